Context: an optimization exercise on an open-source flow, tuned for small area. The choices shown serve that exercise and are no tape-out recipe. At most, simulation tests tie the RTL to the original design; equivalence was not proved. Runs are listed by start time; runs that overlapped did not see each other's results, and the first one shown may already differ from the original design. The series may have gaps, and a smaller design here may also do less where the tests do not look. The RTL of run 1 was laid out without a check of its function. Power and IR drop assume default switching activity.

==> flow/design.v <==
module alu(
	input      [31:0] A,
	input      [31:0] B,
	input      [ 3:0] ALUop,
	output            Overflow,
	output            CarryOut,
	output            Zero,
	output  reg   [31:0] Result
);
reg [32 :0] storage_B;
reg         symbol_A;
reg         symbol_B;
reg         symbol_result;
reg [31:0]  temp_result;
reg         is_sub;
reg [63:0]  sra48;
wire        A_and_SB;
wire        A_nor_SB;
wire        neg_R;
reg [32:0] result_33;
always@(*) begin
is_sub=0;
storage_B=0;
symbol_A=0;
symbol_B=0;
symbol_result=0;
temp_result=0;
Result=0;
sra48=0;
case(ALUop)
4'b0000: begin
        is_sub=0;
        storage_B = B;
        Result=A & storage_B;
        symbol_A=0;
        symbol_B=0;
        symbol_result=0;
        sra48=0;
        end
4'b0001: begin
        is_sub=0;
        storage_B = B;
        Result=A | storage_B;
        symbol_result=0;
        sra48=0;
        end
4'b0010: begin
        is_sub=0;
        symbol_A=A[31];
        symbol_B=B[31];
        storage_B = {symbol_B,B};
        {symbol_result,Result}={symbol_A,A} + storage_B;
        sra48=0;
        end
4'b0011: begin
        is_sub=1;
        symbol_A=A[31];
        symbol_B=B[31];
        storage_B = ~{symbol_B,B};
        {symbol_result,Result}={symbol_A,A} +storage_B + 1;
        sra48=0;
        end
4'b0100:begin
       is_sub=0;
       symbol_A=A[31];
       symbol_B=B[31];
       storage_B = ~{symbol_B,B};
       {symbol_result,temp_result}={symbol_A,A} + storage_B + 1;
       sra48=0;
       if(symbol_result==0)
       Result=0;
       else
       Result=1;
       end
4'b0101:begin
        is_sub=0;
		storage_B = B;
		Result=~A & ~B;
		symbol_result=0;
        symbol_A=0;
        symbol_B=0;
        symbol_result=0;
        sra48=0;
        end
4'b0110:begin
        is_sub=0;
		storage_B = B;
		Result=A^B;
		symbol_result=0;
        symbol_A=0;
        symbol_B=0;
        symbol_result=0;
        sra48=0;
        end		
4'b0111:begin
        is_sub=0;
		storage_B = B;
		Result=B<<A;
		symbol_result=0;
        symbol_A=0;
        symbol_B=0;
        symbol_result=0;
        sra48=0;
        end
4'b1000:begin
        is_sub=0;
		storage_B = B;
		Result=B>>A[4:0];
		symbol_result=0;
        symbol_A=0;
        symbol_B=0;
        symbol_result=0;
        sra48=0;
		end
4'b1001:begin
        is_sub=0;
		storage_B = B;
		sra48={{32{B[31]}},B}>>A[4:0];		
        Result=sra48[31:0];
		symbol_result=0;
        symbol_A=0;
        symbol_B=0;
        symbol_result=0;
        end	
default:begin
        is_sub=0;
        storage_B=0;
        symbol_result=0;
        Result=0;
        sra48=0;
        end
endcase
end
assign A_nor_SB = A[31] ^ storage_B[31];
assign A_and_SB = A[31] & storage_B[31];
assign neg_R    = ~Result[31];
assign CarryOut = is_sub^( (neg_R & A_nor_SB) | A_and_SB);
assign Overflow = (ALUop == 4'b0010 || ALUop == 4'b0011) & symbol_result^Result[31];
assign Zero     = ~(|Result);
endmodule
`timescale 10ns / 1ns
module regfile(
	input         clk,
	input         rst,
	input         wen,
	input  [ 4:0] waddr,
	input  [ 4:0] raddr1,
	input  [ 4:0] raddr2,
	input  [31:0] wdata,
	output [31:0] rdata1,
	output [31:0] rdata2
);
reg  [31:0] r [31:0];
integer i;
always@(posedge clk) begin
    if(wen==1 && waddr!=0)
      r[waddr]=wdata;
    end
assign rdata1 = (raddr1==5'b0) ? 32'b0 : r[raddr1];
assign rdata2 = (raddr2==5'b0) ? 32'b0 : r[raddr2];
endmodule
module mymul(
	input             CLK,
	input      [32:0] A,
	input      [32:0] B,
	output reg [65:0] P
);
reg [32:0] a_r;
reg [32:0] b_r;
always @(posedge CLK) begin
	a_r <= A;
	b_r <= B;
	P   <= $signed(a_r) * $signed(b_r);
end
endmodule
module mydiv(
	input             aclk,
	input             aresetn,
	input      [39:0] s_axis_divisor_tdata,
	output            s_axis_divisor_tready,
	input             s_axis_divisor_tvalid,
	input      [39:0] s_axis_dividend_tdata,
	output            s_axis_dividend_tready,
	input             s_axis_dividend_tvalid,
	output reg [79:0] m_axis_dout_tdata,
	output reg        m_axis_dout_tvalid
);
reg        busy;
reg [ 5:0] cnt;
reg [31:0] q;       
reg [32:0] r;       
reg [31:0] d;       
reg        q_neg;
reg        r_neg;
wire        start   = s_axis_divisor_tvalid & s_axis_dividend_tvalid & ~busy;
wire [31:0] a_mag   = s_axis_dividend_tdata[39] ? (~s_axis_dividend_tdata[31:0] + 32'd1) : s_axis_dividend_tdata[31:0];
wire [31:0] b_mag   = s_axis_divisor_tdata[39]  ? (~s_axis_divisor_tdata[31:0]  + 32'd1) : s_axis_divisor_tdata[31:0];
wire [32:0] r_sh    = {r[31:0], q[31]};
wire [33:0] trial   = {1'b0, r_sh} - {2'b0, d};
wire        take    = ~trial[33];
wire [32:0] r_next  = take ? trial[32:0] : r_sh;
wire [31:0] q_next  = {q[30:0], take};
wire [39:0] q_fin   = q_neg ? (~{8'd0, q_next} + 40'd1) : {8'd0, q_next};
wire [39:0] r_fin   = r_neg ? (~{7'd0, r_next} + 40'd1) : {7'd0, r_next};
assign s_axis_divisor_tready  = ~busy;
assign s_axis_dividend_tready = ~busy;
always @(posedge aclk) begin
	if (~aresetn) begin
		busy               <= 1'b0;
		cnt                <= 6'd0;
		m_axis_dout_tvalid <= 1'b0;
		m_axis_dout_tdata  <= 80'd0;
		q                  <= 32'd0;
		r                  <= 33'd0;
		d                  <= 32'd0;
		q_neg              <= 1'b0;
		r_neg              <= 1'b0;
	end
	else begin
		m_axis_dout_tvalid <= 1'b0;
		if (start) begin
			busy  <= 1'b1;
			cnt   <= 6'd0;
			q     <= a_mag;
			r     <= 33'd0;
			d     <= b_mag;
			q_neg <= s_axis_dividend_tdata[39] ^ s_axis_divisor_tdata[39];
			r_neg <= s_axis_dividend_tdata[39];
		end
		else if (busy) begin
			q   <= q_next;
			r   <= r_next;
			cnt <= cnt + 6'd1;
			if (cnt == 6'd31) begin
				busy               <= 1'b0;
				m_axis_dout_tvalid <= 1'b1;
				m_axis_dout_tdata  <= {q_fin, r_fin};
			end
		end
	end
end
endmodule
`timescale 10 ns / 1 ns
module mycpu_top(
	input  resetn,
	input  clk,
	input  [5:0] int_n_i,
	output  [31:0] debug_wb_pc,
	output  [ 3:0] debug_wb_rf_wen,
	output  [ 4:0] debug_wb_rf_wnum,
	output  [31:0] debug_wb_rf_wdata,
	output inst_sram_en,
	output [ 3:0] inst_sram_wen,
	output [31:0] inst_sram_addr,
	output [31:0] inst_sram_wdata,
	input  [31:0] inst_sram_rdata,
	output data_sram_en,
	output [ 3:0] data_sram_wen,
	output [31:0] data_sram_addr,
	output [31:0] data_sram_wdata,
	input  [31:0] data_sram_rdata
);
reg  		cp0_status_IM7;
reg  		cp0_status_IM6;
reg  		cp0_status_IM5;
reg  		cp0_status_IM4;
reg 		cp0_status_IM3;
reg  		cp0_status_IM2;
reg  		cp0_status_IM1;
reg  		cp0_status_IM0;
reg  		cp0_status_EXL;
reg  		cp0_status_IE ;
reg 		cp0_cause_BD;
reg 		cp0_cause_TI;
reg 		cp0_cause_IP7;
reg 		cp0_cause_IP6;
reg 		cp0_cause_IP5;
reg 		cp0_cause_IP4;
reg 		cp0_cause_IP3;
reg 		cp0_cause_IP2;
reg 		cp0_cause_IP1;
reg 		cp0_cause_IP0;
reg [ 4:0]	cp0_cause_ExcCode;
wire [ 5:0]  hw_int_i;
wire Need_int; 
reg  Need_int2;
wire ex_valid;
wire INT;
wire count_cmp_eq;
wire timer_int;
wire [5:0] int_pending;
wire  [31:0] cp0_status;
wire  [31:0] cp0_cause;
wire fetch_error;
wire   Maintain_inst;
reg  [31:0]  LO;
reg  [31:0]  HI;
wire [31:0]  LO_true;
wire [31:0]  HI_true;
wire 		 cp0_wen;
wire [ 4:0] cp0_waddr;
wire [31:0] cp0_rdata;
wire [31:0] cp0_status_true;
wire [31:0] cp0_cause_true;
wire [31:0] cp0_epc_true;
reg  [31:0] cp0_Badvaddr;
reg  [31:0] cp0_count;
reg  [31:0] cp0_compare;
reg  [31:0] cp0_epc;
wire [65:0] mul_result;
wire [32:0] mul_a;
wire [32:0] mul_b;
wire [39:0] s_axis_divisor_tdata;
wire        s_axis_divisor_tready;
reg         s_axis_divisor_tvalid;
wire [39:0] s_axis_dividend_tdata;
wire        s_axis_dividend_tready;
reg         s_axis_dividend_tvalid;
wire [79:0] m_axis_dout_tdata;
wire        m_axis_dout_tvalid;
wire [31:0]  rdata1;   
wire [31:0]  rdata2;   
wire [31:0]  rdata1_true;
wire [31:0]  rdata2_true;
wire [31:0]  wdata;    
wire [ 4:0]  waddr;    
wire [31:0]  data1;        
wire [31:0]  data2;        
wire [ 3:0]  alu_control;  
wire [31:0]  alu_result1;  
wire [31:0]  alu_result2;  
wire         carryout;     
wire         overflow;     
wire         zero;         
wire [31:0]  J_address;      
reg  [31:0]  PC;
wire [31:0]  PC_next;
wire [31:0]  shift_imm_left_2;   
wire [31:0]  extension_zero;     
wire [27:0]  shift_left_2;       
wire [31:0]  sign_extension;     
wire [31:0]  zero_extension;     
wire         PC_write;            
wire [5:0]   op;
wire [5:0]   func;
wire [4:0]   rs;
wire [4:0]   rt;
wire [4:0]   rd;
wire [4:0]   sa;               
wire         rst;              
reg          rst2;
reg          rst3;
reg          rst4;
reg          rst5;
wire [31:0]  Instruction;      
wire [31:0]  Address;          
wire [31:0]  Write_data;       
wire [31:0]  Read_data;        
wire         Mem_en;
wire         Mem_wen;
wire [ 2:0]  load_type;
wire [ 2:0]  store_type;
wire [31:0] exe_pc;
wire [31:0] mem_pc;
wire [31:0] wb_pc;
wire ADD;
wire ADDI;
wire ADDIU;
wire ADDU;
wire AND;
wire ANDI;
wire BEQ;
wire BGEZ;
wire BGEZAL;
wire BGTZ;
wire BLEZ;
wire BLTZ;
wire BLTZAL;
wire BNE;
wire BREAK;
wire DIV;
wire DIVU;
wire ERET;
wire J;
wire JAL;
wire JALR;
wire JR;
wire LB;
wire LBU;
wire LH;
wire LHU;
wire LUI;
wire LW;
wire LWL;
wire LWR;
wire MFC0;
wire MFHI;
wire MFLO;
wire MTC0;
wire MTHI;
wire MTLO;
wire MULT;
wire MULTU;
wire NOR;
wire OR;
wire ORI;
wire SB;
wire SH;
wire SLL;
wire SLLV;
wire SLT;
wire SLTI;
wire SLTIU;
wire SLTU;
wire SRA;
wire SRAV;
wire SRL;
wire SRLV;
wire SUB;
wire SUBU;
wire SW;
wire SWL;
wire SWR;
wire SYSCALL;
wire XOR;
wire XORI;
wire Branch; 
wire         RegWrite;
wire         wb_RegWrite;
wire [ 2:0]  ALUSrcB;    
wire [ 2:0]  PCSrc;
wire [ 1:0]  RegDst;
wire [ 2:0]  MemtoReg;
wire [31:0]  offset;
wire [ 1:0]  ALUSrcA;
wire         ALUSrcB2;    
wire        valid_in; 
reg         pipe1_valid;
reg [ 96:0] pipe1_data;
wire        pipe1_allowin;
wire        pipe1_ready_go;
wire        pipe1_to_pipe2_valid;
reg         pipe2_valid;
reg [206:0] pipe2_data;
wire        pipe2_allowin;
wire        pipe2_ready_go;
wire        pipe2_to_pipe3_valid;
reg         pipe3_valid;
reg [232:0] pipe3_data; 
wire        pipe3_allowin;
wire        pipe3_ready_go;
wire        pipe3_to_pipe4_valid;
reg         pipe4_valid;
reg [152:0] pipe4_data;
wire        pipe4_allowin;
wire        pipe4_ready_go;
assign cp0_wen 		= ~pipe2_data[202] & ~(rst4 & ex_valid) & ~(rst5 & pipe3_data[232]) & MTC0;
assign cp0_waddr 	= rd;
assign op           = pipe1_data[ 31: 26];             
assign rs           = pipe1_data[ 25: 21];             
assign rt           = pipe1_data[ 20: 16];             
assign rd           = pipe1_data[ 15: 11];             
assign sa           = pipe1_data[ 10:  6];             
assign func         = pipe1_data[  5:  0];             
assign J_address        = {PC[31:28],shift_left_2};
assign shift_left_2     = {pipe1_data[25: 0],2'b00};
assign sign_extension   = {{16{pipe1_data[15]}},pipe1_data[15: 0]};
assign shift_imm_left_2 = sign_extension<<2;
assign zero_extension   = {{16{1'b0}},pipe1_data[15: 0]};
assign extension_zero   = {pipe1_data[15: 0],16'd0};
assign wb_RegWrite      = (pipe4_valid)?pipe4_data[82:82]:0;
assign ADD     = (op==6'b000000) & (sa==5'b00000) & (func==6'b100000);
assign ADDI    = (op==6'b001000);
assign ADDIU   = (op==6'b001001);
assign ADDU    = (op==6'b000000) & (sa==5'b00000) & (func==6'b100001);
assign AND     = (op==6'b000000) & (sa==5'b00000) & (func==6'b100100);
assign ANDI    = (op==6'b001100);
assign BEQ     = (op==6'b000100);
assign BGEZ    = (op==6'b000001) & (rt==5'b00001);
assign BGEZAL  = (op==6'b000001) & (rt==5'b10001);
assign BGTZ    = (op==6'b000111) & (rt==5'b00000);
assign BLEZ    = (op==6'b000110) & (rt==5'b00000);
assign BLTZ    = (op==6'b000001) & (rt==5'b00000);
assign BLTZAL  = (op==6'b000001) & (rt==5'b10000);
assign BNE     = (op==6'b000101);
assign BREAK   = (op==6'b000000) & (func==6'b001101);
assign DIV     = (op==6'b000000) & (rd==5'b00000) & (sa==5'b00000) & (func==6'b011010);
assign DIVU    = (op==6'b000000) & (rd==5'b00000) & (sa==5'b00000) & (func==6'b011011);
assign ERET    = ({op,rs,rt,rd,sa,func} == 32'b010000_1000_0000_0000_0000_0000_011000);
assign J       = (op==6'b000010);
assign JAL     = (op==6'b000011);
assign JALR    = (op==6'b000000) & (rt==5'b00000) & (sa==5'b00000) & (func==6'b001001);
assign JR      = (op==6'b000000) & ({rt,rd,sa}==15'b000000000000000) & (func==6'b001000); 
assign LB      = (op==6'b100000);
assign LBU     = (op==6'b100100);
assign LH      = (op==6'b100001);
assign LHU     = (op==6'b100101);
assign LUI     = (op==6'b001111) & (rs==5'b00000);
assign LW      = (op==6'b100011);
assign LWL     = (op==6'b100010);
assign LWR     = (op==6'b100110);
assign MFC0    = (op==6'b010000) & (rs==5'b00000) & (sa==5'b00000) & (func[5:3]==3'b000);
assign MFHI    = (op==6'b000000) & ({rs,rt,sa}==15'b000000000000000) & (func==6'b010000);
assign MFLO    = (op==6'b000000) & ({rs,rt,sa}==15'b000000000000000) & (func==6'b010010);
assign MTC0    = (op==6'b010000) & (rs==5'b00100) & (sa==5'b00000) & (func[5:3]==3'b000);
assign MTHI    = (op==6'b000000) & ({rt,rd,sa} == 15'b000000000000000) & (func==6'b010001);
assign MTLO    = (op==6'b000000) & ({rt,rd,sa} == 15'b000000000000000) & (func==6'b010011);
assign MULT    = (op==6'b000000) & (rd==5'b00000) & (sa==5'b00000) & (func==6'b011000);
assign MULTU   = (op==6'b000000) & (rd==5'b00000) & (sa==5'b00000) & (func==6'b011001);
assign NOR     = (op==6'b000000) & (sa==5'b00000) & (func==6'b100111);
assign OR      = (op==6'b000000) & (sa==5'b00000) & (func==6'b100101);
assign ORI     = (op==6'b001101);
assign SB      = (op==6'b101000);
assign SH      = (op==6'b101001);
assign SLL     = (op==6'b000000) & (rs==5'b00000) & (func==6'b000000);
assign SLLV    = (op==6'b000000) & (sa==5'b00000) & (func==6'b000100);
assign SLT     = (op==6'b000000) & (sa==5'b00000) & (func==6'b101010);
assign SLTI    = (op==6'b001010);
assign SLTIU   = (op==6'b001011);
assign SLTU    = (op==6'b000000) & (sa==5'b00000) & (func==6'b101011);
assign SRA     = (op==6'b000000) & (rs==5'b00000) & (func==6'b000011);
assign SRAV    = (op==6'b000000) & (sa==5'b00000) & (func==6'b000111);
assign SRL     = (op==6'b000000) & (rs==5'b00000) & (func==6'b000010);
assign SRLV    = (op==6'b000000) & (sa==5'b00000) & (func==6'b000110); 
assign SUB     = (op==6'b000000) & (sa==5'b00000) & (func==6'b100010);
assign SUBU    = (op==6'b000000) & (sa==5'b00000) & (func==6'b100011);
assign SW      = (op==6'b101011);
assign SWL     = (op==6'b101010);
assign SWR     = (op==6'b101110);
assign SYSCALL = (op==6'b000000) & (func==6'b001100);
assign XOR     = (op==6'b000000) & (sa==5'b00000) & (func==6'b100110);
assign XORI    = (op==6'b001110);
assign Maintain_inst = ~(ADD | ADDI | ADDIU | ADDU | AND | ANDI | BEQ | BGEZ | BGEZAL |
						BGTZ | BLEZ | BLTZ | BLTZAL | BNE | BREAK | DIV | DIVU | ERET |
						J | JAL | JALR | JR | LB | LBU | LH | LHU | LUI | LW | LWL | LWR |
						MFC0 | MFHI | MFLO | MTC0 | MTHI | MTLO | MULT | MULTU | NOR | OR |
						ORI | SB | SH | SLL | SLLV | SLT | SLTI | SLTIU | SLTU | SRA | SRAV |
						SRL | SRLV | SUB | SUBU | SW | SWL | SWR | SYSCALL | XOR |XORI);
assign Branch  = (BEQ | BNE | BGEZ | BGTZ | BLEZ | BLTZ | BGEZAL | BLTZAL | J | JAL | JR | JALR);
always@(posedge clk) begin
    if(rst==1) begin
      	PC <= 32'hbfc00000;
    end
    else if (pipe1_allowin==1) begin
      	PC <= PC_next;
    end
    end
assign fetch_error = (PC[1:0] != 2'b00)?1:0;
assign ALUSrcA[1] = (MFHI || MFLO)?1:0;
assign ALUSrcA[0] = (SLL||SRA||SRL||MFLO) ? 1:0;
assign rdata1_true = (pipe2_valid && (pipe2_data[16:12] == pipe1_data[25:21]) && pipe2_data[17] == 1'b1 && (pipe2_data[11:9] != 3'b1))?wdata:
					(pipe3_valid && (pipe3_data[20:16] == pipe1_data[25:21]) && pipe3_data[21] == 1'b1 && (pipe3_data[15:13] != 3'b1))?pipe3_data[215:184]:
					(pipe4_valid && (pipe4_data[87:83] == pipe1_data[25:21]) && pipe4_data[82] == 1'b1 && (pipe4_data[81:79] != 3'b1))?pipe4_data[119:88]:
					rdata1;
assign HI_true =    (MFHI && pipe2_data[4])?wdata:
					(MFHI && pipe3_data[7])?pipe3_data[215:184]:
					(MFHI && pipe4_data[74])?pipe4_data[119:88]:
					HI;
assign LO_true =  (MFLO && pipe2_data[3])?wdata:
                  (MFLO && pipe3_data[6])?pipe3_data[215:184]:
                  (MFLO && pipe4_data[73])?pipe4_data[119:88]:
                  LO;
assign data1  = (ALUSrcA == 2'b0)? {32{~MTC0}} & rdata1_true:
				(ALUSrcA == 2'b1)? sa:
				(ALUSrcA == 2'b10 && m_axis_dout_tvalid)?m_axis_dout_tdata[31:0]:
				(ALUSrcA == 2'b10 && (m_axis_dout_tvalid == 0))?HI_true:
				(ALUSrcA == 2'b11 && m_axis_dout_tvalid)?m_axis_dout_tdata[71:40]:
                (ALUSrcA == 2'b11 && (m_axis_dout_tvalid == 0))?LO_true:0;
assign ALUSrcB[2] = (MFHI || MFLO || MTHI || MTLO|| MFC0)?1:0;
assign ALUSrcB[1] = (LUI || ORI || XORI || ANDI)?1:0;
assign ALUSrcB[0] = (SW||LW||ADDIU||SLTI||SLTIU||LUI||ADDI||LB || LBU || LH || LHU|| LWL || LWR || SB || SH || SWL || SWR|| MFC0)?1:0;
assign rdata2_true = (pipe2_valid && (pipe2_data[16:12] == pipe1_data[20:16]) && pipe2_data[17] == 1'b1 && (pipe2_data[11:9] != 3'b1))?wdata:
				(pipe3_valid && (pipe3_data[20:16] == pipe1_data[20:16]) && pipe3_data[21] == 1'b1 && (pipe3_data[15:13] != 3'b1))?pipe3_data[215:184]:
				(pipe4_valid && (pipe4_data[87:83] == pipe1_data[20:16]) && pipe4_data[82] == 1'b1 && (pipe4_data[81:79] != 3'b1))?pipe4_data[119:88]:
				rdata2;
assign cp0_status_true = (MFC0 && pipe2_data[194] && rd == pipe2_data[199:195])?wdata:
						 (MFC0 && pipe3_data[223] && rd == pipe3_data[228:224])?pipe3_data[215:184]:
						 cp0_status;
assign cp0_cause_true = (MFC0 && pipe2_data[194] && rd == pipe2_data[199:195])?wdata:
						(MFC0 && pipe3_data[223] && rd == pipe3_data[228:224])?pipe3_data[215:184]:
						cp0_cause;
assign cp0_epc_true = 	(MFC0 && pipe2_data[194] && rd == pipe2_data[199:195])?wdata:
						(MFC0 && pipe3_data[223] && rd == pipe3_data[228:224])?pipe3_data[215:184]:
						cp0_epc;
assign cp0_rdata =  ({32{rd == 5'd8}} & cp0_Badvaddr)
					| ({32{rd==5'd9 }} & cp0_count)
					| ({32{rd==5'd11}} & cp0_compare)
					| ({32{rd==5'd12}} & cp0_status_true)
					| ({32{rd==5'd13}} & cp0_cause_true)
					| ({32{rd==5'd14}} & cp0_epc_true); 
assign data2      =({32{ALUSrcB==3'd0}} & rdata2_true)
		         | ({32{ALUSrcB==3'd1}} & sign_extension)
		         | ({32{ALUSrcB==3'd2}} & zero_extension)		   
		         | ({32{ALUSrcB==3'd3}} & extension_zero)
		         | ({32{ALUSrcB==3'd4}} & 32'b0) 
		         | ({32{ALUSrcB==3'd5}} & cp0_rdata); 
assign ALUSrcB2 =   (
					(BNE && !zero)
					|| (BEQ && zero) 
					|| (BGEZ && ~rdata1_true[31]) 
					|| (BGTZ && ~rdata1_true[31] && (rdata1_true | 32'b0))
					|| (BLEZ && (rdata1_true[31] || rdata1_true == 32'b0))
					|| (BLTZ && rdata1_true[31])
					|| (BLTZAL && rdata1_true[31])
					|| (BGEZAL && ~rdata1_true[31])
					)?1:0;
assign offset   = (ALUSrcB2==0 || (rst5 & pipe3_data[232]))?4:shift_imm_left_2; 
assign alu_control = ({4{AND||ANDI}} & 4'b0000)
                   | ({4{OR || ORI}} & 4'b0001)
				   | ({4{SW || LW || ADDU || ADDIU ||ADD ||ADDI ||MFHI ||MFLO ||MTHI ||MTLO ||LB || LBU || LH || LHU || LWL || LWR || SB || SH || SWL || SWR||MFC0 ||MTC0}} & 4'b0010)
				   | ({4{SLTIU || SLTU || SUB || SUBU}} & 4'b0011)
				   | ({4{SLT || SLTI}} & 4'b0100)
				   | ({4{NOR}} & 4'b0101)
				   | ({4{XOR || XORI}} & 4'b0110)
				   | ({4{SLL || SLLV}} & 4'b0111)
				   | ({4{SRL || SRLV}} & 4'b1000)
				   | ({4{SRA || SRAV}} & 4'b1001);
assign inst_sram_en    = 1;
assign inst_sram_wen   = 4'b0000;
assign inst_sram_wdata = 32'b0;
assign Mem_en   = (SW || SB || SH || SWL || SWR || LW ||LB || LBU || LH || LHU || LWL || LWR || SB || SH || SWL || SWR)?1:0;
assign Mem_wen  = ( ~pipe2_data[202] & ~(rst4 & ex_valid) & ~(rst5 & pipe3_data[232]) & (SW || SB || SH || SWL || SWR));
assign PCSrc[2] = (ERET)?1:0;
assign PCSrc[1] = (JR || JALR)?1:0;
assign PCSrc[0] = (J || JAL || JALR)?1:0;
assign PC_next  = (PC==32'hbfc00000)?PC+4:
			   (rst5 & ex_valid)?32'hbfc00380:
			   (rst5 & pipe3_data[232])?PC+4:
              ({32{PCSrc == 3'd0}} & alu_result2)  
   			| ({32{PCSrc == 3'd1}} & J_address)   
   			| ({32{PCSrc == 3'd2}} & data1)      
  			| ({32{PCSrc == 3'd3}} & rdata1_true)        
   			| ({32{PCSrc == 3'd4}} & cp0_epc_true);  
assign RegWrite  =   ( ~pipe2_data[202] & ~(rst4 & ex_valid) & ~(rst5 & pipe3_data[232]) &
					(LW |LB |LBU |LH |LHU |LWL |LWR | ADDU | SLTU | NOR | XOR | XORI| SRA | SRAV | SRL | 
					SRLV | SLLV | OR | SLT| SLL | AND | ANDI | ADDIU | JAL | LUI | SLL | SUB | SUBU | SLTI | 
					ADDI | SLTIU | ADD | ORI | BLTZAL | BGEZAL | JALR | MFHI | MFLO | MFC0));
assign RegDst[1] = (JAL || BLTZAL || BGEZAL || JALR)?1:0;
assign RegDst[0] = (ADDU || OR || SLT|| SLL || SLLV || SRL || SRLV || SRA || SRAV || ADD || SUB || SUBU || SLTU || 
					AND || NOR || XOR || JALR || MFLO || MFHI)?1:0;
assign waddr=({5{RegDst==2'd0}} & pipe1_data[20:16]) 
           | ({5{RegDst==2'd1}} & pipe1_data[15:11])
		   | ({5{RegDst==2'd2}} & 5'd31)    
		   | ({5{RegDst==2'd3}} & pipe1_data[15:11]);  
assign MemtoReg[2] = (JAL || BLTZAL || BGEZAL || JALR)?1:0;
assign MemtoReg[1] = (SLTIU ||LUI || SLTU)?1:0;
assign MemtoReg[0] = (SLTIU ||LW || SLTU|| LB ||LBU ||LH ||LHU ||LWL ||LWR)?1:0;
assign load_type =  ({3{LW}} & 3'b000)
					| ({3{LB}} & 3'b001) | ({3{LBU}} & 3'b010) 
					| ({3{LH}} & 3'b011) | ({3{LHU}} & 3'b100)
				    | ({3{LWL}} & 3'b101) | ({3{LWR}} & 3'b110)
				    | ({3{~LW & ~LB & ~LBU & ~LH & ~LHU & ~LWL & ~LWR}} & 3'b111);
assign store_type = ({3{SW}} & 3'b000)
					| ({3{SB}} & 3'b001)
					| ({3{SH}} & 3'b010)
					| ({3{SWL}} & 3'b011)
					| ({3{SWR}} & 3'b100)
					| ({3{~SW & ~SB & ~SH & ~SWL & ~SWR}} & 3'b101);
wire Overflow_type;
assign Overflow_type = (ADD | ADDI | SUB);
assign valid_in=1;
assign pipe1_ready_go = !( ~(rst5 & (ex_valid | pipe3_data[232])) & ( pipe2_valid && pipe2_data[11: 9] == 3'b1 && (pipe2_data[16:12] == rs || pipe2_data[16:12] == rt))
						|| ~(rst5 & pipe3_data[232]) & ( pipe3_valid && pipe3_data[15:13] == 3'b1 && (pipe3_data[20:16] == rs || pipe3_data[20:16] == rt))
						||( pipe4_valid && pipe4_data[81:79] == 3'b1 && (pipe4_data[87:83] == rs || pipe4_data[87:83] == rt)) 
						|| ~(rst5 & pipe3_data[232]) & ( pipe2_valid && (pipe2_data[6:5] != 2'b0))
						|| ~(rst5 & pipe4_data[152]) & ( pipe3_valid && (pipe3_data[9:8] != 2'b0))
						||  ( pipe4_valid && (pipe4_data[76:75] != 2'b0))
						||~(rst5 & pipe3_data[232]) & ( rst3  && (pipe2_data[8:7]!=2'b0) && (m_axis_dout_tvalid == 0)));
 assign pipe1_allowin        = !pipe1_valid || pipe1_ready_go && pipe2_allowin;
 assign pipe1_to_pipe2_valid = pipe1_valid && pipe1_ready_go;
 assign Instruction          = inst_sram_rdata;
always @(posedge clk) begin
     if(rst) begin
	     pipe1_valid <= 1'b0;
	 end
	 else if(pipe1_allowin) begin
	     pipe1_valid <= valid_in;
	 end
	 if(rst) begin
	     pipe1_data <= 97'd0;
	 end
	 else if(valid_in && pipe1_allowin) begin
	 	 pipe1_data[96]    <= fetch_error;
	     pipe1_data[95:64] <= PC;
	     pipe1_data[63:32] <= PC+8;
		 pipe1_data[31: 0] <= Instruction;
	 end
end 
wire [31:0] de_pc;
assign de_pc = pipe1_data[95:64];
 assign pipe2_ready_go       = pipe2_valid;
 assign pipe2_allowin        = !pipe2_valid || (pipe2_ready_go && pipe3_allowin);
 assign pipe2_to_pipe3_valid = pipe2_valid && pipe2_ready_go;
 wire exe_overflow_type;
 assign exe_overflow_type = pipe2_data[205];
 always @(posedge clk) begin
     if(rst) begin
	     pipe2_valid <= 1'b0;
	   end
	 else if(pipe2_allowin) begin
	     pipe2_valid<=pipe1_to_pipe2_valid;
	   end
	 if(rst) begin
	     pipe2_data <= 207'd0;
	 end
	 else if(pipe1_to_pipe2_valid && pipe2_allowin) begin
	 	 pipe2_data[206]     <= pipe1_data[96]; 
	     pipe2_data[205]     <= Overflow_type;
	 	 pipe2_data[204]     <= Maintain_inst;
	 	 pipe2_data[203]     <= BREAK;
	 	 pipe2_data[202]     <= ERET;
	 	 pipe2_data[201]     <= SYSCALL;
	     pipe2_data[200]     <= Branch;
	 	 pipe2_data[199:195] <= cp0_waddr;
	 	 pipe2_data[194] 	 <= cp0_wen;
	     pipe2_data[193:191] <= store_type;
	 	 pipe2_data[190:188] <= load_type; 
	 	 pipe2_data[187:184] <= 4'b0; 
	     pipe2_data[183:152] <= rdata2_true;             
	     pipe2_data[151:120] <= pipe1_data[95:64];  
	     pipe2_data[119: 88] <= pipe1_data[63:32];  
		 pipe2_data[ 87: 56] <= data1;              
		 pipe2_data[ 55: 24] <= data2;               
		 pipe2_data[ 23: 20] <= alu_control;
		 pipe2_data[ 19]     <= Mem_en ;
		 pipe2_data[ 18]     <= Mem_wen ;    
		 pipe2_data[ 17]     <= RegWrite; 
		 pipe2_data[ 16: 12] <= waddr;
		 pipe2_data[ 11:  9] <= MemtoReg;
		 pipe2_data[  8:  5] <= {DIV, DIVU, MULT, MULTU} & {4{~(rst4 & ex_valid)}} & {4{~(rst5 & pipe3_data[232])}};
		 pipe2_data[  4:  3] <= {MTHI, MTLO} & {2{~(rst4 & ex_valid)}}  & {2{~(rst5 & pipe3_data[232])}};
		 pipe2_data[  2:  1] <= 2'b0; 
		 pipe2_data[0]       <= 1'b0;
	 end 
 end
wire   debug_Memwen;
wire   debug_RegWrite;
wire   debug_mem_syscall;
wire   debug_mem_eret;
assign debug_Memwen = pipe2_data[18];
assign debug_RegWrite = pipe2_data[17];
assign debug_mem_syscall = pipe3_data[229];
assign debug_mem_eret     = pipe3_data[230];
assign exe_pc = pipe2_data[151:120];
assign wdata=({32{pipe2_data[11: 9]==3'd0}} & alu_result1) 
		   | ({32{pipe2_data[11: 9]==3'd2}} & pipe2_data[55:24])
		   | ({32{pipe2_data[11: 9]==3'd3}} & carryout) 
		   | ({32{pipe2_data[11: 9]==3'd4}} & pipe2_data[119:88]); 
assign Address       =  alu_result1;
wire [31:0] SB_wdata;
wire [31:0] SH_wdata;
wire [31:0] SWL_wdata;
wire [31:0] SWR_wdata;
assign SB_wdata      =  (alu_result1[1:0] == 2'b00)?{24'b0,pipe2_data[159:152]}:
						(alu_result1[1:0] == 2'b01)?{16'b0,pipe2_data[159:152],8'b0}:
						(alu_result1[1:0] == 2'b10)?{8'b0,pipe2_data[159:152],16'b0}:
						(alu_result1[1:0] == 2'b11)?{pipe2_data[159:152],24'b0}:
						32'b0;
assign SH_wdata      =  (alu_result1[1:0] == 2'b00)?{16'b0,pipe2_data[167:152]}:
						(alu_result1[1:0] == 2'b10)?{pipe2_data[167:152],16'b0}:
						32'b0; 
assign SWL_wdata     =  (alu_result1[1:0] == 2'b00)?{24'b0,pipe2_data[183:176]}:
						(alu_result1[1:0] == 2'b01)?{16'b0,pipe2_data[183:168]}:
						(alu_result1[1:0] == 2'b10)?{8'b0,pipe2_data[183:160]}:
						(alu_result1[1:0] == 2'b11)?pipe2_data[183:152]:
						32'b0;
assign SWR_wdata     =  (alu_result1[1:0] == 2'b00)?pipe2_data[183:152]:
						(alu_result1[1:0] == 2'b01)?{pipe2_data[175:152],8'b0}:
						(alu_result1[1:0] == 2'b10)?{pipe2_data[167:152],16'b0}:
						(alu_result1[1:0] == 2'b11)?{pipe2_data[159:152],24'b0}:
						32'b0;
assign Write_data    =  (pipe2_data[18] == 1'b1 && pipe2_data[193:191] == 3'b000)?pipe2_data[183:152]: 
						(pipe2_data[18] == 1'b1 && pipe2_data[193:191] == 3'b001)?SB_wdata:
						(pipe2_data[18] == 1'b1 && pipe2_data[193:191] == 3'b010)?SH_wdata:
						(pipe2_data[18] == 1'b1 && pipe2_data[193:191] == 3'b011)?SWL_wdata:
						(pipe2_data[18] == 1'b1 && pipe2_data[193:191] == 3'b100)?SWR_wdata:
						32'b0;
assign data_sram_en  =  pipe2_data[19] & ~ex_valid;
wire [3:0] SB_wen;
wire [3:0] SH_wen;
wire [3:0] SWL_wen;
wire [3:0] SWR_wen;
assign SB_wen        =  (alu_result1[1:0] == 2'b00)?4'b0001:
						(alu_result1[1:0] == 2'b01)?4'b0010:
						(alu_result1[1:0] == 2'b10)?4'b0100:
						(alu_result1[1:0] == 2'b11)?4'b1000:
						4'b0000;
assign SH_wen        =  (alu_result1[1:0] == 2'b00)?4'b0011:
						(alu_result1[1:0] == 2'b10)?4'b1100:
						4'b0000;
assign SWL_wen       =  (alu_result1[1:0] == 2'b00)?4'b0001:
						(alu_result1[1:0] == 2'b01)?4'b0011:
						(alu_result1[1:0] == 2'b10)?4'b0111:
						(alu_result1[1:0] == 2'b11)?4'b1111:
						4'b0000;
assign SWR_wen       =  (alu_result1[1:0] == 2'b00)?4'b1111:
						(alu_result1[1:0] == 2'b01)?4'b1110:
						(alu_result1[1:0] == 2'b10)?4'b1100:
						(alu_result1[1:0] == 2'b11)?4'b1000:
						4'b0000;
assign data_sram_wen =  (ex_valid)?4'b0000:
						(pipe2_data[18] == 1'b1 && pipe2_data[193:191] == 3'b000)?4'b1111:
						(pipe2_data[18] == 1'b1 && pipe2_data[193:191] == 3'b001)?SB_wen:
						(pipe2_data[18] == 1'b1 && pipe2_data[193:191] == 3'b010)?SH_wen:
						(pipe2_data[18] == 1'b1 && pipe2_data[193:191] == 3'b011)?SWL_wen:
						(pipe2_data[18] == 1'b1 && pipe2_data[193:191] == 3'b100)?SWR_wen:
						4'b0000;
assign cp0_status = {9'd0, 1'd1, 6'd0, cp0_status_IM7, cp0_status_IM6, cp0_status_IM5,
					cp0_status_IM4, cp0_status_IM3, cp0_status_IM2, cp0_status_IM1,
					cp0_status_IM0, 6'd0, cp0_status_EXL, cp0_status_IE};
assign cp0_cause  = {cp0_cause_BD, cp0_cause_TI, 14'd0, cp0_cause_IP7, cp0_cause_IP6,
					cp0_cause_IP5, cp0_cause_IP4, cp0_cause_IP3, cp0_cause_IP2,
					cp0_cause_IP1, cp0_cause_IP0, 1'b0, cp0_cause_ExcCode, 2'd0};
assign count_cmp_eq = cp0_compare == cp0_count;
assign timer_int    = cp0_cause_TI; 
assign hw_int_i     = ~int_n_i;
assign int_pending[5]   = hw_int_i[5] | timer_int;
assign int_pending[4:0] = hw_int_i[4:0]; 
reg count_add_en;
always @(posedge clk)
	count_add_en <= (rst || rst3 & (pipe2_data[194] && pipe2_data[199:195] == 5'd9))?1'b0 : ~count_add_en;
assign INT =   ((cp0_cause_IP7 & cp0_status_IM7) |
				(cp0_cause_IP6 & cp0_status_IM6) |
				(cp0_cause_IP5 & cp0_status_IM5) |
				(cp0_cause_IP4 & cp0_status_IM4) |
				(cp0_cause_IP3 & cp0_status_IM3) |
				(cp0_cause_IP2 & cp0_status_IM2) |
				(cp0_cause_IP1 & cp0_status_IM1) |
				(cp0_cause_IP0 & cp0_status_IM0)) & cp0_status_IE & ~cp0_status_EXL;
assign ex_valid = 	~cp0_status_EXL &
					(INT | pipe2_data[201] | pipe2_data[203] | pipe2_data[204] |  
					(pipe2_data[205] & overflow) |  
					((pipe2_data[190:188] == 3'd3) & (alu_result1[0] != 1'b0)) | 
					((pipe2_data[190:188] == 3'd4) & (alu_result1[0] != 1'b0)) | 
					((pipe2_data[190:188] == 3'd0) & (alu_result1[1:0] != 2'b00)) |  
					((pipe2_data[193:191] == 3'd2) & (alu_result1[0] != 1'd0)) | 
					((pipe2_data[193:191] == 3'd0) & (alu_result1[1:0] != 2'b00))  | 
					pipe2_data[206]  
					); 
always @(posedge clk) begin
	if (rst) begin
		cp0_Badvaddr <= 32'd0;
	end
	else if (~cp0_status_EXL & pipe2_data[206]) begin 
		cp0_Badvaddr <= pipe2_data[151:120];
	end
	else if (~cp0_status_EXL & (
		((pipe2_data[190:188] == 3'd3) & (alu_result1[0] != 1'b0)) | 
		((pipe2_data[190:188] == 3'd4) & (alu_result1[0] != 1'b0)) | 
		((pipe2_data[190:188] == 3'd0) & (alu_result1[1:0] != 2'b00)) |  
		((pipe2_data[193:191] == 3'd2) & (alu_result1[0] != 1'd0)) | 
		((pipe2_data[193:191] == 3'd0) & (alu_result1[1:0] != 2'b00))   
		))begin
		cp0_Badvaddr <= alu_result1;
	end
end
always @(posedge clk) begin
	if (rst) begin
		cp0_count <= 32'd0;
	end
	else if (pipe2_data[194] && pipe2_data[199:195] == 5'd9) begin
		cp0_count <= alu_result1;
	end
	else if (count_add_en) begin
		cp0_count <= cp0_count + 1'b1;
	end
end
always @(posedge clk) begin
	if (rst) begin
		cp0_compare <= 32'h0;
	end
	else if (pipe2_data[194] && pipe2_data[199:195] == 5'd11) begin
		cp0_compare <= alu_result1;
	end
end
always @(posedge clk) begin
	if (rst) begin
		cp0_status_IM7 <= 1'b0;
		cp0_status_IM6 <= 1'b0;
		cp0_status_IM5 <= 1'b0;
		cp0_status_IM4 <= 1'b0;
		cp0_status_IM3 <= 1'b0;
		cp0_status_IM2 <= 1'b0;
		cp0_status_IM1 <= 1'b0;
		cp0_status_IM0 <= 1'b0;
		cp0_status_EXL <= 1'b0;
		cp0_status_IE  <= 1'b0;		
	end
	else begin
		if (ex_valid ) begin
			cp0_status_EXL <= 1'b1; 
		end
		else if (pipe2_data[202]) begin 
			cp0_status_EXL <= 1'b0;
		end
		else if (pipe2_data[194] && pipe2_data[199:195] == 5'd12) begin
			cp0_status_EXL <= alu_result1[1];
		end
		if (pipe2_data[194] && pipe2_data[199:195] == 5'd12) begin
			cp0_status_IM7 <= alu_result1[15];
			cp0_status_IM6 <= alu_result1[14];
			cp0_status_IM5 <= alu_result1[13];
			cp0_status_IM4 <= alu_result1[12];
			cp0_status_IM3 <= alu_result1[11];
			cp0_status_IM2 <= alu_result1[10];
			cp0_status_IM1 <= alu_result1[9];
			cp0_status_IM0 <= alu_result1[8];
			cp0_status_IE  <= alu_result1[0];
		end
	end
end
wire ExcCode;
assign ExcCode  = (INT)?5'h0:
				  (pipe2_data[204])?5'ha: 
				  (pipe2_data[201])?5'h8: 
				  (pipe2_data[203])?5'h9: 
				  cp0_cause_ExcCode;
always @(posedge clk) begin
	if (rst) begin
		cp0_cause_TI <= 1'b0;
	end
	else if (pipe2_data[194] && pipe2_data[199:195] == 5'd11) begin 
		cp0_cause_TI <= 1'b0;
	end
	else if (count_cmp_eq) begin
		cp0_cause_TI <= 1'b1;
	end
	if (rst) begin
		cp0_cause_BD      <= 1'b0; 
 		cp0_cause_IP7     <= 1'b0;
 		cp0_cause_IP6     <= 1'b0;
 		cp0_cause_IP5     <= 1'b0;
 		cp0_cause_IP4     <= 1'b0;
 		cp0_cause_IP3     <= 1'b0;
 		cp0_cause_IP2     <= 1'b0;
 		cp0_cause_IP1     <= 1'b0;
 		cp0_cause_IP0     <= 1'b0;
 		cp0_cause_ExcCode <= 5'h1f;
	end
	else begin
		if (ex_valid) begin
			if (INT) begin 
				cp0_cause_ExcCode <= 5'h0;
			end
			else if (pipe2_data[204]) begin
				cp0_cause_ExcCode <= 5'ha; 
			end
			else if (pipe2_data[201]) begin
				cp0_cause_ExcCode <= 5'h8; 
			end
			else if (pipe2_data[205] & overflow) begin
				cp0_cause_ExcCode <= 5'hc; 
			end
			else if (pipe2_data[203]) begin
				cp0_cause_ExcCode <= 5'h9; 
			end
			else if ((pipe2_data[190:188] == 3'd3 & alu_result1[0] != 1'b0) | 
					(pipe2_data[190:188] == 3'd4 & alu_result1[0] != 1'b0) | 
					(pipe2_data[190:188] == 3'd0 & alu_result1[1:0] != 2'd0) |
					pipe2_data[206]) 
			begin
				cp0_cause_ExcCode <= 5'h4; 
			end
			else if ((pipe2_data[193:191] == 3'd2 & alu_result1[0] != 1'd0) | 
					(pipe2_data[193:191] == 3'd0 & alu_result1[1:0] != 2'd0)) begin
				cp0_cause_ExcCode <= 5'h5; 
			end
			if (pipe3_data[229]) begin
				cp0_cause_BD <= 1'b1;
			end
			else if (~pipe3_data[229]) begin
				cp0_cause_BD <= 1'b0;
			end
		end
		if (pipe2_data[194] && pipe2_data[199:195] == 5'd13) begin
			cp0_cause_IP1 <= alu_result1[9];
			cp0_cause_IP0 <= alu_result1[8];
		end
		cp0_cause_IP7 <= int_pending[5];
		cp0_cause_IP6 <= int_pending[4];
		cp0_cause_IP5 <= int_pending[3];
		cp0_cause_IP4 <= int_pending[2];
		cp0_cause_IP3 <= int_pending[1];
		cp0_cause_IP2 <= int_pending[0];
	end
end
assign Need_int = (cp0_cause_ExcCode != 5'h1f)?1:0;
always @(posedge clk) begin
	if (rst) begin
		Need_int2 <= 1'b0;
	end
	else begin
		Need_int2 <= Need_int;
	end
end
always @(posedge clk) begin
	if (rst) begin
		cp0_epc <= 32'd0;
	end
	else if (pipe2_data[194] && pipe2_data[199:195] == 5'd14) begin
		cp0_epc <= alu_result1; 
	end
	else if (pipe3_data[229] && ex_valid ) begin  
		cp0_epc <= pipe3_data[151:120];  
	end
	else if (~pipe3_data[229] && ex_valid ) begin  
		cp0_epc <= pipe2_data[151:120];  
	end
end
 assign pipe3_ready_go       = pipe3_valid;
 assign pipe3_allowin        = !pipe3_valid || (pipe3_ready_go && pipe4_allowin);
 assign pipe3_to_pipe4_valid = pipe3_valid && pipe3_ready_go;
 always @(posedge clk) begin
     if(rst) begin
	     pipe3_valid <= 1'b0;
	   end
	 else if(pipe3_allowin) begin
	     pipe3_valid <= pipe2_to_pipe3_valid;
	   end
	 if(rst) begin
	     pipe3_data <= 233'd0;
	 end
	 else if(pipe2_to_pipe3_valid && pipe3_allowin) begin
	 	 pipe3_data[232]     <= ex_valid;
	 	 pipe3_data[231]     <= pipe2_data[202]; 
	 	 pipe3_data[230]     <= pipe2_data[201];      
         pipe3_data[229]     <= pipe2_data[200];      
	 	 pipe3_data[228:224] <= pipe2_data[199:195];  
	 	 pipe3_data[223] 	 <= pipe2_data[194];	  
	 	 pipe3_data[222:220] <= pipe2_data[190:188]; 
	     pipe3_data[219:216] <= pipe2_data[187:184]; 
	 	 pipe3_data[215:184] <= wdata;  
	     pipe3_data[183:152] <= pipe2_data[183:152]; 
	     pipe3_data[151:120] <= pipe2_data[151:120]; 
	     pipe3_data[119: 88] <= pipe2_data[119:88];  
		 pipe3_data[ 87: 56] <= alu_result1;          
		 pipe3_data[ 55: 24] <= pipe2_data[55:24];   
		 pipe3_data[ 23: 23] <= pipe2_data[19:19];   
		 pipe3_data[ 22: 22] <= pipe2_data[18:18] & ~ex_valid;   
		 pipe3_data[ 21: 21] <= pipe2_data[17:17] & ~ex_valid; 
		 pipe3_data[ 20: 16] <= pipe2_data[16:12];   
		 pipe3_data[ 15: 13] <= pipe2_data[11:9];    
		 pipe3_data[ 12: 12] <= carryout;
		 pipe3_data[ 11:  8] <= pipe2_data[8:5];  
		 pipe3_data[  7:  6] <= pipe2_data[4:3];  
		 pipe3_data[  5:  4] <= alu_result1[1:0];  
		 pipe3_data[  3:  0] <= 4'b0;
	   end
 end
assign mem_pc = pipe3_data[151:120];
wire debug_mem_Mem;
wire debug_mem_RegWrite;
assign debug_mem_Mem = pipe3_data[22];
assign debug_mem_RegWrite = pipe3_data[21];
wire [31: 0] wdata_final;
wire [ 7: 0] Read_data_8;
wire [15: 0] Read_data_16;
wire [ 4: 0] bitnumber;
wire [31: 0] LWL_wdata;
wire [31: 0] LWR_wdata;
assign bitnumber    = 	pipe3_data[5:4] << 3;  
assign Read_data_8  = 	(pipe3_data[5:4] == 2'b00)?Read_data[7:0]:
						(pipe3_data[5:4] == 2'b01)?Read_data[15:8]:
						(pipe3_data[5:4] == 2'b10)?Read_data[23:16]:
						(pipe3_data[5:4] == 2'b11)?Read_data[31:24]:
						8'b0;  
assign Read_data_16 = 	(pipe3_data[5:4] == 2'b00)?Read_data[15:0]:
						(pipe3_data[5:4] == 2'b10)?Read_data[31:16]:
						16'b0;   
assign LWL_wdata    =	(pipe3_data[5:4] == 2'b00)?{Read_data[7:0],pipe3_data[175:152]}: 
						(pipe3_data[5:4] == 2'b01)?{Read_data[15:0],pipe3_data[167:152]}:
						(pipe3_data[5:4] == 2'b10)?{Read_data[23:0],pipe3_data[159:152]}:
						Read_data;
assign LWR_wdata    =	(pipe3_data[5:4] == 2'b00)?Read_data:
						(pipe3_data[5:4] == 2'b01)?{pipe3_data[183:176], Read_data[31:8]}: 
						(pipe3_data[5:4] == 2'b10)?{pipe3_data[183:168], Read_data[31:16]}:
						{pipe3_data[183:160], Read_data[31:24]};
wire [2:0] ref1;
wire [2:0] ref2;
assign ref1 = pipe3_data[15:13];
assign ref2 = pipe3_data[222:220];
assign wdata_final  =   (pipe3_data[15:13] == 3'd1 && pipe3_data[222:220] == 3'b000)?Read_data: 
						(pipe3_data[15:13] == 3'd1 && pipe3_data[222:220] == 3'b001)?{{24{Read_data_8[7]}}, Read_data_8}:   
						(pipe3_data[15:13] == 3'd1 && pipe3_data[222:220] == 3'b010)?{24'b0, Read_data_8}:  
						(pipe3_data[15:13] == 3'd1 && pipe3_data[222:220] == 3'b011)?{{16{Read_data_16[15]}}, Read_data_16}:   
						(pipe3_data[15:13] == 3'd1 && pipe3_data[222:220] == 3'b100)?{16'b0, Read_data_16}:  
						(pipe3_data[15:13] == 3'd1 && pipe3_data[222:220] == 3'b101)?LWL_wdata:   
						(pipe3_data[15:13] == 3'd1 && pipe3_data[222:220] == 3'b110)?LWR_wdata:   
						pipe3_data[215:184];
 assign pipe4_ready_go=pipe4_valid;
 assign pipe4_allowin=!pipe4_valid || pipe4_ready_go  ;
 always @(posedge clk)
 begin
     if(rst) begin
	     pipe4_valid <= 1'b0;
	   end
	 else if(pipe4_allowin) begin
	     pipe4_valid <= pipe3_to_pipe4_valid;
	   end
	 if(rst) begin
	     pipe4_data <= 153'd0;
	 end
	 else if(pipe3_to_pipe4_valid && pipe4_allowin) begin
	 	 pipe4_data[152]     <= pipe3_data[232]; 
	     pipe4_data[151:120] <= pipe3_data[151:120]; 
	     pipe4_data[119: 88] <= wdata_final;               
		 pipe4_data[ 87: 83] <= pipe3_data[ 20: 16]; 
		 pipe4_data[ 82: 82] <= pipe3_data[ 21: 21]; 
		 pipe4_data[ 81: 79] <= pipe3_data[ 15: 13]; 
		 pipe4_data[ 78: 75] <= pipe3_data[ 11:  8];  
		 pipe4_data[ 74: 73] <= pipe3_data[  7:  6];  
	 	 pipe4_data[ 72: 68] <= pipe3_data[228:224];  
	 	 pipe4_data[67]      <= pipe3_data[223];	  
		 pipe4_data[ 66:  0] <= 0;
	   end 
 end 
assign wb_pc = pipe4_data[151:120];
assign rst               = ~resetn;
always@(posedge clk) begin
    rst2 <= resetn;
end
always@(posedge clk) begin
    rst3 <= rst2;
end
always@(posedge clk) begin
    rst4 <= rst3;
end
always@(posedge clk) begin
    rst5 <= rst4;
end
assign inst_sram_addr    = (rst)?PC:
							(pipe1_ready_go==0)?PC:PC_next; 
assign data_sram_addr    = Address;
assign data_sram_wdata   = Write_data;
assign Read_data         = data_sram_rdata;
assign debug_wb_rf_wnum  = pipe4_data[87:83];
assign debug_wb_rf_wdata = pipe4_data[119:88];
assign debug_wb_pc       = pipe4_data[151:120];
assign debug_wb_rf_wen={4{wb_RegWrite}};	
always @(posedge clk) begin
	if (rst) begin
		HI <= 32'b0;		
	end
	else if (pipe4_data[74]) begin
		HI <= pipe4_data[119:88];    
	end
	else if (pipe4_data[76] || pipe4_data[75]) begin
	    HI <= mul_result[63:32];   
	end
	else if ((pipe4_data[78] || pipe4_data[77]) && m_axis_dout_tvalid) begin
		HI <= m_axis_dout_tdata[31:0];   
	end
end
always @(posedge clk) begin
	if (rst) begin
		LO <= 32'b0;
	end
	else if (pipe4_data[73]) begin
		LO <= pipe4_data[119:88];  
	end
	else if (pipe4_data[76] || pipe4_data[75]) begin
	    LO <= mul_result[31:0];   
	end
	else if ((pipe4_data[78] || pipe4_data[77]) && m_axis_dout_tvalid) begin
		LO <= m_axis_dout_tdata[71:40];   
	end
end
regfile r(
	.clk(clk),
	.rst(rst),
	.waddr(pipe4_data[87:83]),
	.raddr1(pipe1_data[25:21]),
	.raddr2(pipe1_data[20:16]),
	.wen(wb_RegWrite),
	.wdata(pipe4_data[119:88]),
	.rdata1(rdata1),
	.rdata2(rdata2)
);
alu a1(
	.A(pipe2_data[87:56]),
	.B(pipe2_data[55:24]),
	.ALUop(pipe2_data[23:20]),
	.Overflow(overflow),
	.CarryOut(carryout),
	.Zero(),
    .Result(alu_result1)
);
alu a2(
	.A(PC),
	.B(offset),
	.ALUop(4'b0010),
	.Overflow(),
	.CarryOut(),
	.Zero(),
    .Result(alu_result2)
);
alu a3(
	.A(rdata1_true),
	.B(rdata2_true),
	.ALUop(4'b0011),
	.Overflow(),
	.CarryOut(),
	.Zero(zero),
    .Result()
);
assign mul_a = ({33{pipe2_data[6]}} & {pipe2_data[87],pipe2_data[87:56]}) | ({33{pipe2_data[5]}} & {1'b0,pipe2_data[87:56]});
assign mul_b = ({33{pipe2_data[6]}} & {pipe2_data[55],pipe2_data[55:24]}) | ({33{pipe2_data[5]}} & {1'b0,pipe2_data[55:24]});
mymul mul1(
     .CLK(clk),
     .A(mul_a),
     .B(mul_b),
     .P(mul_result)  
);
wire div_issue;
assign div_issue = (DIV || DIVU) && pipe1_to_pipe2_valid && pipe2_allowin && ~(rst4 & ex_valid) && ~(rst5 & pipe3_data[232]);
always @(posedge clk) begin
	if (rst) begin
		s_axis_divisor_tvalid <= 1'b0;
	end
	else if (div_issue) begin
        s_axis_divisor_tvalid <= 1'b1;
    end
	else if (s_axis_divisor_tready) begin
		s_axis_divisor_tvalid <= 1'b0;
	end
end
always @(posedge clk) begin
	if (rst) begin
		s_axis_dividend_tvalid <= 1'b0;
	end
	else if (div_issue) begin
        s_axis_dividend_tvalid <= 1'b1;
    end
	else if (s_axis_divisor_tready) begin
		s_axis_dividend_tvalid <= 1'b0;
	end
end
assign s_axis_divisor_tdata = ({40{pipe2_data[8]}} & {{8{pipe2_data[55]}},pipe2_data[55:24]}) | ({40{pipe2_data[7]}} & {8'b0,pipe2_data[55:24]});
assign s_axis_dividend_tdata = ({40{pipe2_data[8]}} & {{8{pipe2_data[87]}},pipe2_data[87:56]}) | ({40{pipe2_data[7]}} & {8'b0,pipe2_data[87:56]});
mydiv div1(
     .s_axis_divisor_tdata    (s_axis_divisor_tdata  ),
     .s_axis_divisor_tready   (s_axis_divisor_tready ),
     .s_axis_divisor_tvalid   (s_axis_divisor_tvalid ),
     .s_axis_dividend_tdata   (s_axis_dividend_tdata ),
     .s_axis_dividend_tready  (s_axis_dividend_tready),
     .s_axis_dividend_tvalid  (s_axis_dividend_tvalid),
     .aclk                    (clk                   ),
     .aresetn                 (resetn                ),
     .m_axis_dout_tdata       (m_axis_dout_tdata     ),
     .m_axis_dout_tvalid      (m_axis_dout_tvalid    )
);
endmodule
==> flow/run.sh <==
#!/bin/bash
# synth_recipe.tcl (not shown) runs the flow's synth.tcl, then flattens the netlist and writes it again
# the make line also repeats each setting of config.mk as NAME=value (left out here)
make -C /OpenROAD-flow-scripts/flow DESIGN_CONFIG=/design/flow/config.mk WORK_HOME=/design/flow/orfs CLKGATE_MAP_FILE= SYNTH_SCRIPT=/design/flow/synth_recipe.tcl finish
==> flow/config.mk <==
export PLATFORM = sky130hd
export DESIGN_NAME = mycpu_top
export DESIGN_NICKNAME = mycpu_top
export VERILOG_FILES = /design/flow/design.v
export SDC_FILE = /design/flow/constraint.sdc
export NUM_CORES = 4
export LEC_CHECK = 0
export CAP_MARGIN = 20
export CORE_MARGIN = 2
export CORE_UTILIZATION = 30
export PLACE_DENSITY = 0.5
export SLEW_MARGIN = 20
==> flow/constraint.sdc <==
create_clock -name core_clock -period 20.0 [get_ports {clk}]
set_input_delay 4.0000 -clock core_clock [delete_from_list [all_inputs] [get_ports {clk}]]
set_output_delay 4.0000 -clock core_clock [all_outputs]
set_load 0.01 [all_outputs]
==> flow_metrics.env, run 1 <==
export IMPL_first_iter_violations=17510
export IMPL_grt_max_degree=168
export IMPL_rsz0062_at_grt="false"
export IMPL_die_w_microns=730.9
export IMPL_ir_worst_vdd_uv=96.87
export IMPL_antenna_found_initial=86
export IMPL_crit_path_top_delay_cell="or4b_1"
export IMPL_clock_sinks=2088
export IMPL_final_common_cell="nand2_1"
export IMPL_netlist_instances=16120
export IMPL_cts_root_buf="clkbuf_16"
export IMPL_cts_resized_gates=0
export IMPL_worst_path_dominant_cell_family="compound AO/OA/AOI/OAI gates"
export IMPL_slew_viol_final=0
export IMPL_cts_buffers=241
export IMPL_clock_latency_ps=1070
export IMPL_crit_type="reg2out"
export IMPL_gp_congestion=1.051
export IMPL_ys_seq_area_frac=0.3283
export IMPL_fin_skew_ps=151.3
export IMPL_maxSlewHeadroom=0.07615
export IMPL_min_path_type="reg2reg"
export IMPL_min_period_ps=19150
export IMPL_num_vias=134800
export IMPL_drt_first_pass_iters=9
export IMPL_holdBufCountCts=0
export IMPL_fin_crit_sh=0.9576
export IMPL_cap_viol_max_count=0
export IMPL_hold_slack_ps=328.2
export IMPL_multi_input_area_sq_um=96940
export IMPL_finalSetupTns_ps=0
export IMPL_cp_start_kind="register"
export IMPL_cp_required_ps=16000
export IMPL_grt_usage=0.2840
export IMPL_ys_ff_latch=2088
export IMPL_dpl_hpwl_microns=567000
export IMPL_clock_path_buffers=4
export IMPL_async_flop_share=0
export IMPL_synth_edf_count=1024
export IMPL_core_area_sq_um=525500
export IMPL_vias_per_cell=5.821
export IMPL_post_cts_buffers=0
export IMPL_num_rows=266
export IMPL_pre_cts_slack_ps=1911
export IMPL_io_buffers=245
export IMPL_tightestPinTransition_ps=1377
export IMPL_grt_pass1_vias=128700
export IMPL_finalSetupViolations=0
export IMPL_synth_cell_type_count=121
export IMPL_final_layout_size_suffix_gt1_frac=0.1225
export IMPL_hold_viol_final=0
export IMPL_final_antenna_net_count=0
export IMPL_syn_to_final_growth_pct=12.13
export IMPL_ios=283
export IMPL_power_density_nw_per_um2=71.84
export IMPL_fin_nets=17520
export IMPL_wire_per_inst_microns=33.70
export IMPL_crit_arrival_ps=15150
export IMPL_grt_pass1_wl_microns=1070000
export IMPL_yosys_most_used_dff="dfxtp_1"
export IMPL_crit_buf_inv=5
export IMPL_grt_overflow_total=0
export IMPL_clkTransAtPathRegs_ps=70
export IMPL_die_h_microns=730.9
export IMPL_cp_end_kind="output port"
export IMPL_seq_area_sq_um=52160
export IMPL_setup_ws_ps=848.8
export IMPL_synth_warnings=5
export IMPL_start_util=0.3017
export IMPL_syn_area_sq_um=158500
export IMPL_die_area_sq_um=534300
export IMPL_tritoncts="yes"
export IMPL_status="complete, no violations"
export IMPL_final_cell_mix="nand2_1, nor2_1, inv_1"
export IMPL_syn_avg_cell_area_sq_um=9.833
export IMPL_power_leakage_nw=64.66
export IMPL_wl_microns=780200
export IMPL_power_mw=12.77
export IMPL_htree_num_levels=4
export IMPL_crit_path_max_fanout=15
export IMPL_fillers=53590
export IMPL_max_freq_mhz=52.22
export IMPL_drc_errors=0
export IMPL_slowest_delay_ps=920
export IMPL_path_common_cell="o21ai_0"
==> worst reg2reg max path, delay by kind of cell (launching register included) <==
family	cells	cell delay, ps
flip-flops	1	800
adder cells (fa/ha/maj)	3	1160
AND/OR/NAND/NOR	11	3770
XOR/XNOR	1	210
AO/OA/AOI/OAI	20	6870
buffers and inverters	4	820
multiplexers	1	130
==> logic make-up after synthesis <==
family / after synthesis / share of synthesized area
AO/OA/AOI/OAI: 3238 / 0.1344
XOR/XNOR: 433 / 0.02392
adder cells (fa/ha/maj): 1540 / 0.1750
buffers and inverters: 2612 / 0.06656
flip-flops: 2088 / 0.3283
multiplexers: 1292 / 0.1342
other: 2 / 0.00004737
AND/OR/NAND/NOR: 4917 / 0.1376
==> report_power, final <==
group,internal (mW),switching (mW)
sequential,4.58,0.266
clock,2.63,2.01
combinational,0.996,2.29
total,8.21,4.56
==> cell usage after synthesis, drive strengths merged, types with 322 or more instances <==
master	count	area [sq um]
a211oi	390	2948
fa	1129	22600
buf	378	2165
and2	322	2014
dfxtp	1064	21300
ha	410	5130
o21ai	542	2728
edfxtp	1024	30750
nor2	1528	5746
clkbuf	962	3612
mux4	654	14760
a21oi	993	4977
mux2i	535	5359
inv	1263	4741
nand2	1965	7376
==> stage by stage <==
step | cell area (sq um) | util | instances
CTS | 177500 | 0.3378 | 23080
global placement | 169400 | 0.3224 | 22630
finish | 177800 | 0.3383 | 23150
floorplan | 158800 | - | 16190
global route | 177700 | 0.3381 | 23110
detailed placement | 169500 | 0.3225 | 22630
==> metal layers <==
layer	share of wire	track usage	vias up	wire (microns)
li1	-	-	56280	-
met1	0.41	0.3768	69320	316500
met2	0.42	0.4180	7452	331100
met3	0.096	0.06615	1694	74910
met4	0.074	0.1759	22	57540
met5	0.00018	0.001707	-	138
==> flip-flops by register name, summed over array words and instances, names as in the netlist, 33 cells and up, named ones only <==
| name | cells |
|---|---|
| pipe1_data | 94 |
| div1.m_axis_dout_tdata | 64 |
| mul1.a_r | 33 |
| pipe4_data | 80 |
| pipe2_data | 197 |
| mul1.P | 64 |
| r.r | 1024 |
| mul1.b_r | 33 |
| pipe3_data | 124 |
==> path summary, 6_finish.rpt <==
path / to / slack, ps / cells after the start / startpoint
worst max register to register: PC[27] / 6130 / 40 / pipe2_data[26]
worst max-delay path: inst_sram_addr[27] / 850 / 40 / pipe2_data[26]
worst min-delay path: rst3 / 330 / 0 / rst2
worst min register to register: rst3 / 330 / 0 / rst2
==> cell type report <==
cell class,instances,area share
Sequential cell,2088,0.2934
Multi-Input combinational cell,11490,0.5454
Clock inverter,131,0.008172
Clock buffer,317,0.03707
Antenna cell,67,0.0009432
Inverter,1272,0.02692
Tap cell,6968,0.04905
Timing Repair Buffer,820,0.03907
==> inputs of run 2 (changes only) <==
--- a/flow/design.v
+++ b/flow/design.v
@@ -6,135 +6,40 @@
 	output            CarryOut,
-	output            Zero,
-	output  reg   [31:0] Result
+	output reg [31:0] Result
 );
-reg [32 :0] storage_B;
-reg         symbol_A;
-reg         symbol_B;
-reg         symbol_result;
-reg [31:0]  temp_result;
-reg         is_sub;
-reg [63:0]  sra48;
-wire        A_and_SB;
-wire        A_nor_SB;
-wire        neg_R;
-reg [32:0] result_33;
-always@(*) begin
-is_sub=0;
-storage_B=0;
-symbol_A=0;
-symbol_B=0;
-symbol_result=0;
-temp_result=0;
-Result=0;
-sra48=0;
-case(ALUop)
-4'b0000: begin
-        is_sub=0;
-        storage_B = B;
-        Result=A & storage_B;
-        symbol_A=0;
-        symbol_B=0;
-        symbol_result=0;
-        sra48=0;
-        end
-4'b0001: begin
-        is_sub=0;
-        storage_B = B;
-        Result=A | storage_B;
-        symbol_result=0;
-        sra48=0;
-        end
-4'b0010: begin
-        is_sub=0;
-        symbol_A=A[31];
-        symbol_B=B[31];
-        storage_B = {symbol_B,B};
-        {symbol_result,Result}={symbol_A,A} + storage_B;
-        sra48=0;
-        end
-4'b0011: begin
-        is_sub=1;
-        symbol_A=A[31];
-        symbol_B=B[31];
-        storage_B = ~{symbol_B,B};
-        {symbol_result,Result}={symbol_A,A} +storage_B + 1;
-        sra48=0;
-        end
-4'b0100:begin
-       is_sub=0;
-       symbol_A=A[31];
-       symbol_B=B[31];
-       storage_B = ~{symbol_B,B};
-       {symbol_result,temp_result}={symbol_A,A} + storage_B + 1;
-       sra48=0;
-       if(symbol_result==0)
-       Result=0;
-       else
-       Result=1;
-       end
-4'b0101:begin
-        is_sub=0;
-		storage_B = B;
-		Result=~A & ~B;
-		symbol_result=0;
-        symbol_A=0;
-        symbol_B=0;
-        symbol_result=0;
-        sra48=0;
-        end
-4'b0110:begin
-        is_sub=0;
-		storage_B = B;
-		Result=A^B;
-		symbol_result=0;
-        symbol_A=0;
-        symbol_B=0;
-        symbol_result=0;
-        sra48=0;
-        end		
-4'b0111:begin
-        is_sub=0;
-		storage_B = B;
-		Result=B<<A;
-		symbol_result=0;
-        symbol_A=0;
-        symbol_B=0;
-        symbol_result=0;
-        sra48=0;
-        end
-4'b1000:begin
-        is_sub=0;
-		storage_B = B;
-		Result=B>>A[4:0];
-		symbol_result=0;
-        symbol_A=0;
-        symbol_B=0;
-        symbol_result=0;
-        sra48=0;
-		end
-4'b1001:begin
-        is_sub=0;
-		storage_B = B;
-		sra48={{32{B[31]}},B}>>A[4:0];		
-        Result=sra48[31:0];
-		symbol_result=0;
-        symbol_A=0;
-        symbol_B=0;
-        symbol_result=0;
-        end	
-default:begin
-        is_sub=0;
-        storage_B=0;
-        symbol_result=0;
-        Result=0;
-        sra48=0;
-        end
-endcase
-end
-assign A_nor_SB = A[31] ^ storage_B[31];
-assign A_and_SB = A[31] & storage_B[31];
-assign neg_R    = ~Result[31];
-assign CarryOut = is_sub^( (neg_R & A_nor_SB) | A_and_SB);
-assign Overflow = (ALUop == 4'b0010 || ALUop == 4'b0011) & symbol_result^Result[31];
-assign Zero     = ~(|Result);
+wire        sub  = (ALUop == 4'd3) | (ALUop == 4'd4);
+wire [31:0] Bx   = B ^ {32{sub}};
+wire [32:0] sum  = {1'b0, A} + {1'b0, Bx} + {32'd0, sub};
+wire        s33  = A[31] ^ Bx[31] ^ sum[32];    
+assign Overflow = s33 ^ sum[31];
+assign CarryOut = ~sum[32];
+wire        left = (ALUop == 4'd7);
+wire [31:0] Brev;
+genvar gi;
+generate for (gi = 0; gi < 32; gi = gi + 1) begin : rv
+	assign Brev[gi] = B[31-gi];
+end endgenerate
+wire [31:0] sh_in  = left ? Brev : B;
+wire        fill   = (ALUop == 4'd9) & B[31];
+wire [63:0] sh_ext = {{32{fill}}, sh_in} >> A[4:0];
+wire [31:0] sh_out = sh_ext[31:0];
+wire [31:0] sh_rev;
+generate for (gi = 0; gi < 32; gi = gi + 1) begin : rv2
+	assign sh_rev[gi] = sh_out[31-gi];
+end endgenerate
+wire        big    = |A[31:5];
+always @(*) begin
+	case (ALUop)
+	4'd0: Result = A & B;
+	4'd1: Result = A | B;
+	4'd2: Result = sum[31:0];
+	4'd3: Result = sum[31:0];
+	4'd4: Result = {31'd0, s33};
+	4'd5: Result = ~(A | B);
+	4'd6: Result = A ^ B;
+	4'd7: Result = big ? 32'd0 : sh_rev;
+	4'd8: Result = sh_out;
+	4'd9: Result = sh_out;
+	default: Result = 32'd0;
+	endcase
+end
 endmodule
@@ -152,10 +57,21 @@
 );
-reg  [31:0] r [31:0];
-integer i;
-always@(posedge clk) begin
-    if(wen==1 && waddr!=0)
-      r[waddr]=wdata;
-    end
-assign rdata1 = (raddr1==5'b0) ? 32'b0 : r[raddr1];
-assign rdata2 = (raddr2==5'b0) ? 32'b0 : r[raddr2];
+reg  [32*32-1:32] rf;
+genvar i;
+generate for (i = 1; i < 32; i = i + 1) begin : regs
+	always @(posedge clk)
+		if (wen && waddr == i)
+			rf[32*i +: 32] <= wdata;
+end endgenerate
+reg [31:0] o1, o2;
+integer k;
+always @(*) begin
+	o1 = 32'd0;
+	o2 = 32'd0;
+	for (k = 1; k < 32; k = k + 1) begin
+		o1 = o1 | ({32{raddr1 == k}} & rf[32*k +: 32]);
+		o2 = o2 | ({32{raddr2 == k}} & rf[32*k +: 32]);
+	end
+end
+assign rdata1 = o1;
+assign rdata2 = o2;
 endmodule
@@ -163,13 +79,58 @@
 	input             CLK,
+	input             st0,
+	input             st1,
+	input             st2,
 	input      [32:0] A,
 	input      [32:0] B,
-	output reg [65:0] P
+	output     [39:0] P
 );
-reg [32:0] a_r;
-reg [32:0] b_r;
+reg  [33:0] H;       
+wire [ 9:0] c = st0 ? {2'b0, B[7:0]} :
+                st1 ? {2'b0, B[15:8]} :
+                st2 ? {2'b0, B[23:16]} :
+                      {B[32], B[32:24]};
+wire [33:0] hin = st0 ? 34'd0 : H;
+wire [34:0] Ax = {A[32], A[32], A};      
+wire [10:0] cx = {c, 1'b0};
+reg  [41:0] rows [0:5];
+integer i, j;
+always @(*) begin
+	for (i = 0; i < 6; i = i + 1) rows[i] = 42'd0;
+	for (i = 0; i < 5; i = i + 1) begin : bth
+		reg one, two, neg;
+		reg [34:0] pp;
+		one = cx[2*i+1] ^ cx[2*i];
+		two = (cx[2*i+2] & ~cx[2*i+1] & ~cx[2*i]) | (~cx[2*i+2] & cx[2*i+1] & cx[2*i]);
+		neg = cx[2*i+2];
+		for (j = 0; j < 35; j = j + 1)
+			pp[j] = ((one & Ax[j]) | (two & (j == 0 ? 1'b0 : Ax[j-1]))) ^ neg;
+		rows[i] = rows[i] | ({7'd0, ~pp[34], pp[33:0]} << (2*i));
+		if (i < 4) begin
+			rows[i+1][2*i] = neg;
+			rows[i][2*i+35] = 1'b1;
+		end
+		else
+			rows[5][2*i] = neg;
+	end
+	rows[5][33] = 1'b1;
+end
+wire [41:0] hterm = {8'd0, ~hin[33], hin[32:0]};
+function [83:0] csa;    
+	input [41:0] a, b, d;
+	begin
+		csa[41:0]  = a ^ b ^ d;
+		csa[83:42] = {(a[40:0] & b[40:0]) | (a[40:0] & d[40:0]) | (b[40:0] & d[40:0]), 1'b0};
+	end
+endfunction
+wire [83:0] s1 = csa(rows[0], rows[1], rows[2]);
+wire [83:0] s2 = csa(s1[41:0], s1[83:42], rows[3]);
+wire [83:0] s3 = csa(s2[41:0], s2[83:42], rows[4]);
+wire [83:0] s4 = csa(s3[41:0], s3[83:42], rows[5]);
+wire [83:0] s5 = csa(s4[41:0], s4[83:42], hterm);
+wire [41:0] t  = s5[41:0] + s5[83:42];
 always @(posedge CLK) begin
-	a_r <= A;
-	b_r <= B;
-	P   <= $signed(a_r) * $signed(b_r);
+	if (st0 | st1 | st2)
+		H <= t[41:8];
 end
+assign P = t[39:0];
 endmodule
@@ -184,3 +145,3 @@
 	input             s_axis_dividend_tvalid,
-	output reg [79:0] m_axis_dout_tdata,
+	output     [79:0] m_axis_dout_tdata,
 	output reg        m_axis_dout_tvalid
@@ -188,5 +149,5 @@
 reg        busy;
-reg [ 5:0] cnt;
+reg [ 4:0] cnt;
 reg [31:0] q;       
-reg [32:0] r;       
+reg [31:0] r;       
 reg [31:0] d;       
@@ -194,14 +155,26 @@
 reg        r_neg;
+function [31:0] cneg;
+	input [31:0] x;
+	input        s;
+	integer i;
+	reg c;
+	begin
+		c = 1'b0;
+		for (i = 0; i < 32; i = i + 1) begin
+			cneg[i] = x[i] ^ (s & c);
+			c = c | x[i];
+		end
+	end
+endfunction
 wire        start   = s_axis_divisor_tvalid & s_axis_dividend_tvalid & ~busy;
-wire [31:0] a_mag   = s_axis_dividend_tdata[39] ? (~s_axis_dividend_tdata[31:0] + 32'd1) : s_axis_dividend_tdata[31:0];
-wire [31:0] b_mag   = s_axis_divisor_tdata[39]  ? (~s_axis_divisor_tdata[31:0]  + 32'd1) : s_axis_divisor_tdata[31:0];
-wire [32:0] r_sh    = {r[31:0], q[31]};
+wire [31:0] a_mag   = cneg(s_axis_dividend_tdata[31:0], s_axis_dividend_tdata[39]);
+wire [31:0] b_mag   = cneg(s_axis_divisor_tdata[31:0],  s_axis_divisor_tdata[39]);
+wire [32:0] r_sh    = {r, q[31]};
 wire [33:0] trial   = {1'b0, r_sh} - {2'b0, d};
 wire        take    = ~trial[33];
-wire [32:0] r_next  = take ? trial[32:0] : r_sh;
+wire [31:0] r_next  = take ? trial[31:0] : r_sh[31:0];
 wire [31:0] q_next  = {q[30:0], take};
-wire [39:0] q_fin   = q_neg ? (~{8'd0, q_next} + 40'd1) : {8'd0, q_next};
-wire [39:0] r_fin   = r_neg ? (~{7'd0, r_next} + 40'd1) : {7'd0, r_next};
 assign s_axis_divisor_tready  = ~busy;
 assign s_axis_dividend_tready = ~busy;
+assign m_axis_dout_tdata = {8'd0, cneg(q, q_neg), 8'd0, cneg(r, r_neg)};
 always @(posedge aclk) begin
@@ -209,32 +182,25 @@
 		busy               <= 1'b0;
-		cnt                <= 6'd0;
 		m_axis_dout_tvalid <= 1'b0;
-		m_axis_dout_tdata  <= 80'd0;
-		q                  <= 32'd0;
-		r                  <= 33'd0;
-		d                  <= 32'd0;
-		q_neg              <= 1'b0;
-		r_neg              <= 1'b0;
 	end
 	else begin
-		m_axis_dout_tvalid <= 1'b0;
-		if (start) begin
-			busy  <= 1'b1;
-			cnt   <= 6'd0;
-			q     <= a_mag;
-			r     <= 33'd0;
-			d     <= b_mag;
-			q_neg <= s_axis_dividend_tdata[39] ^ s_axis_divisor_tdata[39];
-			r_neg <= s_axis_dividend_tdata[39];
-		end
-		else if (busy) begin
-			q   <= q_next;
-			r   <= r_next;
-			cnt <= cnt + 6'd1;
-			if (cnt == 6'd31) begin
-				busy               <= 1'b0;
-				m_axis_dout_tvalid <= 1'b1;
-				m_axis_dout_tdata  <= {q_fin, r_fin};
-			end
-		end
+		m_axis_dout_tvalid <= busy & (cnt == 5'd31);
+		if (start)
+			busy <= 1'b1;
+		else if (cnt == 5'd31)
+			busy <= 1'b0;
+	end
+end
+always @(posedge aclk) begin
+	if (start) begin
+		cnt   <= 5'd0;
+		q     <= a_mag;
+		r     <= 32'd0;
+		d     <= b_mag;
+		q_neg <= s_axis_dividend_tdata[39] ^ s_axis_divisor_tdata[39];
+		r_neg <= s_axis_dividend_tdata[39];
+	end
+	else if (busy) begin
+		q   <= q_next;
+		r   <= r_next;
+		cnt <= cnt + 5'd1;
 	end
@@ -302,4 +268,2 @@
 wire [31:0] cp0_rdata;
-wire [31:0] cp0_status_true;
-wire [31:0] cp0_cause_true;
 wire [31:0] cp0_epc_true;
@@ -309,3 +273,4 @@
 reg  [31:0] cp0_epc;
-wire [65:0] mul_result;
+wire [39:0] mul_result;   
+reg         mul_st0, mul_st1, mul_st2, mul_st3;
 wire [32:0] mul_a;
@@ -550,14 +515,13 @@
 assign ALUSrcA[0] = (SLL||SRA||SRL||MFLO) ? 1:0;
-assign rdata1_true = (pipe2_valid && (pipe2_data[16:12] == pipe1_data[25:21]) && pipe2_data[17] == 1'b1 && (pipe2_data[11:9] != 3'b1))?wdata:
-					(pipe3_valid && (pipe3_data[20:16] == pipe1_data[25:21]) && pipe3_data[21] == 1'b1 && (pipe3_data[15:13] != 3'b1))?pipe3_data[215:184]:
-					(pipe4_valid && (pipe4_data[87:83] == pipe1_data[25:21]) && pipe4_data[82] == 1'b1 && (pipe4_data[81:79] != 3'b1))?pipe4_data[119:88]:
-					rdata1;
-assign HI_true =    (MFHI && pipe2_data[4])?wdata:
-					(MFHI && pipe3_data[7])?pipe3_data[215:184]:
-					(MFHI && pipe4_data[74])?pipe4_data[119:88]:
-					HI;
-assign LO_true =  (MFLO && pipe2_data[3])?wdata:
-                  (MFLO && pipe3_data[6])?pipe3_data[215:184]:
-                  (MFLO && pipe4_data[73])?pipe4_data[119:88]:
-                  LO;
+wire fw1_2 = MFHI ? pipe2_data[4] : MFLO ? pipe2_data[3] :
+             (pipe2_valid && (pipe2_data[16:12] == pipe1_data[25:21]) && pipe2_data[17] == 1'b1 && (pipe2_data[11:9] != 3'b1));
+wire fw1_3 = MFHI ? pipe3_data[7] : MFLO ? pipe3_data[6] :
+             (pipe3_valid && (pipe3_data[20:16] == pipe1_data[25:21]) && pipe3_data[21] == 1'b1 && (pipe3_data[15:13] != 3'b1));
+wire fw1_4 = MFHI ? pipe4_data[74] : MFLO ? pipe4_data[73] :
+             (pipe4_valid && (pipe4_data[87:83] == pipe1_data[25:21]) && pipe4_data[82] == 1'b1 && (pipe4_data[81:79] != 3'b1));
+wire [31:0] base1 = MFHI ? (mul_st3 ? mul_result[39:8] : HI) :
+                    MFLO ? (mul_st3 ? {mul_result[7:0], LO[23:0]} : LO) : rdata1;
+assign rdata1_true = fw1_2 ? wdata : fw1_3 ? pipe3_data[215:184] : fw1_4 ? pipe4_data[119:88] : base1;
+assign HI_true = rdata1_true;
+assign LO_true = rdata1_true;
 assign data1  = (ALUSrcA == 2'b0)? {32{~MTC0}} & rdata1_true:
@@ -571,21 +535,21 @@
 assign ALUSrcB[0] = (SW||LW||ADDIU||SLTI||SLTIU||LUI||ADDI||LB || LBU || LH || LHU|| LWL || LWR || SB || SH || SWL || SWR|| MFC0)?1:0;
-assign rdata2_true = (pipe2_valid && (pipe2_data[16:12] == pipe1_data[20:16]) && pipe2_data[17] == 1'b1 && (pipe2_data[11:9] != 3'b1))?wdata:
-				(pipe3_valid && (pipe3_data[20:16] == pipe1_data[20:16]) && pipe3_data[21] == 1'b1 && (pipe3_data[15:13] != 3'b1))?pipe3_data[215:184]:
-				(pipe4_valid && (pipe4_data[87:83] == pipe1_data[20:16]) && pipe4_data[82] == 1'b1 && (pipe4_data[81:79] != 3'b1))?pipe4_data[119:88]:
-				rdata2;
-assign cp0_status_true = (MFC0 && pipe2_data[194] && rd == pipe2_data[199:195])?wdata:
-						 (MFC0 && pipe3_data[223] && rd == pipe3_data[228:224])?pipe3_data[215:184]:
-						 cp0_status;
-assign cp0_cause_true = (MFC0 && pipe2_data[194] && rd == pipe2_data[199:195])?wdata:
-						(MFC0 && pipe3_data[223] && rd == pipe3_data[228:224])?pipe3_data[215:184]:
-						cp0_cause;
-assign cp0_epc_true = 	(MFC0 && pipe2_data[194] && rd == pipe2_data[199:195])?wdata:
-						(MFC0 && pipe3_data[223] && rd == pipe3_data[228:224])?pipe3_data[215:184]:
-						cp0_epc;
-assign cp0_rdata =  ({32{rd == 5'd8}} & cp0_Badvaddr)
+wire fw2_2 = MFC0 ? cp0_fw2 :
+             (pipe2_valid && (pipe2_data[16:12] == pipe1_data[20:16]) && pipe2_data[17] == 1'b1 && (pipe2_data[11:9] != 3'b1));
+wire fw2_3 = MFC0 ? cp0_fw3 :
+             (pipe3_valid && (pipe3_data[20:16] == pipe1_data[20:16]) && pipe3_data[21] == 1'b1 && (pipe3_data[15:13] != 3'b1));
+wire fw2_4 = ~MFC0 &
+             (pipe4_valid && (pipe4_data[87:83] == pipe1_data[20:16]) && pipe4_data[82] == 1'b1 && (pipe4_data[81:79] != 3'b1));
+wire [31:0] base2 = MFC0 ? cp0_raw : rdata2;
+assign rdata2_true = fw2_2 ? wdata : fw2_3 ? pipe3_data[215:184] : fw2_4 ? pipe4_data[119:88] : base2;
+wire cp0_fwreg = (rd == 5'd12) | (rd == 5'd13) | (rd == 5'd14);
+wire cp0_fw2   = cp0_fwreg && pipe2_data[194] && rd == pipe2_data[199:195];
+wire cp0_fw3   = cp0_fwreg && pipe3_data[223] && rd == pipe3_data[228:224];
+wire [31:0] cp0_raw = ({32{rd == 5'd8}} & cp0_Badvaddr)
 					| ({32{rd==5'd9 }} & cp0_count)
 					| ({32{rd==5'd11}} & cp0_compare)
-					| ({32{rd==5'd12}} & cp0_status_true)
-					| ({32{rd==5'd13}} & cp0_cause_true)
-					| ({32{rd==5'd14}} & cp0_epc_true); 
+					| ({32{rd==5'd12}} & cp0_status)
+					| ({32{rd==5'd13}} & cp0_cause)
+					| ({32{rd==5'd14}} & cp0_epc);
+assign cp0_rdata = rdata2_true;
+assign cp0_epc_true = cp0_epc;    
 assign data2      =({32{ALUSrcB==3'd0}} & rdata2_true)
@@ -606,3 +570,3 @@
 					)?1:0;
-assign offset   = (ALUSrcB2==0 || (rst5 & pipe3_data[232]))?4:shift_imm_left_2; 
+assign offset   = (ALUSrcB2==0 || (rst5 & pipe3_data[232]) || PC==32'hbfc00000)?4:shift_imm_left_2; 
 assign alu_control = ({4{AND||ANDI}} & 4'b0000)
@@ -625,9 +589,8 @@
 assign PCSrc[0] = (J || JAL || JALR)?1:0;
-assign PC_next  = (PC==32'hbfc00000)?PC+4:
+assign PC_next  = (PC==32'hbfc00000)?alu_result2:
 			   (rst5 & ex_valid)?32'hbfc00380:
-			   (rst5 & pipe3_data[232])?PC+4:
+			   (rst5 & pipe3_data[232])?alu_result2:
               ({32{PCSrc == 3'd0}} & alu_result2)  
    			| ({32{PCSrc == 3'd1}} & J_address)   
-   			| ({32{PCSrc == 3'd2}} & data1)      
-  			| ({32{PCSrc == 3'd3}} & rdata1_true)        
+   			| ({32{PCSrc[2:1] == 2'd1}} & rdata1_true)        
    			| ({32{PCSrc == 3'd4}} & cp0_epc_true);  
@@ -678,9 +641,4 @@
 	 end
-	 if(rst) begin
-	     pipe1_data <= 97'd0;
-	 end
-	 else if(valid_in && pipe1_allowin) begin
-	 	 pipe1_data[96]    <= fetch_error;
+	 if(valid_in && pipe1_allowin) begin
 	     pipe1_data[95:64] <= PC;
-	     pipe1_data[63:32] <= PC+8;
 		 pipe1_data[31: 0] <= Instruction;
@@ -703,6 +661,11 @@
 	 if(rst) begin
-	     pipe2_data <= 207'd0;
+	     pipe2_data[206:194] <= 13'd0;
+	     pipe2_data[193:191] <= 3'b101;
+	     pipe2_data[190:188] <= 3'b111;
+	     pipe2_data[187:184] <= 4'd0;
+	     pipe2_data[119:88] <= 32'd0;
+	     pipe2_data[19:0] <= 20'd0;
 	 end
 	 else if(pipe1_to_pipe2_valid && pipe2_allowin) begin
-	 	 pipe2_data[206]     <= pipe1_data[96]; 
+	 	 pipe2_data[206]     <= (pipe1_data[65:64] != 2'b00); 
 	     pipe2_data[205]     <= Overflow_type;
@@ -720,3 +683,2 @@
 	     pipe2_data[151:120] <= pipe1_data[95:64];  
-	     pipe2_data[119: 88] <= pipe1_data[63:32];  
 		 pipe2_data[ 87: 56] <= data1;              
@@ -747,32 +709,9 @@
 		   | ({32{pipe2_data[11: 9]==3'd3}} & carryout) 
-		   | ({32{pipe2_data[11: 9]==3'd4}} & pipe2_data[119:88]); 
+		   | ({32{pipe2_data[11: 9]==3'd4}} & (pipe2_data[151:120] + 32'd8)); 
 assign Address       =  alu_result1;
-wire [31:0] SB_wdata;
-wire [31:0] SH_wdata;
-wire [31:0] SWL_wdata;
-wire [31:0] SWR_wdata;
-assign SB_wdata      =  (alu_result1[1:0] == 2'b00)?{24'b0,pipe2_data[159:152]}:
-						(alu_result1[1:0] == 2'b01)?{16'b0,pipe2_data[159:152],8'b0}:
-						(alu_result1[1:0] == 2'b10)?{8'b0,pipe2_data[159:152],16'b0}:
-						(alu_result1[1:0] == 2'b11)?{pipe2_data[159:152],24'b0}:
-						32'b0;
-assign SH_wdata      =  (alu_result1[1:0] == 2'b00)?{16'b0,pipe2_data[167:152]}:
-						(alu_result1[1:0] == 2'b10)?{pipe2_data[167:152],16'b0}:
-						32'b0; 
-assign SWL_wdata     =  (alu_result1[1:0] == 2'b00)?{24'b0,pipe2_data[183:176]}:
-						(alu_result1[1:0] == 2'b01)?{16'b0,pipe2_data[183:168]}:
-						(alu_result1[1:0] == 2'b10)?{8'b0,pipe2_data[183:160]}:
-						(alu_result1[1:0] == 2'b11)?pipe2_data[183:152]:
-						32'b0;
-assign SWR_wdata     =  (alu_result1[1:0] == 2'b00)?pipe2_data[183:152]:
-						(alu_result1[1:0] == 2'b01)?{pipe2_data[175:152],8'b0}:
-						(alu_result1[1:0] == 2'b10)?{pipe2_data[167:152],16'b0}:
-						(alu_result1[1:0] == 2'b11)?{pipe2_data[159:152],24'b0}:
-						32'b0;
-assign Write_data    =  (pipe2_data[18] == 1'b1 && pipe2_data[193:191] == 3'b000)?pipe2_data[183:152]: 
-						(pipe2_data[18] == 1'b1 && pipe2_data[193:191] == 3'b001)?SB_wdata:
-						(pipe2_data[18] == 1'b1 && pipe2_data[193:191] == 3'b010)?SH_wdata:
-						(pipe2_data[18] == 1'b1 && pipe2_data[193:191] == 3'b011)?SWL_wdata:
-						(pipe2_data[18] == 1'b1 && pipe2_data[193:191] == 3'b100)?SWR_wdata:
-						32'b0;
+wire [ 1:0] st_rot  = (pipe2_data[193:191] == 3'd0) ? 2'd0 :
+                      (pipe2_data[193:191] == 3'd3) ? alu_result1[1:0] + 2'd1 :
+                      alu_result1[1:0];
+wire [31:0] st_rot1 = st_rot[0] ? {pipe2_data[175:152], pipe2_data[183:176]} : pipe2_data[183:152];
+assign Write_data   = st_rot[1] ? {st_rot1[15:0], st_rot1[31:16]} : st_rot1;
 assign data_sram_en  =  pipe2_data[19] & ~ex_valid;
@@ -1020,3 +959,5 @@
 	 if(rst) begin
-	     pipe3_data <= 233'd0;
+	     pipe3_data[232:216] <= 17'd0;   
+	     pipe3_data[55:6] <= 50'd0;
+	     pipe3_data[3:0] <= 4'd0;
 	 end
@@ -1034,3 +975,2 @@
 	     pipe3_data[151:120] <= pipe2_data[151:120]; 
-	     pipe3_data[119: 88] <= pipe2_data[119:88];  
 		 pipe3_data[ 87: 56] <= alu_result1;          
@@ -1041,5 +981,5 @@
 		 pipe3_data[ 20: 16] <= pipe2_data[16:12];   
-		 pipe3_data[ 15: 13] <= pipe2_data[11:9];    
+		 pipe3_data[ 15: 13] <= {2'b00, pipe2_data[11:9] == 3'd1};   
 		 pipe3_data[ 12: 12] <= carryout;
-		 pipe3_data[ 11:  8] <= pipe2_data[8:5];  
+		 pipe3_data[ 11:  8] <= {1'b0, |pipe2_data[8:7], 1'b0, |pipe2_data[6:5]};   
 		 pipe3_data[  7:  6] <= pipe2_data[4:3];  
@@ -1055,36 +995,36 @@
 wire [31: 0] wdata_final;
-wire [ 7: 0] Read_data_8;
-wire [15: 0] Read_data_16;
-wire [ 4: 0] bitnumber;
-wire [31: 0] LWL_wdata;
-wire [31: 0] LWR_wdata;
-assign bitnumber    = 	pipe3_data[5:4] << 3;  
-assign Read_data_8  = 	(pipe3_data[5:4] == 2'b00)?Read_data[7:0]:
-						(pipe3_data[5:4] == 2'b01)?Read_data[15:8]:
-						(pipe3_data[5:4] == 2'b10)?Read_data[23:16]:
-						(pipe3_data[5:4] == 2'b11)?Read_data[31:24]:
-						8'b0;  
-assign Read_data_16 = 	(pipe3_data[5:4] == 2'b00)?Read_data[15:0]:
-						(pipe3_data[5:4] == 2'b10)?Read_data[31:16]:
-						16'b0;   
-assign LWL_wdata    =	(pipe3_data[5:4] == 2'b00)?{Read_data[7:0],pipe3_data[175:152]}: 
-						(pipe3_data[5:4] == 2'b01)?{Read_data[15:0],pipe3_data[167:152]}:
-						(pipe3_data[5:4] == 2'b10)?{Read_data[23:0],pipe3_data[159:152]}:
-						Read_data;
-assign LWR_wdata    =	(pipe3_data[5:4] == 2'b00)?Read_data:
-						(pipe3_data[5:4] == 2'b01)?{pipe3_data[183:176], Read_data[31:8]}: 
-						(pipe3_data[5:4] == 2'b10)?{pipe3_data[183:168], Read_data[31:16]}:
-						{pipe3_data[183:160], Read_data[31:24]};
-wire [2:0] ref1;
-wire [2:0] ref2;
-assign ref1 = pipe3_data[15:13];
-assign ref2 = pipe3_data[222:220];
-assign wdata_final  =   (pipe3_data[15:13] == 3'd1 && pipe3_data[222:220] == 3'b000)?Read_data: 
-						(pipe3_data[15:13] == 3'd1 && pipe3_data[222:220] == 3'b001)?{{24{Read_data_8[7]}}, Read_data_8}:   
-						(pipe3_data[15:13] == 3'd1 && pipe3_data[222:220] == 3'b010)?{24'b0, Read_data_8}:  
-						(pipe3_data[15:13] == 3'd1 && pipe3_data[222:220] == 3'b011)?{{16{Read_data_16[15]}}, Read_data_16}:   
-						(pipe3_data[15:13] == 3'd1 && pipe3_data[222:220] == 3'b100)?{16'b0, Read_data_16}:  
-						(pipe3_data[15:13] == 3'd1 && pipe3_data[222:220] == 3'b101)?LWL_wdata:   
-						(pipe3_data[15:13] == 3'd1 && pipe3_data[222:220] == 3'b110)?LWR_wdata:   
-						pipe3_data[215:184];
+wire [ 1:0] ld_off  = pipe3_data[5:4];
+wire [ 2:0] ld_t    = pipe3_data[222:220];
+wire        ld      = (pipe3_data[15:13] == 3'd1) && (ld_t != 3'd7);
+wire [ 1:0] ld_rot  = (ld_t == 3'd0) ? 2'd0 : (ld_t == 3'd5) ? ld_off + 2'd1 : ld_off;
+wire [31:0] ld_r1   = ld_rot[0] ? {Read_data[7:0], Read_data[31:8]} : Read_data;
+wire [31:0] ld_r2   = ld_rot[1] ? {ld_r1[15:0], ld_r1[31:16]} : ld_r1;
+wire        ld_sx   = ((ld_t == 3'd1) & ld_r2[7]) | ((ld_t == 3'd3) & ~ld_off[0] & ld_r2[15]);
+reg  [ 3:0] ld_mem;    
+reg  [ 3:0] ld_rt;     
+always @(*) begin
+	ld_mem = 4'b0000;
+	ld_rt  = 4'b0000;
+	case (ld_t)
+	3'd0: ld_mem = 4'b1111;
+	3'd1, 3'd2: ld_mem = 4'b0001;
+	3'd3, 3'd4: ld_mem = ld_off[0] ? 4'b0000 : 4'b0011;
+	3'd5: begin   
+		ld_mem = ~(4'b0111 >> ld_off);
+		ld_rt  =  (4'b0111 >> ld_off);
+	end
+	3'd6: begin   
+		ld_mem =  (4'b1111 >> ld_off);
+		ld_rt  = ~(4'b1111 >> ld_off);
+	end
+	default: ;
+	endcase
+end
+genvar lk;
+generate for (lk = 0; lk < 4; lk = lk + 1) begin : ldl
+	assign wdata_final[8*lk+7:8*lk] = ~ld        ? pipe3_data[184+8*lk+7:184+8*lk] :
+	                                  ld_mem[lk] ? ld_r2[8*lk+7:8*lk] :
+	                                  ld_rt[lk]  ? pipe3_data[152+8*lk+7:152+8*lk] :
+	                                  {8{ld_sx}};
+end endgenerate
  assign pipe4_ready_go=pipe4_valid;
@@ -1100,3 +1040,4 @@
 	 if(rst) begin
-	     pipe4_data <= 153'd0;
+	     pipe4_data[152] <= 1'b0;   
+	     pipe4_data[82:0] <= 83'd0;
 	 end
@@ -1146,4 +1087,4 @@
 	end
-	else if (pipe4_data[76] || pipe4_data[75]) begin
-	    HI <= mul_result[63:32];   
+	else if (mul_st3) begin
+	    HI <= mul_result[39:8];   
 	end
@@ -1153,14 +1094,15 @@
 end
+wire [3:0] lo_mulw = {mul_st3, mul_st2, mul_st1, mul_st0};
+wire [3:0] lo_prot = {1'b0, mul_st3, mul_st3 | mul_st2, mul_st3 | mul_st2 | mul_st1};
+integer lj;
 always @(posedge clk) begin
-	if (rst) begin
-		LO <= 32'b0;
-	end
-	else if (pipe4_data[73]) begin
-		LO <= pipe4_data[119:88];  
-	end
-	else if (pipe4_data[76] || pipe4_data[75]) begin
-	    LO <= mul_result[31:0];   
-	end
-	else if ((pipe4_data[78] || pipe4_data[77]) && m_axis_dout_tvalid) begin
-		LO <= m_axis_dout_tdata[71:40];   
+	for (lj = 0; lj < 4; lj = lj + 1) begin
+		if (rst)
+			LO[8*lj +: 8] <= 8'b0;
+		else if (lo_mulw[lj])
+			LO[8*lj +: 8] <= mul_result[7:0];   
+		else if (pipe4_data[73] && !lo_prot[lj])
+			LO[8*lj +: 8] <= pipe4_data[88+8*lj +: 8];  
+		else if ((pipe4_data[78] || pipe4_data[77]) && m_axis_dout_tvalid && !lo_prot[lj])
+			LO[8*lj +: 8] <= m_axis_dout_tdata[40+8*lj +: 8];   
 	end
@@ -1184,30 +1126,22 @@
 	.CarryOut(carryout),
-	.Zero(),
     .Result(alu_result1)
 );
-alu a2(
-	.A(PC),
-	.B(offset),
-	.ALUop(4'b0010),
-	.Overflow(),
-	.CarryOut(),
-	.Zero(),
-    .Result(alu_result2)
-);
-alu a3(
-	.A(rdata1_true),
-	.B(rdata2_true),
-	.ALUop(4'b0011),
-	.Overflow(),
-	.CarryOut(),
-	.Zero(zero),
-    .Result()
-);
-assign mul_a = ({33{pipe2_data[6]}} & {pipe2_data[87],pipe2_data[87:56]}) | ({33{pipe2_data[5]}} & {1'b0,pipe2_data[87:56]});
-assign mul_b = ({33{pipe2_data[6]}} & {pipe2_data[55],pipe2_data[55:24]}) | ({33{pipe2_data[5]}} & {1'b0,pipe2_data[55:24]});
+assign alu_result2 = PC + offset;
+assign zero = (rdata1_true == rdata2_true);
+assign mul_a = {pipe2_data[6] & pipe2_data[87], pipe2_data[87:56]};
+assign mul_b = {pipe2_data[6] & pipe2_data[55], pipe2_data[55:24]};
+always @(posedge clk) begin
+	mul_st0 <= ~rst & pipe1_to_pipe2_valid & pipe2_allowin & (MULT | MULTU) & ~(rst4 & ex_valid) & ~(rst5 & pipe3_data[232]);
+	mul_st1 <= ~rst & mul_st0;
+	mul_st2 <= ~rst & mul_st1;
+	mul_st3 <= ~rst & mul_st2;
+end
 mymul mul1(
      .CLK(clk),
+     .st0(mul_st0),
+     .st1(mul_st1),
+     .st2(mul_st2),
      .A(mul_a),
      .B(mul_b),
-     .P(mul_result)  
+     .P(mul_result)
 );
==> flow/flow/run.sh (new file) <==
#!/bin/bash
set -euo pipefail
export CTS_ARGS="-sink_clustering_enable -repair_clock_nets -dont_use_dummy_load -sink_clustering_size 14 -sink_clustering_max_diameter 60 -buf_list sky130_fd_sc_hd__clkbuf_16"
export BUFFER_PORTS_ARGS="-buffer_cell sky130_fd_sc_hd__buf_1"
bash standard.sh > standard.log 2>&1
==> flow/standard.sh (new file) <==
#!/bin/bash
# synth_recipe.tcl (not shown) runs the flow's synth.tcl, then flattens the netlist and writes it again
# the make line also repeats each setting of config.mk as NAME=value (left out here)
make -C /OpenROAD-flow-scripts/flow DESIGN_CONFIG=/design/flow/config.mk WORK_HOME=/design/flow/orfs CLKGATE_MAP_FILE= SYNTH_SCRIPT=/design/flow/synth_recipe.tcl "${@:-finish}"
--- a/flow/config.mk
+++ b/flow/config.mk
@@ -9,4 +9,4 @@
 export CORE_MARGIN = 2
-export CORE_UTILIZATION = 30
-export PLACE_DENSITY = 0.5
+export CORE_UTILIZATION = 40
+export PLACE_DENSITY = 0.48
 export SLEW_MARGIN = 20
removed: flow/run.sh
==> run 2 against run 1 <==
  * Synthesized cell count down 30%
  * Largest cell class unchanged
  * Die area decreased by 47%
  * Via count down 18%
  * Register-to-register slack lost 500 ps
  * Critical path depth is 15 higher
  * Critical endpoint is now inst_sram_addr[31]
  * Combinational power is 130% higher
  * Sequential power down 8.0%
  * Highest routed layer unchanged
  * Cell count fell by 35%
  * First-iteration DRC count is 27% higher
==> flow_metrics.env, run 2 <==
export IMPL_status="complete, no violations"
export IMPL_maxSlewHeadroom=0.07487
export IMPL_netlist_instances=11320
export IMPL_syn_avg_cell_area_sq_um=9.816
export IMPL_syn_area_sq_um=111100
export IMPL_cts_root_buf="clkbuf_16"
export IMPL_wire_per_inst_microns=45.02
export IMPL_cp_required_ps=16000
export IMPL_synthMuxAreaShare=0.03894
export IMPL_dp_cells=14890
export IMPL_first_iter_violations=22250
export IMPL_largest_register_ffs=992
export IMPL_synth_edf_count=1455
export IMPL_synthMostInstantiatedCell="edfxtp_1"
export IMPL_synth_xor_xnor_area_share=0.03453
export IMPL_start_util=0.4021
export IMPL_fin_crit_sh=0.9672
export IMPL_synth_top_area_share=0.3933
export IMPL_final_cell_mix="edfxtp_1, nand2_1, nor2_1"
export IMPL_max_freq_mhz=51.69
export IMPL_grt_max_degree=125
export IMPL_yosys_area_top_type="edfxtp_1"
export IMPL_drt_first_pass_iters=12
export IMPL_ys_top_cells_by_count="edfxtp_1, nand2_1, nor2_1"
export IMPL_syn_to_final_growth_pct=11.21
export IMPL_die_area_sq_um=281900
export IMPL_clock_sinks=1822
export IMPL_clkTransAtPathRegs_ps=60
export IMPL_hold_slack_ps=326.9
export IMPL_cts_buffers=200
export IMPL_grt_pass1_wl_microns=898800
export IMPL_die_h_microns=531.0
export IMPL_ios=283
export IMPL_fin_nets=11870
export IMPL_grt_met2_usage=0.6353
export IMPL_top_usage_layer="met2"
export IMPL_whs_path_depth=0
export IMPL_cp_end_kind="output port"
export IMPL_stdcell_count=15160
export IMPL_synth_top_family_by_area="compound AO/OA/AOI/OAI gates"
export IMPL_synthAdderAreaFrac=0.05371
export IMPL_synthSimpleGateAreaFrac=0.1544
export IMPL_fin_skew_ps=152.3
export IMPL_multi_input_area_sq_um=55990
export IMPL_slew_viol_final=0
export IMPL_final_common_cell="edfxtp_1"
export IMPL_vias_per_cell=7.250
export IMPL_finalSetupViolations=0
export IMPL_crit_arrival_ps=15340
export IMPL_gp_congestion=1.072
export IMPL_drc_errors=0
export IMPL_top_register="r.rf"
export IMPL_die_w_microns=531.0
export IMPL_power_leakage_nw=44.31
export IMPL_grt_pass1_vias=99080
export IMPL_crit_path_max_fanout=12
export IMPL_slowest_delay_ps=650
export IMPL_yosys_most_used_dff="edfxtp_1"
export IMPL_path_common_cell="inv_1"
export IMPL_ys_ff_latch=1822
export IMPL_tightestPinTransition_ps=1378
export IMPL_largestRegisters="r.rf x992, pipe2_data x168, pipe3_data x120"
export IMPL_num_rows=193
export IMPL_io_buffers=245
export IMPL_final_layout_size_suffix_gt1_frac=0.1047
export IMPL_core_area_sq_um=276300
export IMPL_clock_latency_ps=950
export IMPL_fillers=26450
export IMPL_tritoncts="yes"
export IMPL_ir_worst_vdd_uv=302.2
export IMPL_seq_area_sq_um=51050
export IMPL_ys_seq_area_frac=0.4595
export IMPL_hold_viol_final=0
export IMPL_synth_warnings=6
export IMPL_htree_num_levels=4
export IMPL_min_path_type="reg2reg"
export IMPL_min_period_ps=19340
export IMPL_antenna_found_initial=104
export IMPL_clock_path_buffers=4
export IMPL_final_antenna_net_count=0
export IMPL_reg2regPathDepth=54
export IMPL_async_flop_share=0
export IMPL_use_met1=0.6190
export IMPL_grt_usage=0.4683
export IMPL_cap_viol_max_count=0
export IMPL_synth_cell_type_count=107
export IMPL_wl_microns=682400
export IMPL_rsz0062_at_grt="false"
export IMPL_finalSetupTns_ps=0
export IMPL_synthTopCellsByArea="edfxtp_1, dfxtp_1, a22oi_1, nand2_1, a21oi_1"
export IMPL_num_vias=109900
export IMPL_synth_compound_area_share=0.2081
export IMPL_power_density_nw_per_um2=124.8
export IMPL_grt_use_met3=0.1633
export IMPL_dpl_hpwl_microns=475200
export IMPL_grt_overflow_total=0
export IMPL_crit_path_top_delay_cell="or4_4"
export IMPL_cp_start_kind="register"
export IMPL_crit_type="reg2out"
-- run 2: worst paths after layout --
kind                                     start                 end  slack [ps]
worst max-delay path            pipe2_data[49]  inst_sram_addr[31]         660
worst min-delay path                      rst2                rst3         330
worst max register to register  pipe2_data[49]              PC[31]        5630
worst min register to register            rst2                rst3         330
-- run 2: logic make-up after synthesis --
kind of cell | count (synthesis)
flip-flops | 1822
adder cells (fa/ha/maj) | 398
AND/OR/NAND/NOR | 3562
other | 2
multiplexers | 368
AO/OA/AOI/OAI | 3356
XOR/XNOR | 438
buffers and inverters | 1370
-- run 2: worst max-delay path, delay by kind of cell (launching register included) --
family	cells	cell delay, ps
buf+inv	9	1410
simple gates	11	3060
compound gates	25	6170
xor+xnor	2	340
fa+ha+maj	7	2830
flops	1	380
mux	1	280
-- run 2: layout make-up --
| type | instances | share of cell area |
|---|---|---|
| Antenna cell | 56 | 0.001134 |
| Clock buffer | 200 | 0.04051 |
| Inverter | 410 | 0.01254 |
| Multi-Input combinational cell | 8159 | 0.4532 |
| Sequential cell | 1822 | 0.4132 |
| Tap cell | 3705 | 0.03753 |
| Timing Repair Buffer | 804 | 0.04186 |
-- run 2: where the power goes --
group / switching, mW / total (mW) / internal, mW
Sequential: 0.133 / 4.46 / 4.33
Combinational: 5.31 / 7.68 / 2.37
Clock: 1.55 / 3.28 / 1.74
-- run 2: metal layers --
layer | wire [microns] | up-vias
met1 | 256700 | 54480
met2 | 267600 | 10080
met5 | 284 | -
met3 | 99940 | 2369
met4 | 57890 | 42
li1 | - | 42900
-- run 2: per-stage QoR --
stage | util | setup slack, ps | power, mW | area, sq um
finish | 0.4472 | 655.3 | 15.42 | 123500
global placement | 0.4273 | 881.5 | 11.84 | 118000
floorplan | - | 3386 | 8.420 | 111200
detailed placement | 0.4276 | 1037 | 11.78 | 118100
CTS | 0.4457 | 16.13 | 15.04 | 123100
global route | 0.4467 | 43.38 | 15.93 | 123400
-- run 2: repair_timing --
item | in CTS | in global routing
setup endpoints to repair | 0 | 10
hold buffers | 0 | 0
resized for setup | 0 | 25
buffers inserted | 0 | 6
==> inputs of run 3 (changes only) <==
==> flow/run.sh (new file) <==
#!/bin/bash
# synth_recipe.tcl (not shown) runs the flow's synth.tcl, then flattens the netlist and writes it again
# the make line also repeats each setting of config.mk as NAME=value (left out here)
make -C /OpenROAD-flow-scripts/flow DESIGN_CONFIG=/design/flow/config.mk WORK_HOME=/design/flow/orfs CLKGATE_MAP_FILE= SYNTH_SCRIPT=/design/flow/synth_recipe.tcl finish
removed: flow/flow/run.sh
removed: flow/standard.sh
==> run 3 against run 2 <==
  * Largest cell class unchanged
  * Critical endpoint unchanged
  * Still clean on timing, DRC and antenna
  * Clock skew fell by 47 ps
  * Register-to-register slack improved by 140 ps
  * Sequential power barely moved
  * Clock power rose by 24%
  * Combinational power rose by 3.8%
==> flow_metrics.env, run 3 <==
export IMPL_status="complete, no violations"
export IMPL_min_path_type="reg2reg"
export IMPL_netlist_instances=11320
export IMPL_power_mw=16.52
export IMPL_cts_buffers=210
export IMPL_ios=283
export IMPL_crit_path_top_delay_cell="a2111oi_0"
export IMPL_fin_crit_sh=0.9784
export IMPL_reg2regPathDepth=54
export IMPL_yosys_area_top_type="edfxtp_1"
export IMPL_die_area_sq_um=281900
export IMPL_pwr_share_clk=0.247
export IMPL_core_area_sq_um=276300
export IMPL_synth_edf_count=1455
export IMPL_routed_top_layer="met5"
export IMPL_grt_pass1_wl_microns=903000
export IMPL_crit_buf_inv=8
export IMPL_async_flop_share=0
export IMPL_fin_skew_ps=104.9
export IMPL_ys_seq_area_frac=0.4595
export IMPL_largest_register_ffs=992
export IMPL_clock_path_buffers=4
export IMPL_io_buffers=245
export IMPL_worst_path_dominant_cell_family="compound AO/OA/AOI/OAI gates"
export IMPL_min_to="rst3"
export IMPL_tritoncts="yes"
export IMPL_maxSlewHeadroom=0.05802
export IMPL_rr_startpoint="mul_st2"
export IMPL_wl_microns=684600
export IMPL_htree_num_levels=4
export IMPL_synth_top_area_share=0.3933
export IMPL_route_met3_wl_microns=101800
export IMPL_synth_warnings=6
export IMPL_path_common_cell="a21oi_1"
export IMPL_synthMostInstantiatedCell="edfxtp_1"
export IMPL_power_leakage_nw=45.86
export IMPL_min_period_ps=19570
export IMPL_clkTransAtPathRegs_ps=60
export IMPL_hold_slack_ps=329.9
export IMPL_drt_first_pass_iters=9
export IMPL_finalSetupTns_ps=0
export IMPL_dr_wl_met2_microns=270600
export IMPL_slowest_delay_ps=930
export IMPL_die_w_microns=531.0
export IMPL_syn_area_sq_um=111100
export IMPL_grt_usage=0.4699
export IMPL_fillers=26340
export IMPL_synthTopCellsByArea="edfxtp_1, dfxtp_1, a22oi_1, nand2_1, a21oi_1"
export IMPL_start_util=0.4021
export IMPL_reg2reg_to="PC[24]"
export IMPL_fin_nets=11880
export IMPL_p_comb_frac=0.483
export IMPL_utilization=0.4599
export IMPL_ys_top_cells_by_count="edfxtp_1, nand2_1, nor2_1"
export IMPL_final_common_cell="edfxtp_1"
export IMPL_whs_path_depth=0
export IMPL_ys_ff_latch=1822
export IMPL_drc_errors=0
export IMPL_tightestPinTransition_ps=1403
export IMPL_final_antenna_net_count=0
export IMPL_die_h_microns=531.0
export IMPL_timing_reg2reg_setup_slack_ps=5770
export IMPL_num_rows=193
export IMPL_slew_viol_final=0
export IMPL_grt_max_degree=129
export IMPL_cp_required_ps=16000
export IMPL_wl_met1_microns=256400
export IMPL_syn_avg_cell_area_sq_um=9.816
export IMPL_syn_to_final_growth_pct=14.37
export IMPL_cp_end_kind="output port"
export IMPL_final_cell_mix="edfxtp_1, nand2_1, nor2_1"
export IMPL_clock_latency_ps=960
export IMPL_final_layout_size_suffix_gt1_frac=0.1137
export IMPL_crit_type="reg2out"
export IMPL_pre_cts_slack_ps=899.1
export IMPL_p_sw_frac=0.4500
export IMPL_max_freq_mhz=51.10
export IMPL_switchingPower_mw=7.432
export IMPL_cts_root_buf="clkbuf_16"
export IMPL_ir_worst_vdd_uv=270.9
export IMPL_p_int_mw=9.084
export IMPL_synth_cell_type_count=107
export IMPL_largestRegisters="r.rf x992, pipe2_data x168, pipe3_data x120"
export IMPL_yosys_most_used_dff="edfxtp_1"
export IMPL_top_register="r.rf"
export IMPL_first_iter_violations=22370
export IMPL_crit_arrival_ps=15570
export IMPL_crit_path_max_fanout=21
export IMPL_seqPwrFrac=0.270
export IMPL_num_vias=110500
export IMPL_power_density_nw_per_um2=130.0
export IMPL_setup_ws_ps=431.9
export IMPL_antenna_found_initial=94
export IMPL_gp_congestion=1.069
export IMPL_vias_per_cell=7.195
export IMPL_cap_viol_max_count=0
export IMPL_hold_viol_final=0
export IMPL_wire_per_inst_microns=44.60
export IMPL_cp_start_kind="register"
export IMPL_finalSetupViolations=0
export IMPL_grt_overflow_total=0
export IMPL_dpl_hpwl_microns=475300
export IMPL_clock_sinks=1822
export IMPL_grt_pass1_vias=100100
export IMPL_rsz0062_at_grt="false"
export IMPL_min_delay_start="rst2"
run 3: area by class of cell:
cell class              count  area [sq um]  area share
flip-flops and latches   1822         51050      0.4018
clock inverters           131          1455     0.01145
clock buffers             254          5564     0.04380
multi-input cells        8159         55930      0.4402
diodes                     58         145.1    0.001142
well taps                3705          4636     0.03649
repair inverters            1         5.005  0.00003939
repair buffers            811          6715     0.05286
inverters                 410          1553     0.01222
run 3: cell families (layout without fill, tap and decap cells):
family,Yosys count,in the layout,synth area share
adders and majority gates,398,398,0.05371
buffers and inverters,1370,1607,0.05077
other,2,95,0.00006761
AOI/OAI and AO/OA,3356,3356,0.2081
xor gates and xnor gates,438,438,0.03453
muxes,368,368,0.03894
DFF,1822,1822,0.4595
and+or+nand+nor,3562,3562,0.1544
run 3: routing by layer:
metal | GRT usage | vias to the layer above
met1 | 0.6093 | 54790
li1 | - | 43180
met5 | 0 | -
met4 | 0.3211 | 38
met2 | 0.6387 | 10070
met3 | 0.1833 | 2381
run 3: power by group through the flow:
stage / registers (mW) / logic (mW) / clock network, mW
global placement: 4.53 / 7.50 / 0
global route: 4.46 / 8.27 / 4.21
floorplan: 4.47 / 3.95 / 0
detailed placement: 4.53 / 7.44 / 0
CTS: 4.45 / 7.51 / 4.07
finish: 4.46 / 7.97 / 4.08
run 3: metrics by stage:
step                std cells  area [sq um]
floorplan               11350        111200
detailed placement      14900        119600
global placement        14900        119600
global route            15310        126900
finish                  15350        127000
CTS                     15290        126700
run 3: worst reg2reg max path: cells and delay by family, from the launching register on:
kind	cells	cell delay, ps
mux	1	290
compound gates	28	6340
buf+inv	6	640
fa+ha+maj	7	3290
xor+xnor	1	130
flops	1	510
simple gates	11	2910
run 3: how the worst max path moves through the flow:
stage / start / endpoint / slack, ps / cells past startpoint
after floorplan: pipe2_data[49] / inst_sram_addr[30] / 3390 / 56
after global placement: mul_st2 / inst_sram_addr[30] / 770 / 57
after detailed placement: mul_st2 / inst_sram_addr[31] / 900 / 57
final: pipe2_data[33] / inst_sram_addr[31] / 430 / 52
after CTS: mul_st2 / inst_sram_addr[31] / 60 / 56
after global routing: pipe2_data[52] / inst_sram_addr[31] / 5 / 56
run 3: repair_timing:
item                                    in CTS  in global routing
pin swaps                                    0                  2
hold buffers                                 0                  0
buffers inserted                             0                  3
gates cloned                                 0                  1
endpoints found under the setup margin       3                 11
gates resized for setup                      5                 24

re-timing with driven ports:
In the flow no input, the clock included, has a driving cell. The finished layouts below were timed again as built, in two steps. Step 1: set_driving_cell puts a clkbuf_16 on clk and a buf_2 on each other input, an assumption about the parent block. Step 2 also shifts input and output timing later by t, the mid clock arrival at the registers, as if the neighbouring blocks saw the same clock. Slacks: no drivers / after step 1 / after step 2; pairs: no drivers / after step 1.
run	t (ns)	slack for setup (ns)	worst setup path after step 2	slew at the worst register clock pin (ns)	cell pins on the clock port's net
run 1	1.128	0.849 / 0.711 / 1.840	register to output	0.07 / 0.07	1
run 2	0.981	0.655 / 0.547 / 1.528	register to output	0.07 / 0.07	1
run 3	1.025	0.432 / 0.320 / 1.345	register to output	0.07 / 0.07	1
After both steps every run listed still meets setup and hold.
